Context: an optimization exercise on an open-source flow, tuned for small area. The choices shown serve that exercise and are no tape-out recipe. At most, simulation tests tie the RTL to the original design; equivalence was not proved. Runs are listed by start time; runs that overlapped did not see each other's results, and the first one shown may already differ from the original design. Some runs may be left out. An edit can pass the tests and still lose a function that they never use. Function not checked in runs 1 to 3: the RTL went through the layout flow alone. No activity file was given, so power comes from the tool's default toggle rates.

==> flow/design.v <==
module fifo_top(
input rst, clk, en, clr, push_in, pop_in,
input [7:0] din,
output [7:0] dout,
output empty, full, overrun, underrun,
input [3:0] threshold,
output thre_trigger
);
reg [7:0] mem [0:15];
reg [4:0] waddr;              
wire push, pop;
wire empty_t = (waddr == 5'd0);
wire full_t  = en ? waddr[4] : (waddr != 5'd0);    
assign push = push_in & ~full_t;
assign pop  = pop_in  & ~empty_t;
assign dout = mem[0];
always @(posedge clk, posedge rst)
begin
  if (rst)
    waddr <= 5'd0;
  else if (clr)
    waddr <= 5'd0;
  else
    case ({push, pop})
      2'b10: waddr <= waddr + 5'd1;
      2'b01: waddr <= waddr - 5'd1;
      default: ;
    endcase
end
wire [3:0] wptr = waddr[3:0];
integer i;
always @(posedge clk)
begin
  case ({push, pop})
    2'b01: begin  
      for (i = 0; i < 15; i = i + 1)
        mem[i] <= mem[i+1];
      mem[15] <= 8'h00;
    end
    2'b10: begin
      mem[wptr] <= din;
    end
    2'b11: begin
      for (i = 0; i < 15; i = i + 1)
        mem[i] <= mem[i+1];
      mem[15] <= 8'h00;
      mem[wptr - 4'd1] <= din;
    end
    default: ;
  endcase
end
reg underrun_t;
always @(posedge clk, posedge rst)
begin
  if (rst)
    underrun_t <= 1'b0;
  else if (pop_in == 1'b1 && empty_t == 1'b1)
    underrun_t <= 1'b1;
  else
    underrun_t <= 1'b0;
end
reg overrun_t;
always @(posedge clk, posedge rst)
begin
  if (rst)
    overrun_t <= 1'b0;
  else if (clr)
    overrun_t <= 1'b0;
  else if (push_in == 1'b1 && full_t == 1'b1)
    overrun_t <= 1'b1;
end
reg thre_t;
always @(posedge clk, posedge rst)
begin
  if (rst)
    thre_t <= 1'b0;
  else if (push ^ pop)
    thre_t <= (waddr >= {1'b0, threshold}) ? 1'b1 : 1'b0;
end
assign empty = empty_t;
assign full = full_t;
assign overrun = overrun_t;
assign underrun = underrun_t;
assign thre_trigger = thre_t;
endmodule
module uart_tx_top(
input clk, rst, baud_pulse, pen, thre, stb, sticky_parity, eps, set_break,
input [7:0] din,
input [1:0] wls,
output reg pop, sreg_empty, tx
);
localparam [1:0] idle = 2'd0, start = 2'd1, send = 2'd2, parity = 2'd3;
reg [1:0] state;
reg [7:0] shft_reg;
reg tx_data;
reg d_parity;
reg [2:0] bitcnt;
reg [4:0] count;
reg parity_out;
always @(posedge clk, posedge rst)
begin
  if (rst)
    begin
    state      <= idle;
    count      <= 5'd15;
    bitcnt     <= 3'd0;
    shft_reg   <= 8'h00;
    d_parity   <= 1'b0;
    parity_out <= 1'b0;
    pop        <= 1'b0;
    sreg_empty <= 1'b1;
    tx_data    <= 1'b1;  
    end
  else
    begin
    pop <= 1'b0;                
    if (baud_pulse)
      begin
      case (state)
        idle:
          begin
          if (thre == 1'b0)  
            begin
            if (count != 0)
              begin
              count <= count - 1;
              state <= idle;
              end
            else
              begin
              count      <= 5'd15;
              state      <= start;
              bitcnt     <= {1'b1, wls};
              pop        <= 1'b1;   
              shft_reg   <= din;    
              sreg_empty <= 1'b0;
              tx_data    <= 1'b0;   
              end
            end
          end
        start:
          begin
          if (count != 0)
            begin
            count <= count - 1;
            state <= start;
            end
          else
            begin
            count <= 5'd15;
            state <= send;
            case (wls)
              2'b00: d_parity <= ^shft_reg[4:0];
              2'b01: d_parity <= ^shft_reg[5:0];
              2'b10: d_parity <= ^shft_reg[6:0];
              2'b11: d_parity <= ^shft_reg[7:0];
            endcase
            tx_data  <= shft_reg[0];
            shft_reg <= shft_reg >> 1;
            end
          end
        send:
          begin
          case ({sticky_parity, eps})
            2'b00: parity_out <= ~d_parity;
            2'b01: parity_out <= d_parity;
            2'b10: parity_out <= 1'b1;
            2'b11: parity_out <= 1'b0;
          endcase
          if (bitcnt != 0)
            begin
            if (count != 0)
              begin
              count <= count - 1;
              state <= send;
              end
            else
              begin
              count    <= 5'd15;
              bitcnt   <= bitcnt - 1;
              tx_data  <= shft_reg[0];
              shft_reg <= shft_reg >> 1;
              state    <= send;
              end
            end
          else
            begin
            if (count != 0)
              begin
              count <= count - 1;
              state <= send;
              end
            else
              begin
              count      <= 5'd15;
              sreg_empty <= 1'b1;
              if (pen == 1'b1)
                begin
                state   <= parity;
                count   <= 5'd15;
                tx_data <= parity_out;
                end
              else
                begin
                tx_data <= 1'b1;
                count   <= (stb == 1'b0) ? 5'd15 : (wls == 2'b00) ? 5'd23 : 5'd31;
                state   <= idle;
                end
              end
            end
          end
        parity:
          begin
          if (count != 0)
            begin
            count <= count - 1;
            state <= parity;
            end
          else
            begin
            tx_data <= 1'b1;
            count   <= (stb == 1'b0) ? 5'd15 : (wls == 2'b00) ? 5'd23 : 5'd31;
            state   <= idle;
            end
          end
        default: ;
      endcase
      end
    end
end
always @(posedge clk, posedge rst)
begin
  if (rst)
    tx <= 1'b1;
  else
    tx <= tx_data & ~set_break;
end
endmodule
module uart_rx_top(
input clk, rst, baud_pulse, rx, sticky_parity, eps,
input pen,
input [1:0] wls,
output reg push,
output reg pe, fe, bi,
output reg [7:0] dout
);
localparam [2:0] idle = 3'd0, start = 3'd1, read = 3'd2, parity = 3'd3, stop = 3'd4;
reg [2:0] state;
reg rx_reg;
wire fall_edge;
always @(posedge clk)
begin
  rx_reg <= rx;
end
assign fall_edge = rx_reg;
reg [2:0] bitcnt;
reg [3:0] count;
always @(posedge clk, posedge rst)
begin
  if (rst)
    begin
    state  <= idle;
    push   <= 1'b0;
    pe     <= 1'b0;
    fe     <= 1'b0;
    bi     <= 1'b0;
    bitcnt <= 3'd0;
    dout   <= 8'h00;
    end
  else
    begin
    push <= 1'b0;
    if (baud_pulse)
      begin
      case (state)
        idle:
          begin
          if (!fall_edge)
            begin
            state <= start;
            count <= 4'd15;
            end
          else
            state <= idle;
          end
        start:
          begin
          count <= count - 1;
          if (count == 4'd7)
            begin
            if (rx == 1'b1)
              begin
              state <= idle;
              count <= 4'd15;
              end
            else
              state <= start;
            end
          else if (count == 0)
            begin
            state  <= read;
            count  <= 4'd15;
            bitcnt <= {1'b1, wls};
            end
          end
        read:
          begin
          count <= count - 1;
          if (count == 4'd7)
            begin
            case (wls)
              2'b00: dout <= {3'b000, rx, dout[4:1]};
              2'b01: dout <= {2'b00,  rx, dout[5:1]};
              2'b10: dout <= {1'b0,   rx, dout[6:1]};
              2'b11: dout <= {        rx, dout[7:1]};
            endcase
            state <= read;
            end
          else if (count == 0)
            begin
            if (bitcnt == 0)
              begin
              count <= 4'd15;
              if (pen == 1'b1)
                state <= parity;
              else
                begin
                pe    <= 1'b0;
                state <= stop;
                end
              end
            else
              begin
              bitcnt <= bitcnt - 1;
              state  <= read;
              count  <= 4'd15;
              end
            end
          end
        parity:
          begin
          count <= count - 1;
          if (count == 4'd7)
            begin
            case ({sticky_parity, eps})
              2'b00: pe <= ~^{rx, dout};  
              2'b01: pe <=  ^{rx, dout};  
              2'b10: pe <= ~rx;           
              2'b11: pe <=  rx;           
            endcase
            state <= parity;
            end
          else if (count == 0)
            begin
            state <= stop;
            count <= 4'd15;
            end
          end
        stop:
          begin
          count <= count - 1;
          if (count == 4'd7)
            begin
            fe    <= ~rx;
            push  <= 1'b1;
            state <= stop;
            end
          else if (count == 0)
            begin
            state <= idle;
            count <= 4'd15;
            end
          end
        default: ;
      endcase
      end
    end
end
endmodule
module regs_uart(
input clk, rst,
input wr_i, rd_i,
input rx_fifo_empty_i,
input tx_fifo_empty_i, tx_sreg_empty_i,
input rx_oe, rx_pe, rx_fe, rx_bi,
input [2:0] addr_i,
input [7:0] din_i,
output tx_push_o,  
output rx_pop_o,   
output baud_out,   
output tx_rst, rx_rst,
output [3:0] rx_fifo_threshold,
output reg [7:0] dout_o,
output [7:0] fcr_o,
output [7:0] lcr_o,
input [7:0] rx_fifo_in
);
reg [7:0] fcr;
reg [7:0] lcr;
reg [7:0] lsr;
reg [7:0] scr;
wire dlab = lcr[7];
wire tx_fifo_wr;
assign tx_fifo_wr = wr_i & (addr_i == 3'b000) & (dlab == 1'b0);
assign tx_push_o = tx_fifo_wr;
wire rx_fifo_rd;
assign rx_fifo_rd = rd_i & (addr_i == 3'b000) & (dlab == 1'b0);
assign rx_pop_o = rx_fifo_rd;
reg [7:0] rx_data;
always @(posedge clk, posedge rst)
begin
  if (rst)
    rx_data <= 8'h00;
  else if (rx_pop_o && !rx_fifo_empty_i)
    rx_data <= rx_fifo_in;
end
reg [7:0] dlsb, dmsb;
wire [15:0] dl = {dmsb, dlsb};
always @(posedge clk, posedge rst)
begin
  if (rst)
    dlsb <= 8'h00;
  else if (wr_i && addr_i == 3'b000 && dlab == 1'b1)
    dlsb <= din_i;
end
always @(posedge clk, posedge rst)
begin
  if (rst)
    dmsb <= 8'h00;
  else if (wr_i && addr_i == 3'b001 && dlab == 1'b1)
    dmsb <= din_i;
end
reg update_baud;
reg [15:0] baud_cnt;
reg baud_pulse;
always @(posedge clk)
begin
  update_baud <= wr_i & (dlab == 1'b1) & ((addr_i == 3'b000) | (addr_i == 3'b001));
end
always @(posedge clk, posedge rst)
begin
  if (rst)
    baud_cnt <= 16'h0;
  else if (update_baud || baud_cnt == 16'h0000)
    baud_cnt <= dl;
  else
    baud_cnt <= baud_cnt - 1;
end
always @(posedge clk)
begin
  baud_pulse <= |dl & ~|baud_cnt;
end
assign baud_out = baud_pulse;
always @(posedge clk, posedge rst)
begin
  if (rst)
    fcr <= 8'h00;
  else if (wr_i == 1'b1 && addr_i == 3'h2)
    begin
    fcr[7:6] <= din_i[7:6];
    fcr[3]   <= din_i[3];
    fcr[2]   <= din_i[2];
    fcr[1]   <= din_i[1];
    fcr[0]   <= din_i[0];
    end
  else
    begin
    fcr[2] <= 1'b0;
    fcr[1] <= 1'b0;
    end
end
assign tx_rst = fcr[2];
assign rx_rst = fcr[1];
reg [3:0] rx_fifo_th_count;
always @(*)
begin
  if (fcr[0] == 1'b0)
    rx_fifo_th_count = 4'd0;
  else
    case (fcr[7:6])
      2'b00: rx_fifo_th_count = 4'd1;
      2'b01: rx_fifo_th_count = 4'd4;
      2'b10: rx_fifo_th_count = 4'd8;
      2'b11: rx_fifo_th_count = 4'd14;
    endcase
end
assign rx_fifo_threshold = rx_fifo_th_count;
reg [7:0] lcr_temp;
always @(posedge clk, posedge rst)
begin
  if (rst)
    lcr <= 8'h00;
  else if (wr_i == 1'b1 && addr_i == 3'h3)
    lcr <= din_i;
end
wire read_lcr;
assign read_lcr = ((rd_i == 1) && (addr_i == 3'h3));
always @(posedge clk, posedge rst)
begin
  if (rst)
    lcr_temp <= 8'h00;
  else if (read_lcr)
    lcr_temp <= lcr;
end
always @(posedge clk, posedge rst)
begin
  if (rst)
    lsr <= 8'h60;
  else
    begin
    lsr[0] <= ~rx_fifo_empty_i;
    lsr[1] <= rx_oe;
    lsr[2] <= rx_pe;
    lsr[3] <= rx_fe;
    lsr[4] <= rx_bi;
    lsr[5] <= tx_fifo_empty_i;
    lsr[6] <= tx_fifo_empty_i & tx_sreg_empty_i;
    end
end
reg [7:0] lsr_temp;
wire read_lsr;
assign read_lsr = (rd_i == 1) & (addr_i == 3'h5);
always @(posedge clk, posedge rst)
begin
  if (rst)
    lsr_temp <= 8'h00;
  else if (read_lsr)
    lsr_temp <= lsr;
end
always @(posedge clk, posedge rst)
begin
  if (rst)
    scr <= 8'h00;
  else if (wr_i == 1'b1 && addr_i == 3'h7)
    scr <= din_i;
end
reg [7:0] scr_temp;
wire read_scr;
assign read_scr = (rd_i == 1) & (addr_i == 3'h7);
always @(posedge clk, posedge rst)
begin
  if (rst)
    scr_temp <= 8'h00;
  else if (read_scr)
    scr_temp <= scr;
end
always @(posedge clk)
begin
  case (addr_i)
    3'd0: dout_o <= dlab ? dlsb : rx_data;
    3'd1: dout_o <= dlab ? dmsb : 8'h00;  
    3'd2: dout_o <= 8'h00;      
    3'd3: dout_o <= lcr_temp;   
    3'd4: dout_o <= 8'h00;      
    3'd5: dout_o <= lsr_temp;   
    3'd6: dout_o <= 8'h00;      
    3'd7: dout_o <= scr_temp;   
    default: ;
  endcase
end
assign fcr_o = fcr;
assign lcr_o = lcr;
endmodule
`timescale 1ns / 1ps
module all_mod(
input clk, rst, wr, rd,
input rx,
input [2:0] addr,
input [7:0] din,
output tx,
output [7:0] dout
);
wire [7:0] fcr, lcr;
wire baud_pulse;
wire tx_rst, rx_rst;
wire tx_fifo_pop;
wire [7:0] tx_fifo_out, rx_fifo_out, rx_out;
wire [3:0] rx_fifo_threshold;
wire tx_fifo_push;
wire tx_fifo_empty, tx_sreg_empty;
wire rx_fifo_empty, rx_fifo_overrun;
wire r_pe, r_fe, r_bi;
wire rx_fifo_push, rx_fifo_pop;
wire lcr_set_break    = lcr[6];
wire lcr_stick_parity = lcr[5];
wire lcr_eps          = lcr[4];
wire lcr_pen          = lcr[3];
wire lcr_stb          = lcr[2];
wire [1:0] lcr_wls    = lcr[1:0];
regs_uart uart_regs_inst (
    .clk (clk),
    .rst (rst),
    .wr_i (wr),
    .rd_i (rd),
    .rx_fifo_empty_i (rx_fifo_empty),
    .tx_fifo_empty_i (tx_fifo_empty),
    .tx_sreg_empty_i (tx_sreg_empty),
    .rx_oe (rx_fifo_overrun),
    .rx_pe (r_pe),
    .rx_fe (r_fe),
    .rx_bi (r_bi),
    .addr_i (addr),
    .din_i (din),
    .tx_push_o (tx_fifo_push),
    .rx_pop_o (rx_fifo_pop),
    .baud_out (baud_pulse),
    .tx_rst (tx_rst),
    .rx_rst (rx_rst),
    .rx_fifo_threshold (rx_fifo_threshold),
    .dout_o (dout),
    .fcr_o (fcr),
    .lcr_o (lcr),
    .rx_fifo_in (rx_fifo_out)
);
uart_tx_top uart_tx_inst (
    .clk (clk),
    .rst (rst),
    .baud_pulse (baud_pulse),
    .pen (lcr_pen),
    .thre (tx_fifo_empty),
    .stb (lcr_stb),
    .sticky_parity (lcr_stick_parity),
    .eps (lcr_eps),
    .set_break (lcr_set_break),
    .din (tx_fifo_out),
    .wls (lcr_wls),
    .pop (tx_fifo_pop),
    .sreg_empty (tx_sreg_empty),
    .tx (tx)
);
fifo_top tx_fifo_inst (
    .rst (rst),
    .clk (clk),
    .en (fcr[0]),
    .clr (tx_rst),
    .push_in (tx_fifo_push),
    .pop_in (tx_fifo_pop),
    .din (din),
    .dout (tx_fifo_out),
    .empty (tx_fifo_empty),
    .full (),
    .overrun (),
    .underrun (),
    .threshold (4'h0),
    .thre_trigger ()
);
uart_rx_top uart_rx_inst (
    .clk (clk),
    .rst (rst),
    .baud_pulse (baud_pulse),
    .rx (rx),
    .sticky_parity (lcr_stick_parity),
    .eps (lcr_eps),
    .pen (lcr_pen),
    .wls (lcr_wls),
    .push (rx_fifo_push),
    .pe (r_pe),
    .fe (r_fe),
    .bi (r_bi),
    .dout (rx_out)
);
fifo_top rx_fifo_inst (
    .rst (rst),
    .clk (clk),
    .en (fcr[0]),
    .clr (rx_rst),
    .push_in (rx_fifo_push),
    .pop_in (rx_fifo_pop),
    .din (rx_out),
    .dout (rx_fifo_out),
    .empty (rx_fifo_empty),
    .full (),
    .overrun (rx_fifo_overrun),
    .underrun (),
    .threshold (rx_fifo_threshold),
    .thre_trigger ()
);
endmodule
==> flow/run.sh <==
#!/bin/bash
# synth_recipe.tcl (not shown) runs the flow's synth.tcl, then flattens the netlist and writes it again
# the make line also repeats each setting of config.mk as NAME=value (left out here)
make -C /OpenROAD-flow-scripts/flow DESIGN_CONFIG=/design/flow/config.mk WORK_HOME=/design/flow/orfs CLKGATE_MAP_FILE= SYNTH_SCRIPT=/design/flow/synth_recipe.tcl finish
==> flow/config.mk <==
export PLATFORM = sky130hd
export DESIGN_NAME = all_mod
export DESIGN_NICKNAME = all_mod
export VERILOG_FILES = /design/flow/design.v
export SDC_FILE = /design/flow/constraint.sdc
export NUM_CORES = 4
export LEC_CHECK = 0
export CAP_MARGIN = 20
export CORE_MARGIN = 2
export CORE_UTILIZATION = 40
export SLEW_MARGIN = 20
==> flow/constraint.sdc <==
create_clock -name core_clock -period 10.0 [get_ports {clk}]
set_input_delay 2.0000 -clock core_clock [delete_from_list [all_inputs] [get_ports {clk}]]
set_output_delay 2.0000 -clock core_clock [all_outputs]
set_load 0.01 [all_outputs]
==> metrics.yaml, run 1 <==
multi_input_area_mm2: 0.007856
powerDensity_mw_per_mm2: 186.5
switching_share: 0.2503
cts_resized: 0
fin_cells: 2144
max_clock_freq_mhz: 196.5
dr.pass1.iters: 4
placed_cell_area_mm2: 0.02068
grt_overflow: 0
crit_path_end_kind: "flip-flop"
syn_inst: 1437
cts_tree: "done"
io_pins: 25
peakVddDrop_v: 0.0001291
synth_area_mm2: 0.01983
crit_path_start_kind: "primary input"
min_from: "uart_rx_inst.fe$_DFFE_PP0P_"
grt_pass1_wl_mm: 65.13
row_count: 81
post_drt_via_cell_ratio: 5.331
fin_area_mm2: 0.02225
synth-seq-cells: 410
top_layer_used: "met5"
cp.arrival_ns: 5.43
worstHoldPathCells: 0
seqCellArea_mm2: 0.01152
asyncSetResetFlopFracSynth: 0.3390
via_count: 11430
cts_root_buffer: "clkbuf_16"
synth_top_area_share: 0.3937
crit_type: "primary input to flip-flop"
yosysSeqAreaShare: 0.5807
drive_gt1_frac: 0.3095
drv_cap: 0
fin_nets: 1481
synth.avg_cell_area_um2: 13.80
synth.distinct_cells: 80
area_delta_synth_final_pct: 12.18
hold_viol: 0
ant_nets: 0
hp-class: "flip-flop to flip-flop"
coreArea_mm2: 0.04895
synth_top_area_cell: "edfxtp_1"
io_buffers: 24
start_util: 0.4052
wl_per_cell_um: 18.83
setup_viol: 0
fin_tns_setup_ns: 0
regToRegStartpoint: "rx_fifo_inst.waddr[0]$_DFFE_PP0P_"
drtIter0Drc: 792
cts.sinks: 410
routed_wl_mm: 40.37
ctsLongestPathBuffers: 3
critical_path.max_fanout: 22
met3_length_mm: 1.621
run_status: "complete, no violations"
place_inst: 2058
synth-edff-count: 260
p_leak_nw: 7.893
drc: 0
synth_fp_nets: 1476
r2r_end: "rx_fifo_inst.waddr[4]$_DFFE_PP0P_"
drt-met1-wl_mm: 18.02
cts_buffers: 46
hpwl_mm: 27.12
hold_end: "uart_regs_inst.lsr[3]$_DFF_PP0_"
grt_usage: 0.1619
htree_levels: 2
fin_crit_sh: 0.5089
grt_pass1_vias: 11730
tightest_slew_ns: 1.090
clock_skew_ns: 0.02028
crit_start: "addr[2]"
slew_viol_final: 0
die_y_um: 226.7
die_width_um: 226.7
reg2regPathDepth: 13
r2r_slack_ns: 6.08
post_cts_buffers: 0
clk-insertion-delay-late_ns: 0.59
biggestRegsByFlops: "rx_fifo_inst.mem: 128 flops, tx_fifo_inst.mem: 128 flops, uart_regs_inst.baud_cnt: 16 flops"
ys.flop_type: "edfxtp_1"
ys_warn_count: 4
rsz0062_at_grt: "false"
internal_power_mw: 3.111
die_area_mm2: 0.05138
dr_wl_met2_mm: 19.82
grt_max_degree: 73
nFillCells: 4372
cts.clk_slew.worst_paths_ns: 0.06
gp_congestion: 0.8395
antenna_cells: 0
synth_area_leaders: "edfxtp_1 39%, dfrtp_1 16%, mux2_2 14%"
slew_headroom: 0.2659
p_sw_mw: 1.039
p_clk_frac: 0.415
cp.required_ns: 10.34
power_frac_comb: 0.096
grt_antenna_before_repair: 1
ctsHoldBuffers: 0
fin_crit_ns: 5.089
p_seq_frac: 0.488
worst max path at each step:
stage | to | slack (ns) | cells after the start
after floorplan | rx_fifo_inst.overrun_t$_DFFE_PP0P_ | 4.29 | 1
after global placement | rx_fifo_inst.waddr[4]$_DFFE_PP0P_ | 4.14 | 11
after detailed placement | rx_fifo_inst.waddr[4]$_DFFE_PP0P_ | 4.07 | 11
after CTS | rx_fifo_inst.waddr[4]$_DFFE_PP0P_ | 4.68 | 11
after global routing | rx_fifo_inst.mem[2][4]$_DFFE_PP_ | 4.67 | 6
final | tx_fifo_inst.mem[3][3]$_DFFE_PP_ | 4.91 | 7
metrics by stage:
step                      hold WS [ns]  worst slack (ns)  total power, mW  utilization
after floorplan                 0.3478             4.290            2.315            -
after global placement          0.3638             4.137            2.442       0.4225
after detailed placement        0.3647             4.075            2.456       0.4225
after CTS                       0.3789             4.676            4.191       0.4544
after global routing            0.3818             4.674            4.317       0.4545
final                           0.3760             4.911            4.150       0.4545
layer usage:
metal / global-route usage / vias to the layer above
met5: 0 / -
met4: 0.04733 / 2
met3: 0.03304 / 63
met2: 0.2733 / 176
met1: 0.2103 / 5795
li1: - / 5393
power by group through the flow:
stage | logic (mW) | clock network (mW) | registers [mW]
after floorplan | 0.315 | 0 | 2.00
after global placement | 0.388 | 0 | 2.05
final | 0.399 | 1.72 | 2.03
after CTS | 0.399 | 1.77 | 2.03
after detailed placement | 0.397 | 0 | 2.06
after global routing | 0.444 | 1.83 | 2.04
cell type report:
cell class / count / area share
Tap cell: 664 / 0.03734
Clock inverter: 26 / 0.01181
Multi-Input combinational cell: 910 / 0.3531
Inverter: 36 / 0.006298
Timing Repair Buffer: 38 / 0.01552
Clock buffer: 60 / 0.05826
Sequential cell: 410 / 0.5177
cell usage in the layout, fill, tap and decap left out, types with 11 or more instances in the layout:
cell type        count
dfrtp_1            130
o21ai_0             50
inv_1               34
a21oi_1             44
edfxtp_1           260
mux2i_1             24
mux2_2             248
mux2_4              72
clkbuf_16           48
buf_4               14
xnor2_1             30
nand2b_1            12
nand3_1             13
ha_1                22
nor2_1              66
dfxtp_1             11
and2_1              21
clkdlybuf4s50_1     24
nand2_1             50
o21ai_1             31
nor3_1              21
nor4_1              16
nand3b_1            11
synth_stat cells (9+ instances only):
library cell and n:
edfxtp_1 260, mux2_4 72, nor3_1 21, xnor2_1 30, dfxtp_1 11, nor2b_1 10
clkbuf_1 70, mux2i_1 24, nand2_1 50, inv_1 35, nor3b_1 9, nor2_2 10
nand3b_1 11, and2_1 21, o21ai_0 73, nand2b_1 12, a21oi_1 44, ha_1 22
nor4_1 16, dfrtp_1 130, mux2_2 248, dfstp_2 9, nand3_1 14, nor2_1 66
critical path: stages:
cell	delay, ns
clkdlybuf4s50_1	0.81
nor3_2	0.33
buf_4	0.31
o2111a_1	0.45
o21ai_1	0.33
nor4b_4	0.82
mux2_4	0.35
kinds of logic (layout without fill, tap and decap cells):
logic type | Yosys count | after routing | synth area share
AOI/OAI and AO/OA | 218 | 218 | 0.07646
buffers and inverters | 117 | 160 | 0.02347
xor gates and xnor gates | 36 | 36 | 0.01590
DFF | 410 | 410 | 0.5807
muxes | 344 | 344 | 0.2074
adders and majority gates | 23 | 23 | 0.01489
and+or+nand+nor | 289 | 289 | 0.08113
==> inputs of run 2 (changes only) <==
==> flow/design.v (replaced) <==
module fifo_top(
input rst, clk, en, clr, push_in, pop_in,
input [7:0] din,
output [7:0] dout,
output empty,
output reg overrun
);
reg [127:0] mem;
reg [4:0] cm1;
assign empty = cm1[4];
wire full = en ? (cm1 == 5'b01111) : ~cm1[4];    
wire push = push_in & ~full;
wire pop  = pop_in  & ~cm1[4];
always @(posedge clk, posedge rst)
begin
  if (rst)
    cm1 <= 5'b11111;
  else if (clr)
    cm1 <= 5'b11111;
  else if (push & ~pop)
    cm1 <= cm1 + 5'd1;
  else if (pop & ~push)
    cm1 <= cm1 - 5'd1;
end
always @(posedge clk)
begin
  if (push)
    mem <= {mem[119:0], din};
end
reg [7:0] head;
always @(*)
begin
  case (cm1[3:0])
    4'd0:  head = mem[7:0];
    4'd1:  head = mem[15:8];
    4'd2:  head = mem[23:16];
    4'd3:  head = mem[31:24];
    4'd4:  head = mem[39:32];
    4'd5:  head = mem[47:40];
    4'd6:  head = mem[55:48];
    4'd7:  head = mem[63:56];
    4'd8:  head = mem[71:64];
    4'd9:  head = mem[79:72];
    4'd10: head = mem[87:80];
    4'd11: head = mem[95:88];
    4'd12: head = mem[103:96];
    4'd13: head = mem[111:104];
    4'd14: head = mem[119:112];
    default: head = mem[127:120];
  endcase
end
assign dout = head;
always @(posedge clk, posedge rst)
begin
  if (rst)
    overrun <= 1'b0;
  else if (clr)
    overrun <= 1'b0;
  else if (push_in & full)
    overrun <= 1'b1;
end
endmodule
module uart_tx_top(
input clk, rst, baud_pulse, pen, thre, stb, sticky_parity, eps, set_break,
input [7:0] din,
input [1:0] wls,
output reg pop,
output sreg_empty,
output reg tx
);
localparam [1:0] idle = 2'd0, start = 2'd1, send = 2'd2, parity = 2'd3;
reg [1:0] state;
reg [7:0] shft_reg;    
reg d_parity;
reg [2:0] bitcnt;
reg [4:0] count;
reg parity_out;
wire cz = (count == 5'd0);
wire bz = (bitcnt == 3'd0);
wire [4:0] stop_len = (stb == 1'b0) ? 5'd15 : (wls == 2'b00) ? 5'd23 : 5'd31;
wire go = baud_pulse & (state == idle) & ~thre & cz;
always @(posedge clk, posedge rst)
begin
  if (rst)
    begin
    state <= idle;
    count <= 5'd15;
    end
  else if (baud_pulse)
    begin
    case (state)
      idle:
        if (!thre)
          begin
          if (cz)
            begin
            count <= 5'd15;
            state <= start;
            end
          else
            count <= count - 5'd1;
          end
      start:
        if (cz)
          begin
          count <= 5'd15;
          state <= send;
          end
        else
          count <= count - 5'd1;
      send:
        if (cz)
          begin
          if (!bz)
            count <= 5'd15;
          else if (pen)
            begin
            count <= 5'd15;
            state <= parity;
            end
          else
            begin
            count <= stop_len;
            state <= idle;
            end
          end
        else
          count <= count - 5'd1;
      default:  
        if (cz)
          begin
          count <= stop_len;
          state <= idle;
          end
        else
          count <= count - 5'd1;
    endcase
    end
end
always @(posedge clk)
begin
  pop <= go;
  if (go)
    begin
    shft_reg <= din;
    bitcnt   <= {1'b1, wls};
    end
  else if (baud_pulse && state == send && cz && !bz)
    begin
    shft_reg <= shft_reg >> 1;
    bitcnt   <= bitcnt - 3'd1;
    end
  if (baud_pulse && state == start && cz)
    case (wls)
      2'b00: d_parity <= ^shft_reg[4:0];
      2'b01: d_parity <= ^shft_reg[5:0];
      2'b10: d_parity <= ^shft_reg[6:0];
      2'b11: d_parity <= ^shft_reg[7:0];
    endcase
  if (baud_pulse && state == send && !(cz && bz))
    case ({sticky_parity, eps})
      2'b00: parity_out <= ~d_parity;
      2'b01: parity_out <= d_parity;
      2'b10: parity_out <= 1'b1;
      2'b11: parity_out <= 1'b0;
    endcase
end
assign sreg_empty = ~((state == start) | (state == send));
reg tx_data;
always @(*)
begin
  case (state)
    idle:    tx_data = 1'b1;
    start:   tx_data = 1'b0;
    send:    tx_data = shft_reg[0];
    default: tx_data = parity_out;
  endcase
end
always @(posedge clk)
begin
  tx <= tx_data & ~set_break;
end
endmodule
module uart_rx_top(
input clk, rst, baud_pulse, rx, sticky_parity, eps,
input pen,
input [1:0] wls,
output reg push,
output reg pe, fe,
output reg [7:0] dout
);
localparam [2:0] idle = 3'd0, start = 3'd1, read = 3'd2, parity = 3'd3, stop = 3'd4;
reg [2:0] state;
reg rx_reg;
always @(posedge clk)
begin
  rx_reg <= rx;
end
reg [2:0] bitcnt;
reg [3:0] count;
wire c7 = (count == 4'd7);
wire c0 = (count == 4'd0);
wire bz = (bitcnt == 3'd0);
always @(posedge clk, posedge rst)
begin
  if (rst)
    state <= idle;
  else if (baud_pulse)
    case (state)
      idle:   if (!rx_reg) state <= start;
      start:  if (c7 && rx) state <= idle;
              else if (c0) state <= read;
      read:   if (c0 && bz) state <= pen ? parity : stop;
      parity: if (c0) state <= stop;
      stop:   if (c0) state <= idle;
      default: ;
    endcase
end
always @(posedge clk)
begin
  push <= baud_pulse && state == stop && c7;
  if (baud_pulse)
    count <= (state == idle) ? 4'd15 : count - 4'd1;
  if (baud_pulse && state == start && c0)
    bitcnt <= {1'b1, wls};
  else if (baud_pulse && state == read && c0 && !bz)
    bitcnt <= bitcnt - 3'd1;
end
always @(posedge clk, posedge rst)
begin
  if (rst)
    begin
    pe   <= 1'b0;
    fe   <= 1'b0;
    dout <= 8'h00;
    end
  else if (baud_pulse)
    begin
    if (state == read && c7)
      case (wls)
        2'b00: dout <= {3'b000, rx, dout[4:1]};
        2'b01: dout <= {2'b00,  rx, dout[5:1]};
        2'b10: dout <= {1'b0,   rx, dout[6:1]};
        2'b11: dout <= {        rx, dout[7:1]};
      endcase
    if (state == read && c0 && bz && !pen)
      pe <= 1'b0;
    if (state == parity && c7)
      case ({sticky_parity, eps})
        2'b00: pe <= ~^{rx, dout};
        2'b01: pe <=  ^{rx, dout};
        2'b10: pe <= ~rx;
        2'b11: pe <=  rx;
      endcase
    if (state == stop && c7)
      fe <= ~rx;
    end
end
endmodule
module regs_uart(
input clk, rst,
input wr_i, rd_i,
input rx_fifo_empty_i,
input tx_fifo_empty_i, tx_sreg_empty_i,
input rx_oe, rx_pe, rx_fe,
input [2:0] addr_i,
input [7:0] din_i,
input [7:0] rx_fifo_in,
output tx_push_o,
output rx_pop_o,
output reg baud_out,
output reg tx_rst, rx_rst,
output reg fifo_en,
output reg [7:0] lcr,
output reg [7:0] dout_o
);
wire dlab = lcr[7];
wire a0 = (addr_i == 3'd0);
assign tx_push_o = wr_i & a0 & ~dlab;
assign rx_pop_o  = rd_i & a0 & ~dlab;
reg [7:0] rx_data;
always @(posedge clk, posedge rst)
begin
  if (rst)
    rx_data <= 8'h00;
  else if (rx_pop_o && !rx_fifo_empty_i)
    rx_data <= rx_fifo_in;
end
reg [7:0] dlsb, dmsb;
always @(posedge clk, posedge rst)
begin
  if (rst)
    begin
    dlsb <= 8'h00;
    dmsb <= 8'h00;
    end
  else if (wr_i && dlab)
    begin
    if (addr_i == 3'd0) dlsb <= din_i;
    if (addr_i == 3'd1) dmsb <= din_i;
    end
end
wire [15:0] dl = {dmsb, dlsb};
reg update_baud;
reg [15:0] baud_cnt;
always @(posedge clk)
begin
  update_baud <= wr_i & dlab & (addr_i[2:1] == 2'b00);
end
always @(posedge clk, posedge rst)
begin
  if (rst)
    baud_cnt <= 16'h0;
  else if (update_baud || baud_cnt == 16'h0000)
    baud_cnt <= dl;
  else
    baud_cnt <= baud_cnt - 16'd1;
end
always @(posedge clk)
begin
  baud_out <= (|dl) & ~(|baud_cnt);
end
wire wr_fcr = wr_i & (addr_i == 3'd2);
always @(posedge clk, posedge rst)
begin
  if (rst)
    begin
    fifo_en <= 1'b0;
    rx_rst  <= 1'b0;
    tx_rst  <= 1'b0;
    end
  else
    begin
    if (wr_fcr) fifo_en <= din_i[0];
    rx_rst <= wr_fcr & din_i[1];
    tx_rst <= wr_fcr & din_i[2];
    end
end
reg [7:0] lcr_temp;
always @(posedge clk, posedge rst)
begin
  if (rst)
    lcr <= 8'h00;
  else if (wr_i && addr_i == 3'd3)
    lcr <= din_i;
end
always @(posedge clk, posedge rst)
begin
  if (rst)
    lcr_temp <= 8'h00;
  else if (rd_i && addr_i == 3'd3)
    lcr_temp <= lcr;
end
reg lsr_dr, lsr_oe, lsr_pe, lsr_fe, lsr_thre, lsr_temt;
always @(posedge clk)
begin
  lsr_dr   <= ~rx_fifo_empty_i;
  lsr_oe   <= rx_oe;
  lsr_pe   <= rx_pe;
  lsr_fe   <= rx_fe;
  lsr_thre <= tx_fifo_empty_i;
  lsr_temt <= tx_fifo_empty_i & tx_sreg_empty_i;
end
reg [7:0] lsr_temp;
always @(posedge clk, posedge rst)
begin
  if (rst)
    lsr_temp <= 8'h00;
  else if (rd_i && addr_i == 3'd5)
    lsr_temp <= {1'b0, lsr_temt, lsr_thre, 1'b0, lsr_fe, lsr_pe, lsr_oe, lsr_dr};
end
reg [7:0] scr, scr_temp;
always @(posedge clk, posedge rst)
begin
  if (rst)
    scr <= 8'h00;
  else if (wr_i && addr_i == 3'd7)
    scr <= din_i;
end
always @(posedge clk, posedge rst)
begin
  if (rst)
    scr_temp <= 8'h00;
  else if (rd_i && addr_i == 3'd7)
    scr_temp <= scr;
end
always @(posedge clk)
begin
  case (addr_i)
    3'd0: dout_o <= dlab ? dlsb : rx_data;
    3'd1: dout_o <= dlab ? dmsb : 8'h00;
    3'd3: dout_o <= lcr_temp;
    3'd5: dout_o <= lsr_temp;
    3'd7: dout_o <= scr_temp;
    default: dout_o <= 8'h00;
  endcase
end
endmodule
`timescale 1ns / 1ps
module all_mod(
input clk, rst, wr, rd,
input rx,
input [2:0] addr,
input [7:0] din,
output tx,
output [7:0] dout
);
wire [7:0] lcr;
wire fifo_en, tx_rst, rx_rst;
wire baud_pulse;
wire tx_fifo_push, tx_fifo_pop;
wire [7:0] tx_fifo_out;
wire tx_fifo_empty, tx_sreg_empty;
wire rx_fifo_push, rx_fifo_pop;
wire [7:0] rx_out, rx_fifo_out;
wire rx_fifo_empty, rx_fifo_overrun;
wire r_pe, r_fe;
regs_uart uart_regs_inst (
    .clk (clk),
    .rst (rst),
    .wr_i (wr),
    .rd_i (rd),
    .rx_fifo_empty_i (rx_fifo_empty),
    .tx_fifo_empty_i (tx_fifo_empty),
    .tx_sreg_empty_i (tx_sreg_empty),
    .rx_oe (rx_fifo_overrun),
    .rx_pe (r_pe),
    .rx_fe (r_fe),
    .addr_i (addr),
    .din_i (din),
    .rx_fifo_in (rx_fifo_out),
    .tx_push_o (tx_fifo_push),
    .rx_pop_o (rx_fifo_pop),
    .baud_out (baud_pulse),
    .tx_rst (tx_rst),
    .rx_rst (rx_rst),
    .fifo_en (fifo_en),
    .lcr (lcr),
    .dout_o (dout)
);
uart_tx_top uart_tx_inst (
    .clk (clk),
    .rst (rst),
    .baud_pulse (baud_pulse),
    .pen (lcr[3]),
    .thre (tx_fifo_empty),
    .stb (lcr[2]),
    .sticky_parity (lcr[5]),
    .eps (lcr[4]),
    .set_break (lcr[6]),
    .din (tx_fifo_out),
    .wls (lcr[1:0]),
    .pop (tx_fifo_pop),
    .sreg_empty (tx_sreg_empty),
    .tx (tx)
);
fifo_top tx_fifo_inst (
    .rst (rst),
    .clk (clk),
    .en (fifo_en),
    .clr (tx_rst),
    .push_in (tx_fifo_push),
    .pop_in (tx_fifo_pop),
    .din (din),
    .dout (tx_fifo_out),
    .empty (tx_fifo_empty),
    .overrun ()
);
uart_rx_top uart_rx_inst (
    .clk (clk),
    .rst (rst),
    .baud_pulse (baud_pulse),
    .rx (rx),
    .sticky_parity (lcr[5]),
    .eps (lcr[4]),
    .pen (lcr[3]),
    .wls (lcr[1:0]),
    .push (rx_fifo_push),
    .pe (r_pe),
    .fe (r_fe),
    .dout (rx_out)
);
fifo_top rx_fifo_inst (
    .rst (rst),
    .clk (clk),
    .en (fifo_en),
    .clr (rx_rst),
    .push_in (rx_fifo_push),
    .pop_in (rx_fifo_pop),
    .din (rx_out),
    .dout (rx_fifo_out),
    .empty (rx_fifo_empty),
    .overrun (rx_fifo_overrun)
);
endmodule
--- a/flow/config.mk
+++ b/flow/config.mk
@@ -5,6 +5,7 @@
 export SDC_FILE = /design/flow/constraint.sdc
 export NUM_CORES = 4
 export LEC_CHECK = 0
+export ABC_AREA = 1
 export CAP_MARGIN = 20
 export CORE_MARGIN = 2
 export CORE_UTILIZATION = 40
==> run 2 against run 1 <==
Sequential power rose by 2%. Global-route usage rose by 2.1 points. Synthesized area fell by 13%. Total power rose by 16%. Cell count rose by 9.9%. First-iteration DRC count rose by 38%. Critical path depth did not move. Clock power rose by 2%. Setup slack improved by 0.46 ns. Hold slack got worse by 0.0044 ns. Critical endpoint is now tx_fifo_inst.mem[19]$_DFFE_PP_. Sequential share of layout area rose by 6.1 points. Final area fell by 11%.
==> metrics.yaml, run 2 <==
biggestRegsByFlops: "rx_fifo_inst.mem: 128 flops, tx_fifo_inst.mem: 128 flops, uart_regs_inst.baud_cnt: 16 flops"
grt_pass1_wl_mm: 63.22  # -2.9%
internal_power_mw: 3.327  # +6.9%
crit_chain: "clkdlybuf4s50_1 -> nor2_1 -> nand2_1 -> nor2_1 -> nand2_1 -> inv_4 -> buf_4"
synth.distinct_cells: 44  # -45%
p_seq_frac: 0.434  # -0.054
synth_area_leaders: "edfxtp_1 48%, dfrtp_1 14%, nand2_1 14%"
crit_path_start_kind: "primary input"
post_cts_buffers: 0  # unchanged
peakVddDrop_v: 0.0001412  # +9.4%
hp-class: "flip-flop to flip-flop"
via_count: 11660  # +2.0%
ctsHoldBuffers: 0  # unchanged
crit_slowest_cell: "buf_4"
p_leak_nw: 8.187  # +3.7%
rsz0062_at_grt: "false"
synth_fp_nets: 1711  # +16%
run_status: "complete, no violations"
reg2regPathDepth: 6  # -7
tightest_slew_ns: 0.9944  # -0.09521 ns
synth_area_mm2: 0.01731  # -13%
ys_warn_count: 4  # unchanged
fin_tns_setup_ns: 0  # unchanged
grt_antenna_before_repair: 0  # -1
dr.pass1.iters: 5  # +1
p_sw_mw: 1.473  # +42%
yosysMostFrequentCell: "nand2_1"
fin_area_mm2: 0.01985  # -11%
cts.clk_slew.worst_paths_ns: 0.06  # about the same
drive_gt1_frac: 0.09656  # -0.2129
synth_xor_area_frac: 0.009105  # -0.006793
synth-compound-area-share: 0.05687  # -0.01959
synth.avg_cell_area_um2: 10.34  # -25%
die_width_um: 212.1  # -6.4%
synth-seq-cells: 408  # -0.49%
synth_top_family_by_area: "simple AND/OR/NAND/NOR gates"
yosysSeqAreaShare: 0.6635  # +0.08281
ys.flop_type: "edfxtp_1"
wl_per_cell_um: 16.98  # -9.8%
critical_path.max_stage_delay_ns: 0.84  # +0.02 ns
cp.arrival_ns: 4.84  # -0.59 ns
htree_levels: 2  # unchanged
r2r_end: "tx_fifo_inst.mem[19]$_DFFE_PP_"
row_count: 76  # -6.2%
routed_wl_mm: 40.00  # -0.91%
synth-edff-count: 274  # +5.4%
critPathBufInv: 3  # +1
fin_crit_sh: 0.4631  # -0.04574
crit_type: "primary input to flip-flop"
max_clock_freq_mhz: 215.9  # +9.9%
clk-insertion-delay-late_ns: 0.59  # about the same
cts_tree: "done"
synthAdderAreaFrac: 0.01604  # +0.001154
powerDensity_mw_per_mm2: 241.8  # +30%
die_area_mm2: 0.04497  # -12%
grt_pass1_vias: 11440  # -2.5%
io_pins: 25  # unchanged
hold_end: "uart_regs_inst.lsr_oe$_DFF_P_"
slew_headroom: 0.3371  # +0.07115
coreArea_mm2: 0.04289  # -12%
critical_path.max_fanout: 80  # +260%
slew_viol_final: 0  # unchanged
hpwl_mm: 26.52  # -2.2%
regToRegStartpoint: "uart_regs_inst.lcr[7]$_DFFE_PP0P_"
synth_top_area_share: 0.4752  # +0.08155
final_cell_mix: "633 x nand2_1, 274 x edfxtp_1, 149 x nor2_1"
worstHoldPathCells: 0  # unchanged
setup_viol: 0  # unchanged
die_y_um: 212.1  # -6.4%
antenna_cells: 0  # unchanged
drtIter0Drc: 1096  # +38%
drc: 0  # unchanged
ctsLongestPathBuffers: 3  # unchanged
grt_usage: 0.1832  # +0.02128
post_drt_via_cell_ratio: 4.949  # -7.2%
clock_skew_ns: 0.03632  # +0.01604 ns
cts_resized: 0  # unchanged
placed_cell_area_mm2: 0.01823  # -12%
min_from: "rx_fifo_inst.overrun$_DFFE_PP0P_"
worst_path_dominant_cell_family: "buffers and inverters"
ant_nets: 0  # unchanged
grt_overflow: 0  # unchanged
asyncSetResetFlopFracSynth: 0.2745  # -0.06451
switching_share: 0.3068  # +0.05652
crit_path_end_kind: "flip-flop"
nFillCells: 3954  # -9.6%
gp_congestion: 0.8729  # +4.0%
cts_buffers: 45  # -2.2%
hold_viol: 0  # unchanged
fin_crit_ns: 4.631  # -0.4574 ns
cts_root_buffer: "clkbuf_16"
synth_top_area_cell: "edfxtp_1"
grt_max_degree: 81  # +11%
area_delta_synth_final_pct: 14.66
drv_cap: 0  # unchanged
layout_commonest_cell: "nand2_1"
io_buffers: 24  # unchanged
cts.sinks: 408  # -0.49%
power_frac_comb: 0.199  # +0.103
fin_nets: 1771  # +20%
syn_inst: 1674  # +16%
synth_top_cells_by_count: "633 x nand2_1, 274 x edfxtp_1, 150 x nor2_1, 121 x inv_1, 98 x dfrtp_1"
start_util: 0.4037  # -0.001435
p_clk_frac: 0.367  # -0.048
synth.mux.area_fraction: 0.01142  # -0.1960
cp.required_ns: 10.21  # -0.13 ns
r2r_slack_ns: 6.66  # +0.58 ns
yosys.area_share.simple: 0.2088  # +0.1276
run 2: cell families after synthesis:
family                     Yosys count
buffers and inverters              146
and+or+nand+nor                    892
xor gates and xnor gates            18
DFF                                408
adders and majority gates           21
AOI/OAI and AO/OA                  172
muxes                               17
run 2: routing by layer:
layer	GRT usage	vias up	wire, um
met2	0.3015	276	18980
met1	0.2441	5618	17890
met4	0.06945	0	1157
met5	0	-	0
met3	0.03028	80	1970
li1	-	5686	-
run 2: metrics by stage:
step	util	hold slack, ns	std cells	power [mW]	setup slack (ns)
CTS	0.4628	0.3717	2356	4.851	5.396
floorplan	-	0.3472	1674	2.745	1.968
finish	0.4629	0.3716	2356	4.800	5.369
global route	0.4629	0.3776	2356	5.060	5.149
detailed placement	0.4251	0.3569	2272	3.073	4.789
global placement	0.4251	0.3525	2272	3.050	4.836
run 2: layout make-up:
type                       instances  area, um^2  share of cell area
sequential                       408       11490              0.5787
multi-input combinational       1120        5240              0.2640
clock buffer                      62        1344             0.06769
tap                              585       732.0             0.03687
inverter                         130       493.0             0.02483
timing repair buffer              29       281.5             0.01418
clock inverter                    22       272.8             0.01374
run 2: power groups by stage:
stage               Clock (mW)  Combinational [mW]  Sequential (mW)
global route              1.87                1.09             2.10
CTS                       1.81               0.963             2.08
floorplan                    0               0.672             2.07
detailed placement           0               0.958             2.11
finish                    1.76               0.954             2.08
global placement             0               0.939             2.11
run 2: worst register-to-register path: cells and delay by family, from the launching register on:
| family | cells | cell delay (ns) |
|---|---|---|
| simple gates | 3 | 0.71 |
| buf+inv | 3 | 1.64 |
| flops | 1 | 0.54 |
run 2: worst max path at each step:
stage                                          startpoint                              end  slack, ns  cells past startpoint
after floorplan           rx_fifo_inst.cm1[0]$_DFFE_PP1P_  rx_fifo_inst.cm1[4]$_DFFE_PP1P_       1.97                     13
after global placement                            addr[1]   tx_fifo_inst.mem[37]$_DFFE_PP_       4.84                      7
after detailed placement                          addr[1]   tx_fifo_inst.mem[37]$_DFFE_PP_       4.79                      7
after CTS                                         addr[1]   tx_fifo_inst.mem[97]$_DFFE_PP_       5.40                      7
after global routing                              addr[1]  tx_fifo_inst.mem[121]$_DFFE_PP_       5.15                      7
final                                             addr[1]   tx_fifo_inst.mem[19]$_DFFE_PP_       5.37                      7
==> inputs of run 3 (changes only) <==
--- a/flow/config.mk
+++ b/flow/config.mk
@@ -5,7 +5,6 @@
 export SDC_FILE = /design/flow/constraint.sdc
 export NUM_CORES = 4
 export LEC_CHECK = 0
-export ABC_AREA = 1
 export CAP_MARGIN = 20
 export CORE_MARGIN = 2
 export CORE_UTILIZATION = 40
==> run 3 against run 2 <==
Wire length down 0.20%. Largest power group unchanged. Fmax is 9.3% lower. Still clean. Cell count decreased by 17%. Critical path depth shrank 1. Critical path type unchanged. Hold slack improved by 0.0018 ns. Via count shrank 5.5%. Register-to-register slack worse by 0.41 ns. Final area shrank 0.55%.
==> metrics.yaml, run 3 <==
yosysMostFrequentCell: "edfxtp_1"
peakVddDrop_v: 0.0001865  # +32%
ant_nets: 0  # unchanged
antenna_cells: 0  # unchanged
synth_fp_nets: 1354  # -21%
hp-class: "flip-flop to flip-flop"
coreArea_mm2: 0.04317  # +0.67%
ctsLongestPathBuffers: 3  # unchanged
drtIter0Drc: 1214  # +11%
cp.required_ns: 10.19  # -0.02 ns
drc: 0  # unchanged
io_pins: 25  # unchanged
grt_overflow: 0  # unchanged
cts_root_buffer: "clkbuf_16"
cts.sinks: 408  # unchanged
cts_buffers: 44  # -2.2%
hold_viol: 0  # unchanged
clk-insertion-delay-late_ns: 0.57  # -0.02 ns
ys_warn_count: 4  # unchanged
slew_viol_final: 0  # unchanged
post_cts_buffers: 0  # unchanged
ys.flop_type: "edfxtp_1"
p_seq_frac: 0.452  # +0.018
biggestRegsByFlops: "rx_fifo_inst.mem: 128 flops, tx_fifo_inst.mem: 128 flops, uart_regs_inst.baud_cnt: 16 flops"
drive_gt1_frac: 0.1486  # +0.05205
cp.arrival_ns: 5.29  # +0.45 ns
ctsHoldBuffers: 0  # unchanged
tightest_slew_ns: 1.012  # +0.01722 ns
drv_cap: 0  # unchanged
grt_antenna_before_repair: 0  # unchanged
routed_wl_mm: 39.92  # -0.20%
synth_area_leaders: "edfxtp_1 47%, dfrtp_1 14%, mux2_2 4.9%"
powerDensity_mw_per_mm2: 245.9  # +1.7%
r2r_slack_ns: 6.25  # -0.41 ns
p_leak_nw: 7.095  # -13%
dr.pass1.iters: 5  # unchanged
synth-seq-cells: 408  # unchanged
area_delta_synth_final_pct: 12.54
synth_top_area_cell: "edfxtp_1"
start_util: 0.4063  # +0.002607
cts_resized: 0  # unchanged
crit_type: "primary input to flip-flop"
critical_path.max_fanout: 79  # -1.3%
via_count: 11020  # -5.5%
grt_pass1_vias: 10870  # -5.0%
yosysSeqAreaShare: 0.6549  # -0.008614
clock_skew_ns: 0.01854  # -0.01777 ns
synth_top_cells_by_count: "274 x edfxtp_1, 98 x dfrtp_1, 89 x nand2_1, 77 x mux2_2, 75 x o21ai_0"
place_ws_ns: 4.324  # -0.4646 ns
htree_levels: 2  # unchanged
synth.avg_cell_area_um2: 13.32  # +29%
internal_power_mw: 3.333  # +0.20%
layout_commonest_cell: "edfxtp_1"
die_area_mm2: 0.04555  # +1.3%
crit_path_end_kind: "flip-flop"
fin_crit_sh: 0.5105  # +0.04742
cts.clk_slew.worst_paths_ns: 0.06  # about the same
grt_pass1_wl_mm: 63.11  # -0.16%
cts_tree: "done"
fin_tns_setup_ns: 0  # unchanged
synth-edff-count: 274  # unchanged
synth_area_mm2: 0.01754  # +1.3%
final_cell_mix: "274 x edfxtp_1, 98 x dfrtp_1, 89 x nand2_1"
fin_crit_ns: 5.105  # +0.4742 ns
p_clk_frac: 0.333  # -0.034
power_frac_comb: 0.215  # +0.016
slew_headroom: 0.3256  # -0.01148
max_clock_freq_mhz: 195.9  # -9.3%
fin_nets: 1367  # -23%
rsz0062_at_grt: "false"
post_drt_via_cell_ratio: 5.648  # +14%
setup_viol: 0  # unchanged
layout_setup_ws_ns: 4.895  # -0.4742 ns
fin_area_mm2: 0.01974  # -0.55%
syn_inst: 1317  # -21%
io_buffers: 24  # unchanged
crit_path_start_kind: "primary input"
synth_top_area_share: 0.4690  # -0.006169
grt_usage: 0.1790  # -0.004231
grt_max_degree: 80  # -1.2%
row_count: 76  # unchanged
gp_congestion: 0.8112  # -7.1%
p_sw_mw: 1.520  # +3.2%
hpwl_mm: 25.29  # -4.6%
die_width_um: 213.4  # +0.64%
synth.distinct_cells: 82  # +86%
placed_cell_area_mm2: 0.01831  # +0.44%
wl_per_cell_um: 20.46  # +21%
run_status: "complete, no violations"
switching_share: 0.3132  # +0.006418
asyncSetResetFlopFracSynth: 0.2745  # unchanged
die_y_um: 213.4  # +0.64%
[run 3: changes by cell type in the layout (fill, tap and decap cells not counted), moves of 20 or more]
| cell | before | now |
|---|---|---|
| a21oi_1 | 18 | 58 |
| inv_1 | 119 | 40 |
| mux2i_1 | 1 | 46 |
| xnor2_1 | 3 | 28 |
| o21ai_1 | 20 | 0 |
| nor3_1 | 7 | 28 |
| nor2_1 | 149 | 59 |
| nand2_1 | 633 | 89 |
| mux2_2 | 14 | 77 |
[run 3: area by class of cell]
type	instances	area, um^2
clock buffers	57	1190
clock inverters	25	239.0
fillers	3919	23430
inverters	45	173.9
multi-input cells	797	5603
flip-flops and latches	408	11490
well taps	585	732.0
repair buffers	34	315.3
[run 3: worst max-delay path: stages]
cell             delay [ns]
clkdlybuf4s50_1        0.88
nor4_4                 0.63
nand2_1                0.19
nor2_4                 0.12
buf_4                  0.51
buf_4                  0.86
[run 3: worst paths after layout]
path / start / end / cells past startpoint
hold reg to reg: uart_rx_inst.fe$_DFFE_PP0P_ / uart_regs_inst.lsr_fe$_DFF_P_ / 0
min in group asynchronous: rst / uart_rx_inst.dout[1]$_DFFE_PP0P_ / 2
setup reg to reg: tx_fifo_inst.cm1[1]$_DFFE_PP1P_ / tx_fifo_inst.cm1[4]$_DFFE_PP1P_ / 10
max in group asynchronous: rst / uart_regs_inst.scr[3]$_DFFE_PP0P_ / 3
hold / removal: uart_rx_inst.fe$_DFFE_PP0P_ / uart_regs_inst.lsr_fe$_DFF_P_ / 0
setup / recovery: addr[1] / tx_fifo_inst.mem[69]$_DFFE_PP_ / 6
[run 3: cells by family (layout without fill, tap and decap cells)]
group	after synthesis	in the layout	share of synthesized area
flops	408	408	0.6549
simple gates	339	339	0.1015
xor+xnor	36	36	0.01797
mux	129	129	0.08338
compound gates	272	272	0.1002
buf+inv	112	161	0.02618
fa+ha+maj	21	21	0.01583
[run 3: through the flow]
| stage | utilization | hold slack, ns | instances | power (mW) |
|---|---|---|---|---|
| 2_1_floorplan | - | 0.3416 | 1317 | 2.915 |
| 3_3_place_gp | 0.4242 | 0.3544 | 1869 | 3.245 |
| 3_5_place_dp | 0.4242 | 0.3537 | 1869 | 3.254 |
| 4_1_cts | 0.4573 | 0.3735 | 1951 | 4.879 |
| 5_1_grt | 0.4573 | 0.3895 | 1951 | 5.084 |
| 6_report | 0.4573 | 0.3734 | 1951 | 4.854 |
[run 3: power groups by stage]
| stage | clock network (mW) | registers, mW | logic, mW |
|---|---|---|---|
| CTS | 1.65 | 2.19 | 1.04 |
| floorplan | 0 | 2.09 | 0.820 |
| finish | 1.62 | 2.19 | 1.04 |
| global placement | 0 | 2.22 | 1.03 |
| detailed placement | 0 | 2.22 | 1.03 |
| global route | 1.72 | 2.22 | 1.15 |
[run 3: metal layers]
| metal | vias to the layer above | track usage | routed length, um | part of all wire |
|---|---|---|---|---|
| met5 | - | 0 | 0 | 0 |
| met4 | 0 | 0.05412 | 845 | 0.021 |
| met3 | 58 | 0.02783 | 2137 | 0.054 |
| met2 | 341 | 0.2704 | 18080 | 0.45 |
| met1 | 5594 | 0.2668 | 18860 | 0.47 |
| li1 | 5027 | - | - | - |
==> inputs of run 4 (changes only) <==
--- a/flow/design.v
+++ b/flow/design.v
@@ -27,29 +27,11 @@
   if (push)
     mem <= {mem[119:0], din};
 end
-reg [7:0] head;
-always @(*)
-begin
-  case (cm1[3:0])
-    4'd0:  head = mem[7:0];
-    4'd1:  head = mem[15:8];
-    4'd2:  head = mem[23:16];
-    4'd3:  head = mem[31:24];
-    4'd4:  head = mem[39:32];
-    4'd5:  head = mem[47:40];
-    4'd6:  head = mem[55:48];
-    4'd7:  head = mem[63:56];
-    4'd8:  head = mem[71:64];
-    4'd9:  head = mem[79:72];
-    4'd10: head = mem[87:80];
-    4'd11: head = mem[95:88];
-    4'd12: head = mem[103:96];
-    4'd13: head = mem[111:104];
-    4'd14: head = mem[119:112];
-    default: head = mem[127:120];
-  endcase
-end
-assign dout = head;
+wire [3:0] s = cm1[3:0];
+wire [63:0] l1 = s[3] ? mem[127:64] : mem[63:0];
+wire [31:0] l2 = s[2] ? l1[63:32] : l1[31:0];
+wire [15:0] l3 = s[1] ? l2[31:16] : l2[15:0];
+assign dout = s[0] ? l3[15:8] : l3[7:0];
 always @(posedge clk, posedge rst)
 begin
   if (rst)
--- a/flow/config.mk
+++ b/flow/config.mk
@@ -8,4 +8,5 @@
 export CAP_MARGIN = 20
 export CORE_MARGIN = 2
 export CORE_UTILIZATION = 40
+export CTS_BUF_LIST = sky130_fd_sc_hd__clkbuf_4
 export SLEW_MARGIN = 20
==> run 4 against run 3 <==
Clock skew up 0.046 ns. First-iteration DRC count down 41%. Synthesized area down 3.9%. Global-route usage down 1.8 points. Synthesized cell count down 21%. Final area down 3.1%. Combinational power down about 40%. Setup slack worse by 0.20 ns. Clock-buffer cell count up 109. Cell count down 9.4%. Total power down 11%. Register-to-register slack better by 0.29 ns.
==> metrics.yaml, run 4 <==
syn_inst: 1037  # -21%
fin_tns_setup_ns: 0  # unchanged
layout_commonest_cell: "edfxtp_1"
synth_area_mm2: 0.01685  # -3.9%
run_status: "complete, no violations"
cts.sinks: 408  # unchanged
ys.flop_type: "edfxtp_1"
synth_area_leaders: "edfxtp_1 49%, dfrtp_1 15%, mux4_2 8.7%"
drt-met1-wl_mm: 15.75  # -16%
grt_overflow: 0  # unchanged
internal_power_mw: 3.146  # -5.6%
max_clock_freq_mhz: 188.6  # -3.7%
biggestRegsByFlops: "rx_fifo_inst.mem: 128 flops, tx_fifo_inst.mem: 128 flops, uart_regs_inst.baud_cnt: 16 flops"
nFillCells: 3651  # -6.8%
synth.distinct_cells: 58  # -29%
crit_path_start_kind: "primary input"
fin_cells: 1768  # -9.4%
synth.avg_cell_area_um2: 16.25  # +22%
fin_area_mm2: 0.01913  # -3.1%
grt_max_degree: 75  # -6.3%
power_frac_comb: 0.144  # -0.071
yosysMostFrequentCell: "edfxtp_1"
cts.clk_slew.worst_paths_ns: 0.06  # about the same
row_count: 75  # -1.3%
hp-class: "flip-flop to flip-flop"
final_cell_mix: "274 x edfxtp_1, 166 x clkbuf_4, 98 x dfrtp_1"
grt_usage: 0.1613  # -0.01768
post_cts_buffers: 0  # unchanged
drive_gt1_frac: 0.2757  # +0.1271
drv_cap: 0  # unchanged
dr.pass1.iters: 5  # unchanged
switching_share: 0.2707  # -0.04254
peakVddDrop_v: 0.0001480  # -21%
p_sw_mw: 1.168  # -23%
fin_util: 0.4581  # +0.0008170
place_inst: 1563  # -16%
die_area_mm2: 0.04379  # -3.9%
io_buffers: 24  # unchanged
cts_buffers: 106  # +140%
powerDensity_mw_per_mm2: 225.5  # -8.3%
crit_start: "addr[1]"
fin_crit_ns: 5.301  # +0.1959 ns
hpwl_mm: 21.87  # -14%
seqCellArea_mm2: 0.01149  # unchanged
slew_headroom: 0.3736  # +0.04802
p_clk_frac: 0.352  # +0.019
wl_per_cell_um: 19.41  # -5.1%
cts_root_buffer: "clkbuf_4"
crit_path_end_kind: "flip-flop"
drc: 0  # unchanged
cts_resized: 0  # unchanged
via_count: 9279  # -16%
htree_levels: 3  # +1
r2r_slack_ns: 6.54  # +0.29 ns
gp_congestion: 0.7814  # -3.7%
synth_fp_nets: 1074  # -21%
p_seq_frac: 0.503  # +0.051
crit_end: "tx_fifo_inst.cm1[1]$_DFFE_PP1P_"
grt_pass1_wl_mm: 53.93  # -15%
layout_setup_ws_ns: 4.699  # -0.1959 ns
io_pins: 25  # unchanged
fin_crit_sh: 0.5301  # +0.01959
met3_length_mm: 1.888  # -12%
die_width_um: 209.3  # -1.9%
crit_type: "primary input to flip-flop"
slew_viol_final: 0  # unchanged
synth_top_cells_by_count: "274 x edfxtp_1, 98 x dfrtp_1, 65 x mux4_2, 62 x mux2_2, 53 x mux2i_1"
tightest_slew_ns: 0.9396  # -0.07203 ns
ctsLongestPathBuffers: 3  # unchanged
synth_top_area_cell: "edfxtp_1"
ys_warn_count: 4  # unchanged
multi_input_area_mm2: 0.005061  # -9.7%
fin_nets: 1169  # -14%
synth-seq-cells: 408  # unchanged
area_delta_synth_final_pct: 13.51
top_layer_used: "met4"
ctsHoldBuffers: 0  # unchanged
r2r_end: "tx_fifo_inst.cm1[1]$_DFFE_PP1P_"
cts_tree: "done"
hold_viol: 0  # unchanged
asyncSetResetFlopFracSynth: 0.2745  # unchanged
clk-insertion-delay-late_ns: 0.83  # +0.26 ns
reg2regPathDepth: 6  # -4
cp.arrival_ns: 6.00  # +0.71 ns
routed_wl_mm: 34.32  # -14%
die_y_um: 209.3  # -1.9%
yosysSeqAreaShare: 0.6817  # +0.02679
place_ws_ns: 3.859  # -0.4650 ns
regToRegStartpoint: "uart_regs_inst.lcr[7]$_DFFE_PP0P_"
start_util: 0.4036  # -0.002764
synth-edff-count: 274  # unchanged
dr_wl_met2_mm: 15.77  # -13%
synth_top_area_share: 0.4882  # +0.01919
setup_viol: 0  # unchanged
cp.required_ns: 10.70  # +0.51 ns
coreArea_mm2: 0.04176  # -3.3%
grt_pass1_vias: 9575  # -12%
clock_skew_ns: 0.06427  # +0.04572 ns
rsz0062_at_grt: "false"
ant_nets: 0  # unchanged
drtIter0Drc: 713  # -41%
grt_antenna_before_repair: 2  # +2
post_drt_via_cell_ratio: 5.248  # -7.1%
placed_cell_area_mm2: 0.01766  # -3.6%
critical_path.max_fanout: 72  # -8.9%
p_leak_nw: 7.006  # -1.2%
## run 4: cell types whose count changed after synthesis, sizes merged, moves of 12 or more
| cell | before | now |
|---|---|---|
| clkbuf | 42 | 29 |
| mux2 | 77 | 62 |
| a21oi | 60 | 36 |
| nor3 | 29 | 14 |
| nand3 | 35 | 12 |
| mux4 | 6 | 65 |
| nor2 | 62 | 47 |
| o21ai | 75 | 21 |
| nand2 | 89 | 41 |
| a22oi | 13 | 1 |
## run 4: power groups by stage
| stage | sequential (mW) | combinational [mW] | clock [mW] |
|---|---|---|---|
| 2_1_floorplan | 2.09 | 0.530 | 0 |
| 3_3_place_gp | 2.20 | 0.622 | 0 |
| 3_5_place_dp | 2.21 | 0.632 | 0 |
| 4_1_cts | 2.17 | 0.634 | 1.58 |
| 5_1_grt | 2.19 | 0.690 | 1.67 |
| 6_report | 2.17 | 0.623 | 1.52 |
## run 4: per-stage QoR
| stage | hold slack [ns] | power, mW |
|---|---|---|
| 2_1_floorplan | 0.3468 | 2.625 |
| 3_3_place_gp | 0.3576 | 2.825 |
| 3_5_place_dp | 0.3566 | 2.838 |
| 4_1_cts | 0.3706 | 4.384 |
| 5_1_grt | 0.3762 | 4.554 |
| 6_report | 0.3668 | 4.314 |
## run 4: critical path: stages
cell and delay [ns]:
clkdlybuf4s50_1 0.69, or3_4 0.58, or3b_1 0.44, or2_4 0.27, inv_4 0.52, buf_4 0.82
xnor2_1 0.35, mux2i_1 0.26
## run 4: how the worst min path moves through the flow
stage                                startpoint                       endpoint  slack (ns)  cells after the start
floorplan           uart_rx_inst.pe$_DFFE_PP0P_  uart_regs_inst.lsr_pe$_DFF_P_        0.35                      0
global placement    uart_rx_inst.fe$_DFFE_PP0P_  uart_regs_inst.lsr_fe$_DFF_P_        0.36                      0
detailed placement  uart_rx_inst.fe$_DFFE_PP0P_  uart_regs_inst.lsr_fe$_DFF_P_        0.36                      0
CTS                 uart_rx_inst.fe$_DFFE_PP0P_  uart_regs_inst.lsr_fe$_DFF_P_        0.37                      0
global route        uart_rx_inst.fe$_DFFE_PP0P_  uart_regs_inst.lsr_fe$_DFF_P_        0.38                      0
finish              uart_rx_inst.fe$_DFFE_PP0P_  uart_regs_inst.lsr_fe$_DFF_P_        0.37                      0
## run 4: logic make-up (layout without fill, tap and decap cells)
family,after synthesis,count (layout),share of synthesized area
adders and majority gates,21,21,0.01648
xor gates and xnor gates,34,34,0.01767
buffers and inverters,79,268,0.01864
AOI/OAI and AO/OA,128,128,0.04915
DFF,408,408,0.6817
muxes,180,180,0.1598
other,0,3,0
and+or+nand+nor,187,187,0.05658
## run 4: layout make-up
class                           instances  share of cell area
Clock inverter                         36             0.01151
Sequential cell                       408              0.6006
Clock buffer                          166             0.06515
Antenna cell                            3           0.0003924
Timing Repair Buffer                   31             0.01531
Inverter                               35            0.007260
Tap cell                              539             0.03525
Multi-Input combinational cell        550              0.2646
## run 4: metal layers
layer	global-route usage	up-vias
met4	0.06700	0
met3	0.04459	67
met1	0.2241	4716
li1	-	4290
met5	0	-
met2	0.2405	206
==> inputs of run 5 (changes only) <==
--- a/flow/config.mk
+++ b/flow/config.mk
@@ -8,5 +8,6 @@
 export CAP_MARGIN = 20
 export CORE_MARGIN = 2
 export CORE_UTILIZATION = 40
-export CTS_BUF_LIST = sky130_fd_sc_hd__clkbuf_4
+export CTS_BUF_LIST = sky130_fd_sc_hd__clkbuf_2 sky130_fd_sc_hd__clkbuf_4
+export CTS_CLUSTER_SIZE = 20
 export SLEW_MARGIN = 20
==> run 5 against run 4 <==
Still clean. Hold slack is the same. Flip-flop and latch count is the same. Wire length unchanged. Largest cell class unchanged.
==> metrics.yaml, run 5 <==
start_util: 0.4036  # unchanged
synth-edff-count: 274  # unchanged
ctsHoldBuffers: 0  # unchanged
area_delta_synth_final_pct: 13.51  # unchanged
place_ws_ns: 3.859  # unchanged
synth-seq-cells: 408  # unchanged
cp.required_ns: 10.70  # about the same
syn_inst: 1037  # unchanged
slew_viol_final: 0  # unchanged
layout_commonest_cell: "edfxtp_1"
routed_wl_mm: 34.32  # unchanged
drtIter0Drc: 713  # unchanged
grt_max_degree: 75  # unchanged
fin_crit_sh: 0.5301  # unchanged
die_y_um: 209.3  # unchanged
yosysSeqAreaShare: 0.6817  # unchanged
crit_type: "primary input to flip-flop"
fin_util: 0.4581  # unchanged
grt_pass1_vias: 9575  # unchanged
critical_path.max_fanout: 72  # unchanged
setup_viol: 0  # unchanged
cts_tree: "done"
fin_area_mm2: 0.01913  # unchanged
p_leak_nw: 7.006  # unchanged
crit_slowest_cell: "buf_4"
gp_congestion: 0.7814  # unchanged
fin_crit_ns: 5.301  # unchanged
drive_gt1_frac: 0.2757  # unchanged
cp.arrival_ns: 6.00  # about the same
finalPower_mw: 4.314  # unchanged
fin_nets: 1169  # unchanged
synth_fp_nets: 1074  # unchanged
synth_top_cells_by_count: "274 x edfxtp_1, 98 x dfrtp_1, 65 x mux4_2, 62 x mux2_2, 53 x mux2i_1"
crit_chain: "clkdlybuf4s50_1 -> or3_4 -> or3b_1 -> or2_4 -> inv_4 -> buf_4 -> xnor2_1 -> mux2i_1"
drc: 0  # unchanged
hpwl_mm: 21.87  # unchanged
wl_per_cell_um: 19.41  # unchanged
synth.avg_cell_area_um2: 16.25  # unchanged
clock_skew_ns: 0.06427  # unchanged
clk-insertion-delay-late_ns: 0.83  # about the same
asyncSetResetFlopFracSynth: 0.2745  # unchanged
synth_area_leaders: "edfxtp_1 49%, dfrtp_1 15%, mux4_2 8.7%"
critPathBufInv: 3  # unchanged
ys.flop_type: "edfxtp_1"
dr.pass1.iters: 5  # unchanged
post_cts_buffers: 0  # unchanged
synth_top_area_share: 0.4882  # unchanged
peakVddDrop_v: 0.0001480  # unchanged
grt_antenna_before_repair: 2  # unchanged
die_area_mm2: 0.04379  # unchanged
cts_buffers: 106  # unchanged
grt_usage: 0.1613  # unchanged
htree_levels: 3  # unchanged
cts_root_buffer: "clkbuf_4"
hp-class: "flip-flop to flip-flop"
coreArea_mm2: 0.04176  # unchanged
tightest_slew_ns: 0.9396  # unchanged
hold_viol: 0  # unchanged
grt_pass1_wl_mm: 53.93  # unchanged
yosysMostFrequentCell: "edfxtp_1"
fin_tns_setup_ns: 0  # unchanged
cts_resized: 0  # unchanged
die_width_um: 209.3  # unchanged
worst_path_dominant_cell_family: "buffers and inverters"
grt_overflow: 0  # unchanged
layout_setup_ws_ns: 4.699  # unchanged
synth_area_mm2: 0.01685  # unchanged
biggestRegsByFlops: "rx_fifo_inst.mem: 128 flops, tx_fifo_inst.mem: 128 flops, uart_regs_inst.baud_cnt: 16 flops"
powerDensity_mw_per_mm2: 225.5  # unchanged
io_buffers: 24  # unchanged
ant_nets: 0  # unchanged
max_clock_freq_mhz: 188.6  # unchanged
synth_top_area_cell: "edfxtp_1"
final_cell_mix: "274 x edfxtp_1, 166 x clkbuf_4, 98 x dfrtp_1"
run_status: "complete, no violations"
io_pins: 25  # unchanged
cts.clk_slew.worst_paths_ns: 0.06  # about the same
crit_path_start_kind: "primary input"
critical_path.max_stage_delay_ns: 0.82  # about the same
ys_warn_count: 4  # unchanged
row_count: 75  # unchanged
via_count: 9279  # unchanged
synth.distinct_cells: 58  # unchanged
rsz0062_at_grt: "false"
crit_path_end_kind: "flip-flop"
slew_headroom: 0.3736  # unchanged
placed_cell_area_mm2: 0.01766  # unchanged
drv_cap: 0  # unchanged
cts.sinks: 408  # unchanged
ctsLongestPathBuffers: 3  # unchanged
post_drt_via_cell_ratio: 5.248  # unchanged
## run 5: cell counts in the layout (fill, tap and decap cells not counted)
Identical to the previous run, type by type.
## run 5: cells by family after synthesis
group,share of synthesized area
buf+inv,0.01864
simple gates,0.05658
flops,0.6817
mux,0.1598
xor+xnor,0.01767
compound gates,0.04915
fa+ha+maj,0.01648
## run 5: power breakdown
| group | internal (mW) | switching [mW] | total, mW |
|---|---|---|---|
| combinational | 0.340 | 0.283 | 0.623 |
| sequential | 1.97 | 0.198 | 2.17 |
| clock | 0.833 | 0.686 | 1.52 |
| total | 3.15 | 1.17 | 4.31 |
## run 5: metrics by stage
stage,instances,hold WS [ns]
floorplan,1037,0.3468
global placement,1563,0.3576
detailed placement,1563,0.3566
CTS,1765,0.3706
global route,1766,0.3762
finish,1768,0.3668
## run 5: path summary, 6_finish.rpt
check | start | endpoint | slack [ns] | cells past startpoint
setup reg to reg | uart_regs_inst.lcr[7]$_DFFE_PP0P_ | tx_fifo_inst.cm1[1]$_DFFE_PP1P_ | 6.54 | 6
max in group asynchronous | rst | uart_regs_inst.dmsb[4]$_DFFE_PP0P_ | 7.04 | 3
hold / removal | uart_rx_inst.fe$_DFFE_PP0P_ | uart_regs_inst.lsr_fe$_DFF_P_ | 0.37 | 0
setup / recovery | addr[1] | tx_fifo_inst.cm1[1]$_DFFE_PP1P_ | 4.70 | 8
hold reg to reg | uart_rx_inst.fe$_DFFE_PP0P_ | uart_regs_inst.lsr_fe$_DFF_P_ | 0.37 | 0
min in group asynchronous | rst | uart_regs_inst.rx_rst$_DFF_PP0_ | 1.58 | 2
## run 5: cell type report
class | instances | area, um^2
antenna | 3 | 7.507
sequential | 408 | 11490
clock buffer | 166 | 1246
clock inverter | 36 | 220.2
fill | 3651 | 22630
inverter | 35 | 138.9
multi-input combinational | 550 | 5061
tap | 539 | 674.4
timing repair buffer | 31 | 292.8
## run 5: metal layers
metal	wire length (um)	GRT usage	up-vias
li1	-	-	4290
met1	15750	0.2241	4716
met2	15770	0.2405	206
met3	1888	0.04459	67
met4	906	0.06700	0
met5	0	0	-
## run 5: worst register-to-register path, delay by kind of cell (launching register included)
family	cells	cell delay (ns)
flip-flops	1	0.60
AND/OR/NAND/NOR	2	0.77
XOR/XNOR	1	0.38
buffers and inverters	2	1.38
multiplexers	1	0.26
==> inputs of run 6 (changes only) <==
--- a/flow/config.mk
+++ b/flow/config.mk
@@ -8,6 +8,7 @@
 export CAP_MARGIN = 20
 export CORE_MARGIN = 2
 export CORE_UTILIZATION = 40
-export CTS_BUF_LIST = sky130_fd_sc_hd__clkbuf_2 sky130_fd_sc_hd__clkbuf_4
+export CTS_BUF_LIST = sky130_fd_sc_hd__clkbuf_8
+export CTS_CLUSTER_DIAMETER = 60
 export CTS_CLUSTER_SIZE = 20
 export SLEW_MARGIN = 20
==> run 6 against run 5 <==
Sequential share of layout area increased by 2.4 points. First-iteration DRC count increased by 3.2%. Via count decreased by 5.3%. Cell count decreased by 8.3%. Hold slack improved by 0.012 ns. Clock power decreased by 34%. Critical endpoint is now tx_fifo_inst.cm1[0]$_DFFE_PP1P_.
==> metrics.yaml, run 6 <==
run_status: "complete, no violations"
p_leak_nw: 6.515  # -7.0%
whs_ns: 0.3786  # +0.01176 ns
reg2regPathDepth: 7  # +1
layout_commonest_cell: "edfxtp_1"
cts.sinks: 408  # unchanged
synth.distinct_cells: 58  # unchanged
synth_fp_nets: 1074  # unchanged
fin_area_mm2: 0.01839  # -3.9%
synth-compound-area-share: 0.04915  # unchanged
critical_path.max_fanout: 72  # unchanged
crit_chain: "clkdlybuf4s50_1 -> or3_4 -> or3b_1 -> or2_4 -> inv_4 -> buf_4 -> xnor2_1 -> mux2i_1"
grt_antenna_before_repair: 2  # unchanged
fin_util: 0.4404  # -0.01774
cts_buffers: 31  # -71%
synth_area_leaders: "edfxtp_1 49%, dfrtp_1 15%, mux4_2 8.7%"
hpwl_mm: 21.87  # unchanged
grt_pass1_wl_mm: 51.96  # -3.7%
grt_pass1_vias: 8831  # -7.8%
peakVddDrop_v: 0.0001185  # -20%
critPathBufInv: 3  # unchanged
slew_viol_final: 0  # unchanged
coreArea_mm2: 0.04176  # unchanged
io_buffers: 24  # unchanged
ctsHoldBuffers: 0  # unchanged
synthAdderAreaFrac: 0.01648  # unchanged
ys_warn_count: 4  # unchanged
rsz0062_at_grt: "false"
min_from: "uart_rx_inst.fe$_DFFE_PP0P_"
post_drt_via_cell_ratio: 5.419  # +3.3%
fin_tns_setup_ns: 0  # unchanged
powerDensity_mw_per_mm2: 206.7  # -8.4%
worst_path_dominant_cell_family: "buffers and inverters"
yosys.area_share.simple: 0.05657  # unchanged
layout_setup_ws_ns: 4.603  # -0.09551 ns
dr.pass1.iters: 5  # unchanged
die_area_mm2: 0.04379  # unchanged
synth_top_area_share: 0.4882  # unchanged
grt_usage: 0.1535  # -0.007776
ant_nets: 0  # unchanged
nFillCells: 3648  # -0.082%
r2r_slack_ns: 6.53  # about the same
ys.flop_type: "edfxtp_1"
hold_viol: 0  # unchanged
drtIter0Drc: 736  # +3.2%
ctsLongestPathBuffers: 3  # unchanged
final_cell_mix: "274 x edfxtp_1, 98 x dfrtp_1, 65 x mux4_2"
via_count: 8785  # -5.3%
fin_nets: 1094  # -6.4%
cp.arrival_ns: 6.01  # about the same
fin_crit_ns: 5.397  # +0.09551 ns
critical_path.max_stage_delay_ns: 0.82  # about the same
asyncSetResetFlopFracSynth: 0.2745  # unchanged
clk-insertion-delay-late_ns: 0.67  # -0.16 ns
cts.clk_slew.worst_paths_ns: 0.12  # +0.06 ns
synth-seq-cells: 408  # unchanged
wl_per_cell_um: 20.57  # +6.0%
finalPower_mw: 3.801  # -12%
cts_root_buffer: "clkbuf_8"
max_clock_freq_mhz: 185.3  # -1.8%
clock_skew_ns: 0.05977  # -0.004494 ns
slew_headroom: 0.3613  # -0.01233
synth_top_family_by_area: "multiplexers"
synth_top_cells_by_count: "274 x edfxtp_1, 98 x dfrtp_1, 65 x mux4_2, 62 x mux2_2, 53 x mux2i_1"
crit_path_start_kind: "primary input"
die_width_um: 209.3  # unchanged
antenna_cells: 0  # -3
placed_cell_area_mm2: 0.01766  # unchanged
routed_wl_mm: 33.35  # -2.8%
regToRegStartpoint: "tx_fifo_inst.cm1[2]$_DFFE_PP1P_"
r2r_end: "tx_fifo_inst.cm1[0]$_DFFE_PP1P_"
worstHoldPathCells: 0  # unchanged
synth.avg_cell_area_um2: 16.25  # unchanged
tightest_slew_ns: 0.9581  # +0.01849 ns
row_count: 75  # unchanged
grt_overflow: 0  # unchanged
synth.mux.area_fraction: 0.1598  # unchanged
synth-edff-count: 274  # unchanged
place_ws_ns: 3.859  # unchanged
drv_cap: 0  # unchanged
cts_tree: "done"
drive_gt1_frac: 0.1932  # -0.08253
cts_resized: 0  # unchanged
hold_end: "uart_regs_inst.lsr_fe$_DFF_P_"
start_util: 0.4036  # unchanged
fin_crit_sh: 0.5397  # +0.009551
synth_area_mm2: 0.01685  # unchanged
crit_type: "primary input to flip-flop"
cp.required_ns: 10.61  # -0.09 ns
yosysSeqAreaShare: 0.6817  # unchanged
htree_levels: 1  # -2
fin_cells: 1621  # -8.3%
die_y_um: 209.3  # unchanged
syn_inst: 1037  # unchanged
biggestRegsByFlops: "rx_fifo_inst.mem: 128 flops, tx_fifo_inst.mem: 128 flops, uart_regs_inst.baud_cnt: 16 flops"
post_cts_buffers: 0  # unchanged
io_pins: 25  # unchanged
crit_path_end_kind: "flip-flop"
place_inst: 1563  # unchanged
seqCellArea_mm2: 0.01149  # unchanged
yosysMostFrequentCell: "edfxtp_1"
synth_top_area_cell: "edfxtp_1"
hp-class: "flip-flop to flip-flop"
synth_xor_area_frac: 0.01767  # unchanged
grt_max_degree: 75  # unchanged
crit_slowest_cell: "buf_4"
setup_viol: 0  # unchanged
area_delta_synth_final_pct: 9.117
multi_input_area_mm2: 0.005061  # unchanged
drc: 0  # unchanged
gp_congestion: 0.7814  # unchanged
[run 6: cell type report]
type / instances / area share
clock inverter: 27 / 0.01667
clock buffer: 31 / 0.02320
timing repair buffer: 31 / 0.01592
inverter: 35 / 0.007553
tap: 539 / 0.03667
multi-input combinational: 550 / 0.2752
sequential: 408 / 0.6248
[run 6: where the power goes]
part | leakage (nW) | internal [mW] | switching (mW) | total [mW]
combinational | 2.21 | 0.340 | 0.283 | 0.623
clock | 0.389 | 0.403 | 0.605 | 1.01
sequential | 3.92 | 1.97 | 0.199 | 2.17
[run 6: logic make-up after synthesis]
logic type,Yosys count
AND/OR/NAND/NOR,187
AO/OA/AOI/OAI,128
flip-flops,408
adder cells (fa/ha/maj),21
buffers and inverters,79
XOR/XNOR,34
multiplexers,180
[run 6: worst register-to-register path, stage by stage, from the launching register on]
cell	delay, ns
dfstp_2	1.16
nand4_1	0.19
a21oi_1	0.23
or2_4	0.18
inv_4	0.23
buf_4	0.55
xnor2_1	0.61
mux2i_1	0.26
[run 6: worst max path at each step]
| stage | startpoint | endpoint | slack [ns] | depth (start not counted) |
|---|---|---|---|---|
| after global placement | addr[1] | tx_fifo_inst.cm1[0]$_DFFE_PP1P_ | 4.00 | 8 |
| after detailed placement | addr[1] | tx_fifo_inst.cm1[1]$_DFFE_PP1P_ | 3.86 | 8 |
| after CTS | addr[1] | tx_fifo_inst.cm1[0]$_DFFE_PP1P_ | 4.62 | 8 |
| after floorplan | addr[2] | tx_fifo_inst.cm1[0]$_DFFE_PP1P_ | 4.71 | 7 |
| final | addr[1] | tx_fifo_inst.cm1[0]$_DFFE_PP1P_ | 4.60 | 8 |
| after global routing | addr[1] | tx_fifo_inst.cm1[0]$_DFFE_PP1P_ | 4.35 | 8 |
[run 6: per-layer routing]
layer | part of all wire | wire length, um | GRT usage | up-vias
li1 | - | - | - | 4038
met1 | 0.47 | 15730 | 0.2273 | 4558
met2 | 0.46 | 15370 | 0.2344 | 141
met3 | 0.042 | 1391 | 0.02469 | 46
met4 | 0.025 | 843 | 0.04729 | 2
met5 | 0.00039 | 13 | 0 | -
==> inputs of run 7 (changes only) <==
==> flow/flow/run.sh (new file) <==
#!/bin/bash
# Standard ORFS layout, with CTS told not to add dummy loads.
cat standard.sh > standard_sh_copy.log
cat config.mk > config_copy.log
export CTS_ARGS="-sink_clustering_enable -repair_clock_nets -dont_use_dummy_load -sink_clustering_size 20 -sink_clustering_max_diameter 60 -buf_list sky130_fd_sc_hd__clkbuf_8"
bash standard.sh > standard.log 2>&1
==> flow/standard.sh (new file) <==
#!/bin/bash
# synth_recipe.tcl (not shown) runs the flow's synth.tcl, then flattens the netlist and writes it again
# the make line also repeats each setting of config.mk as NAME=value (left out here)
make -C /OpenROAD-flow-scripts/flow DESIGN_CONFIG=/design/flow/config.mk WORK_HOME=/design/flow/orfs CLKGATE_MAP_FILE= SYNTH_SCRIPT=/design/flow/synth_recipe.tcl "${@:-finish}"
removed: flow/run.sh
==> run 7 against run 6 <==
Synthesized cell count did not move. Global-route usage decreased by 0.084 points. Flip-flop and latch count unchanged. First-iteration DRC count rose by 8.7%. Total power shrank 6.1%. Sequential power is essentially flat. Register-to-register slack hardly changed. Clock skew rose by 0.062 ns. Critical path depth unchanged. Die area unchanged. Critical endpoint is now tx_fifo_inst.cm1[3]$_DFFE_PP1P_.
==> metrics.yaml, run 7 <==
multi_input_area_mm2: 0.005061  # unchanged
ant_nets: 0  # unchanged
ctsLongestPathBuffers: 3  # unchanged
hpwl_mm: 21.87  # unchanged
synth_fp_nets: 1074  # unchanged
synth.mux.area_fraction: 0.1598  # unchanged
synth_top_area_share: 0.4882  # unchanged
critical_path.max_stage_delay_ns: 0.82  # about the same
hp-class: "flip-flop to flip-flop"
drc: 0  # unchanged
cp.depth: 8  # unchanged
synth_area_mm2: 0.01685  # unchanged
clock_skew_ns: 0.1215  # +0.06177 ns
crit_path_start_kind: "primary input"
critPathBufInv: 3  # unchanged
die_width_um: 209.3  # unchanged
die_area_mm2: 0.04379  # unchanged
start_util: 0.4036  # unchanged
cts_tree: "done"
synth_area_leaders: "edfxtp_1 49%, dfrtp_1 15%, mux4_2 8.7%"
synthAdderAreaFrac: 0.01648  # unchanged
post_drt_via_cell_ratio: 5.474  # +1.0%
synth.distinct_cells: 58  # unchanged
coreArea_mm2: 0.04176  # unchanged
regToRegStartpoint: "tx_fifo_inst.cm1[2]$_DFFE_PP1P_"
crit_type: "primary input to flip-flop"
fin_crit_ns: 5.412  # +0.01529 ns
synth_xor_area_frac: 0.01767  # unchanged
final_cell_mix: "274 x edfxtp_1, 98 x dfrtp_1, 65 x mux4_2"
run_status: "complete, no violations"
seqCellArea_mm2: 0.01149  # unchanged
p_leak_nw: 6.349  # -2.5%
crit_path_end_kind: "flip-flop"
gp_congestion: 0.7814  # unchanged
synth_top_cells_by_count: "274 x edfxtp_1, 98 x dfrtp_1, 65 x mux4_2, 62 x mux2_2, 53 x mux2i_1"
row_count: 75  # unchanged
r2r_end: "tx_fifo_inst.cm1[3]$_DFFE_PP1P_"
syn_inst: 1037  # unchanged
drive_gt1_frac: 0.1810  # -0.01212
drv_cap: 0  # unchanged
htree_levels: 1  # unchanged
cts.clk_slew.worst_paths_ns: 0.11  # about the same
slew_viol_final: 0  # unchanged
rsz0062_at_grt: "false"
yosysSeqAreaShare: 0.6817  # unchanged
ctsHoldBuffers: 0  # unchanged
drtIter0Drc: 800  # +8.7%
worst_path_dominant_cell_family: "buffers and inverters"
grt_overflow: 0  # unchanged
yosys.area_share.simple: 0.05657  # unchanged
grt_pass1_wl_mm: 51.61  # -0.68%
crit_end: "tx_fifo_inst.cm1[3]$_DFFE_PP1P_"
yosysMostFrequentCell: "edfxtp_1"
hold_viol: 0  # unchanged
asyncSetResetFlopFracSynth: 0.2745  # unchanged
layout_commonest_cell: "edfxtp_1"
ys.flop_type: "edfxtp_1"
synth.avg_cell_area_um2: 16.25  # unchanged
synth-compound-area-share: 0.04915  # unchanged
biggestRegsByFlops: "rx_fifo_inst.mem: 128 flops, tx_fifo_inst.mem: 128 flops, uart_regs_inst.baud_cnt: 16 flops"
setup_viol: 0  # unchanged
synth-edff-count: 274  # unchanged
cts_buffers: 31  # unchanged
slew_headroom: 0.3803  # +0.01902
powerDensity_mw_per_mm2: 197.3  # -4.5%
r2r_slack_ns: 6.54  # about the same
crit_start: "addr[1]"
cts.sinks: 408  # unchanged
dr.pass1.iters: 5  # unchanged
via_count: 8725  # -0.68%
synth-seq-cells: 408  # unchanged
max_clock_freq_mhz: 184.8  # -0.28%
fin_nets: 1094  # unchanged
crit_chain: "clkdlybuf4s50_1 -> or3_4 -> or3b_1 -> or2_4 -> inv_4 -> buf_4 -> xnor2_1 -> mux2i_1"
post_cts_buffers: 0  # unchanged
cp.arrival_ns: 6.01  # about the same
nFillCells: 3667  # +0.52%
cts_root_buffer: "clkbuf_8"
grt_antenna_before_repair: 2  # unchanged
cts_resized: 0  # unchanged
reg2regPathDepth: 7  # unchanged
ys_warn_count: 4  # unchanged
fin_util: 0.4330  # -0.007341
synth_top_family_by_area: "multiplexers"
die_y_um: 209.3  # unchanged
grt_pass1_vias: 8809  # -0.25%
antenna_cells: 0  # unchanged
area_delta_synth_final_pct: 7.298
io_pins: 25  # unchanged
grt_max_degree: 75  # unchanged
fin_tns_setup_ns: 0  # unchanged
cp.required_ns: 10.59  # -0.02 ns
critical_path.max_fanout: 72  # unchanged
io_buffers: 24  # unchanged
clk-insertion-delay-late_ns: 0.67  # about the same
tightest_slew_ns: 0.9295  # -0.02853 ns
peakVddDrop_v: 0.0001397  # +18%
crit_slowest_cell: "buf_4"
fin_crit_sh: 0.5412  # +0.001529
grt_usage: 0.1527  # -0.0008379
synth_top_area_cell: "edfxtp_1"
wl_per_cell_um: 20.74  # +0.82%
routed_wl_mm: 33.06  # -0.85%
run 7: cell counts after synthesis:
No cell type changed its count.
run 7: per-stage QoR:
stage,setup WS [ns],std cells,hold WS (ns),power [mW],area [um^2]
final,4.588,1594,0.3593,3.567,18080
after detailed placement,3.859,1563,0.3566,2.838,17660
after CTS,4.615,1594,0.3661,3.619,18080
after global routing,4.343,1594,0.3819,3.753,18080
after floorplan,4.711,1037,0.3468,2.625,16850
after global placement,4.002,1563,0.3576,2.825,17650
run 7: worst min-delay path by stage:
stage / startpoint / end / cells past startpoint
after global placement: uart_rx_inst.fe$_DFFE_PP0P_ / uart_regs_inst.lsr_fe$_DFF_P_ / 0
after CTS: uart_rx_inst.pe$_DFFE_PP0P_ / uart_regs_inst.lsr_pe$_DFF_P_ / 0
final: uart_rx_inst.pe$_DFFE_PP0P_ / uart_regs_inst.lsr_pe$_DFF_P_ / 0
after floorplan: uart_rx_inst.pe$_DFFE_PP0P_ / uart_regs_inst.lsr_pe$_DFF_P_ / 0
after global routing: uart_rx_inst.pe$_DFFE_PP0P_ / uart_regs_inst.lsr_pe$_DFF_P_ / 0
after detailed placement: uart_rx_inst.fe$_DFFE_PP0P_ / uart_regs_inst.lsr_fe$_DFF_P_ / 0
run 7: cells by family (layout without fill, tap and decap cells):
| family | after synthesis | after routing |
|---|---|---|
| AO/OA/AOI/OAI | 128 | 128 |
| multiplexers | 180 | 180 |
| buffers and inverters | 79 | 97 |
| flip-flops | 408 | 408 |
| XOR/XNOR | 34 | 34 |
| adder cells (fa/ha/maj) | 21 | 21 |
| AND/OR/NAND/NOR | 187 | 187 |
run 7: layout make-up:
| type | count | share of cell area |
|---|---|---|
| Multi-Input combinational cell | 550 | 0.2799 |
| Tap cell | 539 | 0.03730 |
| Timing Repair Buffer | 31 | 0.01619 |
| Clock buffer | 31 | 0.02360 |
| Sequential cell | 408 | 0.6353 |
| Inverter | 35 | 0.007681 |
run 7: power by group:
part           switching [mW]  leakage [nW]  total [mW]  internal [mW]
clock network           0.500         0.223       0.776          0.276
logic                   0.283          2.21       0.623          0.340
registers               0.198          3.92        2.17           1.97
run 7: worst register-to-register path, cell delays in order (launching register included):
cell and delay, ns:
dfstp_2 1.15, nand4_1 0.19, a21oi_1 0.23, or2_4 0.18, inv_4 0.22, buf_4 0.56
xnor2_1 0.61, mux2i_1 0.25
run 7: metal layers:
| metal | share of wire | global-route usage | wire length [um] | vias up |
|---|---|---|---|---|
| met4 | 0.029 | 0.04754 | 950 | 2 |
| met1 | 0.47 | 0.2245 | 15530 | 4530 |
| met2 | 0.46 | 0.2344 | 15140 | 151 |
| li1 | - | - | - | 3994 |
| met5 | 0.00039 | 0 | 13 | - |
| met3 | 0.043 | 0.02484 | 1429 | 48 |
==> inputs of run 8 (changes only) <==
==> flow/flow/run.sh (replaced) <==
#!/bin/bash
# Standard ORFS layout, except: CTS adds no dummy loads, and the port
# buffers are the smallest buffer cell.
export CTS_ARGS="-sink_clustering_enable -repair_clock_nets -dont_use_dummy_load -sink_clustering_size 20 -sink_clustering_max_diameter 60 -buf_list sky130_fd_sc_hd__clkbuf_8"
export BUFFER_PORTS_ARGS="-buffer_cell sky130_fd_sc_hd__buf_1"
bash standard.sh > standard.log 2>&1
==> run 8 against run 7 <==
Still clean on timing, DRC and antenna. Non-clock buffer count unchanged. First-iteration DRC count down 9.5%. Final area down 0.81%. Cell count unchanged. Critical path type unchanged. Critical endpoint is now tx_fifo_inst.mem[29]$_DFFE_PP_. Largest power group unchanged.
==> metrics.yaml, run 8 <==
cp.arrival_ns: 4.62  # -1.39 ns
cts_buffers: 31  # unchanged
ant_nets: 0  # unchanged
nFillCells: 3715  # +1.3%
row_count: 75  # unchanged
grt_antenna_before_repair: 2  # unchanged
crit_path_start_kind: "primary input"
via_count: 8692  # -0.38%
dr.pass1.iters: 5  # unchanged
grt_pass1_vias: 8732  # -0.87%
routed_wl_mm: 32.65  # -1.2%
synth_area_mm2: 0.01685  # unchanged
cts.clk_slew.worst_paths_ns: 0.08  # -0.03 ns
cp.required_ns: 10.25  # -0.34 ns
area_delta_synth_final_pct: 6.430
die_y_um: 209.3  # unchanged
synth.distinct_cells: 58  # unchanged
hpwl_mm: 21.86  # about the same
synth_top_area_cell: "edfxtp_1"
cts_root_buffer: "clkbuf_8"
fin_util: 0.4295  # -0.003506
hp-class: "flip-flop to flip-flop"
grt_overflow: 0  # unchanged
p_leak_nw: 6.287  # -0.98%
io_buffers: 24  # unchanged
fin_crit_sh: 0.4374  # -0.1038
layout_setup_ws_ns: 5.626  # +1.038 ns
cts.sinks: 408  # unchanged
htree_levels: 1  # unchanged
crit_type: "primary input to flip-flop"
rsz0062_at_grt: "false"
fin_tns_setup_ns: 0  # unchanged
cts_resized: 0  # unchanged
crit_path_end_kind: "flip-flop"
synth-edff-count: 274  # unchanged
drv_cap: 0  # unchanged
setup_viol: 0  # unchanged
max_clock_freq_mhz: 228.6  # +24%
critical_path.max_fanout: 89  # +24%
slew_headroom: 0.3422  # -0.03814
fin_nets: 1094  # unchanged
slew_viol_final: 0  # unchanged
post_drt_via_cell_ratio: 5.453  # -0.38%
synth_top_cells_by_count: "274 x edfxtp_1, 98 x dfrtp_1, 65 x mux4_2, 62 x mux2_2, 53 x mux2i_1"
synth_fp_nets: 1074  # unchanged
final_cell_mix: "274 x edfxtp_1, 98 x dfrtp_1, 65 x mux4_2"
drc: 0  # unchanged
coreArea_mm2: 0.04176  # unchanged
fin_crit_ns: 4.374  # -1.038 ns
hold_viol: 0  # unchanged
grt_pass1_wl_mm: 50.85  # -1.5%
ctsHoldBuffers: 0  # unchanged
synth_area_leaders: "edfxtp_1 49%, dfrtp_1 15%, mux4_2 8.7%"
layout_commonest_cell: "edfxtp_1"
clock_skew_ns: 0.05477  # -0.06677 ns
syn_inst: 1037  # unchanged
gp_congestion: 0.8001  # +2.4%
grt_max_degree: 90  # +20%
post_cts_buffers: 0  # unchanged
start_util: 0.4036  # unchanged
die_area_mm2: 0.04379  # unchanged
grt_usage: 0.1506  # -0.002051
synth-seq-cells: 408  # unchanged
wl_per_cell_um: 20.48  # -1.2%
ys_warn_count: 4  # unchanged
die_width_um: 209.3  # unchanged
drive_gt1_frac: 0.1810  # unchanged
synth_top_area_share: 0.4882  # unchanged
synth.avg_cell_area_um2: 16.25  # unchanged
drtIter0Drc: 724  # -9.5%
antenna_cells: 0  # unchanged
powerDensity_mw_per_mm2: 197.9  # +0.33%
place_ws_ns: 4.739  # +0.8797 ns
clk-insertion-delay-late_ns: 0.65  # -0.02 ns
ctsLongestPathBuffers: 3  # unchanged
yosysSeqAreaShare: 0.6817  # unchanged
yosysMostFrequentCell: "edfxtp_1"
biggestRegsByFlops: "rx_fifo_inst.mem: 128 flops, tx_fifo_inst.mem: 128 flops, uart_regs_inst.baud_cnt: 16 flops"
asyncSetResetFlopFracSynth: 0.2745  # unchanged
cts_tree: "done"
tightest_slew_ns: 0.9867  # +0.05721 ns
io_pins: 25  # unchanged
peakVddDrop_v: 0.0001288  # -7.8%
run_status: "complete, no violations"
ys.flop_type: "edfxtp_1"
==> run 8: cell count changes in the layout (fill, tap and decap cells not counted) <==
cell,before,now
buf_4,7,6
buf_6,0,1
buf_1,0,24
clkdlybuf4s50_1,24,0
==> run 8: cell families (layout without fill, tap and decap cells) <==
family                     Yosys count  count (layout)  synth area share
and+or+nand+nor                    187             187           0.05658
muxes                              180             180            0.1598
xor gates and xnor gates            34              34           0.01767
AOI/OAI and AO/OA                  128             128           0.04915
adders and majority gates           21              21           0.01648
DFF                                408             408            0.6817
buffers and inverters               79              97           0.01864
==> run 8: worst max-delay path, stage by stage <==
cell and delay (ns):
buf_1 0.27, or3_4 0.53, or3b_1 0.42, or2_4 0.27, inv_4 0.38, buf_6 0.68
==> run 8: power by group <==
part	switching [mW]	leakage, nW	internal (mW)
clock network	0.494	0.223	0.276
registers	0.195	3.92	1.97
logic	0.289	2.15	0.326
total	0.978	6.29	2.57
==> run 8: layout make-up <==
class / count / area, um^2 / share of cell area
inverter: 35 / 138.9 / 0.007743
tap: 539 / 674.4 / 0.03760
clock buffer: 31 / 426.7 / 0.02379
sequential: 408 / 11490 / 0.6405
timing repair buffer: 31 / 146.4 / 0.008162
multi-input combinational: 550 / 5061 / 0.2822
==> run 8: final timing paths <==
check	start	endpoint	slack [ns]	cells past startpoint
worst max-delay path	addr[1]	tx_fifo_inst.mem[29]$_DFFE_PP_	5.63	6
worst min-delay path	rx_fifo_inst.overrun$_DFFE_PP0P_	uart_regs_inst.lsr_oe$_DFF_P_	0.38	0
worst max register to register	uart_tx_inst.count[0]$_DFFE_PP1P_	uart_tx_inst.shft_reg[1]$_DFFE_PP_	6.86	8
worst min register to register	rx_fifo_inst.overrun$_DFFE_PP0P_	uart_regs_inst.lsr_oe$_DFF_P_	0.38	0
max in group asynchronous	rst	uart_regs_inst.baud_cnt[7]$_DFF_PP0_	7.27	3
min in group asynchronous	rst	uart_tx_inst.count[4]$_DFFE_PP0P_	1.48	2
==> run 8: stage by stage <==
step	cells	hold slack [ns]	total power [mW]	instance area, um^2
finish	1594	0.3794	3.550	17940
global route	1594	0.3855	3.731	17940
CTS	1594	0.3803	3.600	17930
detailed placement	1563	0.3606	2.829	17510
global placement	1563	0.3535	2.816	17500
floorplan	1037	0.3468	2.625	16850
==> run 8: per-layer routing <==
metal | vias up | share of wire | routed length (um) | global-route usage
met5 | - | 0.00037 | 12 | 0
met4 | 2 | 0.017 | 543 | 0.03793
met3 | 40 | 0.040 | 1308 | 0.02185
met2 | 150 | 0.47 | 15330 | 0.2357
met1 | 4491 | 0.47 | 15460 | 0.2230
li1 | 4009 | - | - | -

==> what the ideal ports hide <==
The results above use ideal ports. As a check the final layouts listed here were re-extracted and re-timed, cells and wires unchanged.
Step 1 (the two cells are an assumption about what drives the block):
set clk [get_ports {clk}]
set_driving_cell -lib_cell sky130_fd_sc_hd__clkbuf_16 $clk
set_driving_cell -lib_cell sky130_fd_sc_hd__buf_2 [delete_from_list [all_inputs] $clk]
Step 2 also shifts input and output timing later by t, the mid clock arrival at the registers, as if the neighbouring blocks saw the same clock.
a / b / c = no drivers / after step 1 / after step 2; a / b = the first two.
| run | t, ns | setup slack, ns | worst hold slack (ns) |
|---|---|---|---|
| run 1 | 0.635 | 4.911 / 4.912 / 4.277 | 0.376 / 0.376 / 0.376 |
| run 2 | 0.626 | 5.369 / 5.396 / 4.770 | 0.372 / 0.372 / 0.372 |
| run 3 | 0.617 | 4.895 / 4.914 / 4.296 | 0.373 / 0.373 / 0.373 |
| run 4 | 0.849 | 4.699 / 4.701 / 3.852 | 0.367 / 0.367 / 0.367 |
| run 5 | 0.849 | 4.699 / 4.701 / 3.852 | 0.367 / 0.367 / 0.367 |
| run 6 | 0.687 | 4.603 / 4.599 / 3.912 | 0.379 / 0.379 / 0.379 |
| run 7 | 0.652 | 4.588 / 4.582 / 3.930 | 0.359 / 0.359 / 0.359 |
| run 8 | 0.670 | 5.626 / 5.620 / 4.950 | 0.379 / 0.379 / 0.379 |
After both steps setup and hold are still met in every run listed.
